Background: an optimization exercise with open tools, aiming at small area. Do not read the settings as production practice. RTL that was checked went through simulation tests only; none was proved equivalent to the original. The runs stand in the order in which they began. Some may have run side by side, so a run need not build on the results above it, and the first need not be the original design. Some runs may be left out. An edit can pass the tests and still lose a function that they never use. The RTL of run 3 was laid out without a check of its function. No activity file was given, so power comes from the tool's default toggle rates.

$ cat config.mk
export PLATFORM = sky130hd
export DESIGN_NAME = AudDSP
export DESIGN_NICKNAME = AudDSP
export VERILOG_FILES = /design/flow/design.v
export SDC_FILE = /design/flow/constraint.sdc
export NUM_CORES = 4
export LEC_CHECK = 0
export CAP_MARGIN = 20
export CORE_MARGIN = 2
export CORE_UTILIZATION = 40
export SLEW_MARGIN = 20
$ cat constraint.sdc
create_clock -name core_clock -period 100.0 [get_ports {i_clk}]
set_input_delay 20.0000 -clock core_clock [delete_from_list [all_inputs] [get_ports {i_clk}]]
set_output_delay 20.0000 -clock core_clock [all_outputs]
set_load 0.01 [all_outputs]
$ cat run.sh
#!/bin/bash
# synth_recipe.tcl (not shown) runs the flow's synth.tcl, then flattens the netlist and writes it again
# the make line also repeats each setting of config.mk as NAME=value (left out here)
make -C /OpenROAD-flow-scripts/flow DESIGN_CONFIG=/design/flow/config.mk WORK_HOME=/design/flow/orfs CLKGATE_MAP_FILE= SYNTH_SCRIPT=/design/flow/synth_recipe.tcl finish
$ cat design.v
module AudDSP (
    input i_rst_n,
    input i_clk,
    input i_start,  
    input i_pause,  
    input [2:0] i_speed,
    input i_is_slow,
    input i_slow_mode,
    input i_daclrck,                
    input signed [15:0] i_sram_data,
    input [19:0] i_sram_stop_addr,  
    output signed [15:0] o_dac_data,
    output o_en,                    
    output o_is_pause,
    output [19:0] o_sram_addr
);
    localparam S_IDLE = 0;
    localparam S_PAUSE = 1;
    localparam S_PLAY = 2;
    localparam S_EMPTY = 3;
    reg [2:0] state_r, state_w;
    reg is_pause_r, is_pause_w;
    reg is_slow_r, is_slow_w;
    reg slow_mode_r, slow_mode_w;
    reg [2:0] speed_r, speed_w;
    reg [3:0] slow_counter_r, slow_counter_w;
    reg [1:0] get_data_counter_r, get_data_counter_w;
    reg [19:0] addr_r, addr_w;
    reg signed [15:0] sram_data_r, sram_data_w, sram_data_next_r, sram_data_next_w;
    reg [15:0] o_data_r, o_data_w;
    assign o_en = !i_daclrck;
    assign o_dac_data = o_data_r;
    assign o_sram_addr = addr_r;
    assign o_is_pause = is_pause_r;
    always @(*) begin
        state_w = state_r;
        case(state_r)
            S_IDLE: begin
                if(i_start)         state_w = S_PAUSE;
                else                state_w = S_IDLE;
            end
            S_PAUSE: begin
                if(!is_pause_r)     state_w = S_PLAY;
                else                state_w = S_PAUSE;
            end
            S_PLAY: begin
                if(is_pause_r)      state_w = S_PAUSE;
                else begin
                    if(!i_daclrck)  state_w = S_EMPTY;
                    else            state_w = S_PLAY;
                end
            end
            S_EMPTY: begin
                if(is_pause_r)      state_w = S_PAUSE;
                else begin
                    if(!i_daclrck)  state_w = S_EMPTY;
                    else            state_w = S_PLAY;
                end
            end
        endcase
    end
    always @(*) begin
        slow_counter_w = slow_counter_r;
        case(state_r)
            S_IDLE:     slow_counter_w = 0;
            S_PAUSE:    slow_counter_w = 0;
            S_PLAY: begin
                if(is_slow_r && !is_pause_r && i_daclrck) begin
                    if(slow_counter_r == speed_r)   slow_counter_w = 0;
                    else                            slow_counter_w = slow_counter_r + 1;
                end
            end
        endcase
    end
    always @(*) begin
        get_data_counter_w = get_data_counter_r;
        case(state_r)
            S_IDLE:     get_data_counter_w = 0;
            S_PAUSE:    get_data_counter_w = 0;
            S_PLAY: begin
                if(get_data_counter_r < 3)  get_data_counter_w = get_data_counter_r + 1;
            end
            S_EMPTY:    get_data_counter_w = 0;
        endcase
    end
    always @(*) begin
        is_pause_w = is_pause_r;
        case(state_r)
            S_IDLE:                 is_pause_w = 1;
            S_PAUSE: if(i_pause)    is_pause_w = 0;
            S_PLAY:  if(i_pause)    is_pause_w = 1;
            S_EMPTY: if(i_pause)    is_pause_w = 1;
        endcase
    end
    always @(*) begin
        is_slow_w = is_slow_r;
        slow_mode_w = slow_mode_r;
        speed_w = speed_r;
        case(state_r)
            S_IDLE: begin
                is_slow_w = 0;
                slow_mode_w = 0;
                speed_w = 0;
            end
            S_PAUSE: begin
                is_slow_w = i_is_slow;
                slow_mode_w = i_slow_mode;
                speed_w = i_speed;
            end
            S_PLAY: begin
                is_slow_w = is_slow_r;
                slow_mode_w = slow_mode_r;
                speed_w = speed_r;
            end
            S_EMPTY: begin
                is_slow_w = i_is_slow;
                slow_mode_w = i_slow_mode;
                speed_w = i_speed;
            end
        endcase
    end
    reg [20:0] temp_addr;      
    always @(*) begin
        addr_w = addr_r;
        temp_addr = addr_r;
        case(state_r)
            S_IDLE:     temp_addr = 0;
            S_PLAY: begin
                if(get_data_counter_r == 0) begin
                    if(is_slow_r) begin
                        if(slow_counter_r == 0)     temp_addr = addr_r + 1;
                    end
                    else                            temp_addr = addr_r + speed_r + 1;
                end
            end
        endcase
        if(temp_addr > i_sram_stop_addr)    addr_w = 0;
        else                                addr_w = temp_addr;
    end
    always @(*) begin
        sram_data_w = sram_data_r;
        sram_data_next_w = sram_data_next_r;
        case(state_r)
            S_IDLE: begin
                sram_data_w = 0;
                sram_data_next_w = 0;
            end
            S_PAUSE: begin
                sram_data_next_w = i_sram_data;
            end
            S_PLAY: begin
                if(get_data_counter_r == 2) begin
                    if(is_slow_r)begin           
                        if(slow_counter_r == 0) begin
                            sram_data_w = sram_data_next_r;
                            sram_data_next_w = i_sram_data;
                        end
                    end
                    else begin                   
                        sram_data_w = sram_data_next_r;
                        sram_data_next_w = i_sram_data;
                    end
                end
            end
        endcase
    end
    reg signed [16:0] diff;
    reg signed [20:0] diff_counter_prod;
    reg signed [20:0] diff_counter_prod_div_speed;
    always @(*) begin
        o_data_w = o_data_r;
        diff = 0;
        diff_counter_prod = 0;
        diff_counter_prod_div_speed = 0;
        case(state_r)
            S_IDLE: o_data_w = 0;
            S_PLAY: begin
                if(get_data_counter_r == 3) begin
                    if(is_slow_r) begin
                        if(slow_mode_r) begin
                            diff = $signed(sram_data_next_r) - $signed(sram_data_r);
                            diff_counter_prod = $signed(diff) * $signed({1'b0, slow_counter_r});
                            diff_counter_prod_div_speed = $signed($signed(diff_counter_prod) / $signed({1'b0, speed_r + 1}));
                            o_data_w = $signed($signed(sram_data_r) + $signed(diff_counter_prod_div_speed));
                        end
                        else o_data_w = sram_data_r;
                    end
                    else o_data_w = sram_data_r;
                end
            end
        endcase
    end
    always_ff @(posedge i_clk or negedge i_rst_n) begin
        if(!i_rst_n) begin
            state_r <= S_IDLE;
            is_pause_r <= 1;
            addr_r <= 0;
            speed_r <= 0;
            o_data_r <= 0;
            is_slow_r <= 0;
            slow_mode_r <= 0;
            sram_data_r <= 0;
            slow_counter_r <= 0;
            sram_data_next_r <= 0;
            get_data_counter_r <= 0;
        end
        else begin
            state_r <= state_w;
            is_pause_r <= is_pause_w;
            addr_r <= addr_w;
            speed_r <= i_speed;
            o_data_r <= o_data_w;
            is_slow_r <= i_is_slow;
            slow_mode_r <= i_slow_mode;
            sram_data_r <= sram_data_w;
            slow_counter_r <= slow_counter_w;
            sram_data_next_r <= sram_data_next_w;
            get_data_counter_r <= get_data_counter_w;
        end
    end
endmodule
==> results of run 1 <==
## state kept, by name (all words and copies together) (netlist names), 2 cells and up
name,flops
addr_r,20
o_data_r,16
sram_data_next_r,16
sram_data_r,16
slow_counter_r,4
speed_r,3
get_data_counter_r,2
state_r,2
## through the flow
| step | instance area, sq um | setup WS [ns] | utilization, % | hold WS (ns) |
|---|---|---|---|---|
| CTS | 30200 | 20.80 | 43.2 | 0.483 |
| global route | 30200 | 12.30 | 43.2 | 0.498 |
| detailed placement | 30000 | 20.99 | 42.8 | 0.473 |
| finish | 30200 | 20.01 | 43.2 | 0.481 |
| floorplan | 28400 | 31.56 | - | 0.450 |
| global placement | 30000 | 23.34 | 42.8 | 0.462 |
## layout by cell type, fill, tap and decap left out, types with 29 or more instances in the layout
cell type / Yosys / final
dfrtp_1: 81 / 80
nand3_1: 116 / 115
nor2_1: 346 / 346
clkdlybuf4s50_1: 0 / 82
and3_1: 66 / 66
fa_1: 37 / 37
o21ai_0: 198 / 198
nor4_1: 31 / 31
xnor2_1: 175 / 173
a21oi_1: 253 / 253
o21a_1: 88 / 88
o211ai_1: 42 / 42
and2_1: 125 / 125
ha_1: 235 / 235
o21ai_1: 29 / 29
or2_2: 42 / 42
o31ai_1: 49 / 49
nand2_1: 383 / 383
a31oi_1: 59 / 59
a211oi_1: 50 / 50
nor3_1: 135 / 134
xor2_1: 92 / 91
nor2b_1: 31 / 31
a21o_1: 96 / 96
or3_1: 60 / 60
nand2b_1: 51 / 51
mux2i_1: 51 / 51
nand4_1: 67 / 67
inv_1: 188 / 188
## logic make-up (layout without fill, tap and decap cells)
logic type	Yosys count	in the layout	synth area share, %
buffers and inverters	303	310	4.75
adders and majority gates	273	273	13.0
muxes	80	80	3.03
other	1	12	0.0132
xor gates and xnor gates	277	277	8.83
AOI/OAI and AO/OA	1224	1224	30.9
and+or+nand+nor	1681	1681	32.2
DFF	82	82	7.25
## tightest hold or removal path, cell delays in order (launching register included)
cell and delay, ns:
dfrtp_1 0.34, nand2_1 0.04, o21ai_0 0.06
## worst max path at each step
stage / start / endpoint / slack (ns)
after detailed placement: speed_r[0] / o_data_r[15] / 20.99
after CTS: speed_r[0] / o_data_r[15] / 20.80
after floorplan: speed_r[0] / o_data_r[15] / 31.56
final: speed_r[0] / o_data_r[15] / 20.01
after global placement: speed_r[0] / o_data_r[15] / 23.34
after global routing: speed_r[0] / o_data_r[15] / 12.30
## layer usage
metal	global-route usage (%)	part of all wire [%]	wire length [um]
met5	0	0	0
met4	3.85	1.4	1220
met3	1.59	4.1	3520
met2	37.7	45	38800
met1	32.2	49	42300
## synthesized netlist by cell type (25+ instances only)
library cell	n
clkbuf_1	46
inv_1	188
a21oi_1	253
o211ai_1	42
xor2_1	92
and2_1	125
or3_1	60
nor4_1	31
o31ai_1	49
nand2b_1	51
buf_2	29
and3_1	66
a211oi_1	50
a31oi_1	59
nand2_1	383
nor2b_1	31
or2_2	42
o21a_1	88
mux2i_1	51
nor3_1	135
xnor2_1	175
and4_1	25
fa_1	37
o21ai_0	198
nor2_1	346
o21ai_1	29
buf_4	25
ha_1	235
dfrtp_1	81
nand4_1	67
a21o_1	96
nand3_1	116
## area by class of cell
cell class	instances	area share, %
flip-flops and latches	82	6.80
repair buffers	107	3.34
multi-input cells	3547	82.8
well taps	940	3.89
inverters	188	2.34
clock buffers	12	0.816
clock inverters	3	0.0580
==> impl_metrics.csv, run 1 <==
group,metric,value,unit
routing,drc,0,
setup_path,crit_buf_inv,7,
setup_path,critPathMaxFanout,37,
cts,clk_path_buf_depth,2,
setup_path,worstSetupPathType,"flip-flop to flip-flop",
cts,clk_pin_slew,0.06,ns
place,post-place-cells,4864,
hold_path,hp-class,"flip-flop to flip-flop",
setup_path,crit_arrival,80.19,ns
cts,cts_root_buf,"clkbuf_16",
finish,final_cells,4879,
floorplanning,die_w,270,um
setup_path,crit_required,100.20,ns
logic_synthesis,synthFlopType,"dfrtp_1",
finish,regArea,2050,sq um
finish,fillers,7349,
hold_path,hold_path_depth,2,
timing,rsz0062_at_grt,"false",
floorplanning,std_cell_rows,97,
timing,finalSetupViolations,0,
setup_path,end_kind,"flip-flop",
cts,postCtsSetupRepairBufs,0,
place,post-dp-hpwl,70500,um
cts,holdBufCountCts,0,
cts,cts_buffers,9,
logic_synthesis,syn-cell-area,28300,sq um
setup_path,cp-start-kind,"flip-flop",
setup_path,r2r-end,"o_data_r[15]",
routing,avgRoutedWirePerCell,17.6,um
outcome,outcome,"timing/DRC/antenna clean",
cts,cts_resized,0,
routing,vias,29400,
logic_synthesis,postSynthCellCount,3921,
setup_path,cp_slowest_cell,"nor4_2",
floorplanning,top_level_ports,84,
logic_synthesis,synth.distinct_cells,161,
timing,fin_setup_tns,0,ns
finish,drive_gt1_share,7.01,%
floorplanning,die_area,73000,sq um
timing,slew_headroom,28.5,%
logic_synthesis,synth_area_leaders,"ha_1, dfrtp_1, xnor2_1",
setup_path,cp_common_cell,"ha_1",
global_route,overflow,0,
routing,drt_iter0_markers,1963,
global_route,antenna_found_initial,0,
timing,fin_skew,0.00875,ns
setup_path,crit_family,"simple AND/OR/NAND/NOR gates",
floorplanning,start_util,40.4,%
timing,worst_slew_pin_slew,1.06,ns
finish,final_nets,4253,
logic_synthesis,avgSynthCellArea,7.22,sq um
logic_synthesis,ys_ff_latch,82,
timing,fmax,12.5,MHz
hold_path,worstHoldStart,"o_data_r[14]",
setup_path,r2r_cells,316,
timing,finalMaxSlewViolations,0,
cts,clock_latency,0.33,ns
timing,finalCritPeriodShare,80.0,%
routing,routed_wl,85900,um
logic_synthesis,synth-edff-count,0,
global_route,grt_max_degree,69,
logic_synthesis,yosysSeqAreaShare,7.25,%
cts,cts.sinks,82,
routing,viasPerCell,6.03,
floorplanning,coreArea,70000,sq um
setup_path,slowest_delay,0.81,ns
routing,drt_first_pass_iters,8,
cts,htreeDepth,3,
setup_path,reg2reg_from,"speed_r[0]",
timing,fin_crit,79.99,ns
logic_synthesis,synth_top_area_cell,"ha_1",
place,place.gp.congestion,0.973,
setup_path,cp.depth,316,
logic_synthesis,ys_warn_count,1,
job,cap_violations,0,
global_route,grt_pass1_vias,27400,
global_route,track_usage,22.6,%
floorplanning,die_h,270,um
finish,n_antenna_cell,0,
logic_synthesis,synth_top_area_share,10.4,%
logic_synthesis,async_reset_ff_share,100,%
timing,hold_viol,0,
global_route,grt_pass1_wl,142000,um
finish,multi_input_area,25000,sq um
finish,syn2layout_area_growth,6.68,%
hold_path,whs_endpoint,"o_data_r[14]",
routing,ant_nets,0,
cts,cts_tree,"yes",
place,io_buffers,83,
setup_path,timing.reg2reg.setup_slack,20.01,ns
Power of run 1 is left out: the tool's default activity adds up to more than one toggle a clock period on the data nets, which glitch-free logic cannot reach.
==> run 2, diff against run 1 <==
==> design.v (replaced) <==
module AudDSP (
    input i_rst_n,
    input i_clk,
    input i_start,
    input i_pause,
    input [2:0] i_speed,
    input i_is_slow,
    input i_slow_mode,
    input i_daclrck,
    input signed [15:0] i_sram_data,
    input [19:0] i_sram_stop_addr,
    output signed [15:0] o_dac_data,
    output o_en,
    output o_is_pause,
    output [19:0] o_sram_addr
);
    localparam S_IDLE  = 2'd0;
    localparam S_PAUSE = 2'd1;
    localparam S_PLAY  = 2'd2;
    localparam S_EMPTY = 2'd3;
    reg [1:0]  state_r;
    reg        is_pause_r;
    reg [19:0] addr_r;
    reg [15:0] o_data_r;
    reg [15:0] sram_data_r;
    reg [2:0]  speed_r;
    reg        is_slow_r;
    reg        slow_mode_r;
    reg [3:0]  slow_counter_r;
    reg [1:0]  get_data_counter_r;
    reg [15:0] sram_data_next_r;
    assign o_en = !i_daclrck;
    assign o_dac_data = o_data_r;
    assign o_sram_addr = addr_r;
    assign o_is_pause = is_pause_r;
    wire idle  = state_r == S_IDLE;
    wire pause = state_r == S_PAUSE;
    wire play  = state_r == S_PLAY;
    wire empty = state_r == S_EMPTY;
    wire play0 = play && get_data_counter_r == 2'd0;
    wire play2 = play && get_data_counter_r == 2'd2;
    wire play3 = play && get_data_counter_r == 2'd3;
    wire sc_zero = slow_counter_r == 4'd0;
    wire fetch   = !is_slow_r || sc_zero;
    reg [1:0] state_w;
    always @(*) begin
        case (state_r)
            S_IDLE:  state_w = i_start ? S_PAUSE : S_IDLE;
            S_PAUSE: state_w = is_pause_r ? S_PAUSE : S_PLAY;
            default: state_w = is_pause_r ? S_PAUSE : (i_daclrck ? S_PLAY : S_EMPTY);
        endcase
    end
    wire [3:0]  addr_inc = !play0 ? 4'd0 : (is_slow_r ? {3'd0, sc_zero} : {1'b0, speed_r} + 4'd1);
    wire [20:0] temp_addr = {1'b0, addr_r} + {17'd0, addr_inc};
    wire [19:0] addr_w = (temp_addr > {1'b0, i_sram_stop_addr}) ? 20'd0 : temp_addr[19:0];
    wire [15:0] interp;
    AudDSP_interp u_interp (
        .cur(sram_data_r), .nxt(sram_data_next_r),
        .k((is_slow_r && slow_mode_r) ? slow_counter_r : 4'd0),
        .sp(speed_r), .out(interp)
    );
    always @(posedge i_clk or negedge i_rst_n) begin
        if (!i_rst_n) begin
            state_r     <= S_IDLE;
            is_pause_r  <= 1'b1;
            addr_r      <= 20'd0;
            o_data_r    <= 16'd0;
            sram_data_r <= 16'd0;
        end else begin
            state_r <= state_w;
            if (pause)                      is_pause_r <= is_pause_r && !i_pause;
            else if (play || empty)         is_pause_r <= is_pause_r || i_pause;
            addr_r <= addr_w;
            if (play3)                      o_data_r <= interp;
            if (play2 && fetch)             sram_data_r <= sram_data_next_r;
        end
    end
    always @(posedge i_clk) begin
        speed_r     <= i_speed;
        is_slow_r   <= i_is_slow;
        slow_mode_r <= i_slow_mode;
        if (pause || (play2 && fetch)) sram_data_next_r <= i_sram_data;
        if (!play) get_data_counter_r <= 2'd0;
        else if (get_data_counter_r != 2'd3) get_data_counter_r <= get_data_counter_r + 2'd1;
        if (pause || idle) slow_counter_r <= 4'd0;
        else if (play && is_slow_r && i_daclrck)
            slow_counter_r <= (slow_counter_r == {1'b0, speed_r}) ? 4'd0 : slow_counter_r + 4'd1;
    end
endmodule
module AudDSP_interp (
    input  [15:0] cur,
    input  [15:0] nxt,
    input  [3:0]  k,
    input  [2:0]  sp,
    output [15:0] out
);
    wire signed [16:0] diff = $signed({nxt[15], nxt}) - $signed({cur[15], cur});
    wire neg = diff[16];
    wire signed [20:0] prod = diff * $signed({1'b0, k}) + $signed({18'd0, neg ? sp : 3'd0});
    wire [3:0] dv = {1'b0, sp} + 4'd1;
    reg [2:0] rem [0:20];
    reg [15:0] quo;
    integer i;
    reg [4:0] t;
    reg [4:0] sub;
    always @(*) begin
        rem[20] = prod[20] ? sp : 3'd0;
        quo = 16'd0;
        for (i = 19; i >= 0; i = i - 1) begin
            t = {1'b0, rem[i+1], prod[i]};
            sub = t - {1'b0, dv};
            if (!sub[4]) rem[i] = sub[2:0];
            else         rem[i] = t[2:0];
            if (i < 16) quo[i] = !sub[4];
        end
    end
    assign out = cur + quo;
endmodule
==> run 2 against run 1 <==
Net effect: clock-buffer cell count down 2; synthesized cell count is 68% lower; sequential share of layout area increased by 10 points; cell area is 60% lower; still clean on timing, DRC and antenna; global-route usage shrank 5.1 points; critical path depth shrank 313; cell count fell by 66%; via count fell by 71%; critical endpoint is now o_en; first-iteration DRC count down 85%; register-to-register slack gained 46 ns.
==> impl_metrics.csv, run 2 <==
group,metric,value,unit
logic_synthesis,netlist_top_cells_count,"inv_1, ha_1, nor2_1",
finish,layout_common_cells,"inv_1, ha_1, nor2_1",
timing,hold_viol,0,
global_route,met3_usage,2.52,%
logic_synthesis,avgSynthCellArea,8.56,sq um
routing,drt_iter0_markers,293,
global_route,met1_usage,23.4,%
logic_synthesis,synth.distinct_cells,68,
setup_path,cp_slowest_cell,"clkdlybuf4s50_1",
timing,fmax,24.4,MHz
hold_path,hp-class,"flip-flop to flip-flop",
cts,htreeDepth,3,
routing,ant_nets,0,
logic_synthesis,ys_warn_count,3,
finish,largest_reg_flops,20,
cts,cts_buffers,9,
global_route,grt_busiest_layer,"met2",
setup_path,worstSetupPathType,"input port to primary output",
logic_synthesis,syn-cell-area,10600,sq um
global_route,grt_pass1_wl,40300,um
setup_path,crit_chain,"clkdlybuf4s50_1 > inv_1 > clkdlybuf4s50_1",
floorplanning,coreArea,26100,sq um
finish,syn2layout_area_growth,14.8,%
floorplanning,start_util,40.8,%
floorplanning,top_level_ports,84,
cts,cts.sinks,82,
routing,drt_first_pass_iters,6,
timing,finalSetupViolations,0,
routing,viasPerCell,5.08,
routing,drc,0,
outcome,outcome,"timing/DRC/antenna clean",
timing,finalCritPeriodShare,41.1,%
logic_synthesis,async_reset_ff_share,67.1,%
finish,final_core_util,46.8,%
timing,finalMaxSlewViolations,0,
finish,final_common_cell,"inv_1",
timing,fin_setup_tns,0,ns
finish,top_register,"addr_r",
global_route,track_usage,17.5,%
global_route,grt_max_degree,56,
cts,clk_path_buf_depth,2,
floorplanning,die_h,167,um
cts,cts_tree,"yes",
timing,fin_skew,0.0119,ns
timing,rsz0062_at_grt,"false",
cts,holdBufCountCts,0,
logic_synthesis,synth_area_leaders,"ha_1, dfrtp_1, fa_1",
place,io_buffers,83,
logic_synthesis,postSynthCellCount,1241,
timing,worst_slew_pin_slew,0.856,ns
timing,slew_headroom,42.9,%
setup_path,crit_arrival,21.06,ns
setup_path,critPathMaxFanout,3,
floorplanning,std_cell_rows,59,
logic_synthesis,synth-edff-count,16,
timing,fin_crit,41.06,ns
setup_path,cp_common_cell,"clkdlybuf4s50_1",
cts,cts_root_buf,"clkbuf_16",
finish,final_cells,1665,
finish,drive_gt1_share,4.89,%
job,cap_violations,0,
cts,cts_resized,0,
place,place_ws,58.95,ns
setup_path,cp-start-kind,"input port",
setup_path,slowest_delay,0.53,ns
cts,clock_latency,0.35,ns
place,post-dp-hpwl,20100,um
routing,avgRoutedWirePerCell,14.7,um
logic_synthesis,yosysMostFrequentCell,"inv_1",
place,place.gp.congestion,0.847,
setup_path,timing.reg2reg.setup_slack,66.35,ns
place,post-place-cells,1649,
cts,postCtsSetupRepairBufs,0,
floorplanning,die_area,27900,sq um
global_route,overflow,0,
global_route,antenna_found_initial,0,
logic_synthesis,synth_top_area_share,20.7,%
setup_path,crit_required,80.00,ns
logic_synthesis,ys_ff_latch,82,
routing,routed_wl,24400,um
global_route,grt_pass1_vias,8364,
logic_synthesis,synth_top_area_cell,"ha_1",
routing,vias,8452,
finish,n_antenna_cell,0,
cts,clk_pin_slew,0.07,ns
finish,final_nets,1605,
floorplanning,die_w,167,um
logic_synthesis,synthFlopType,"dfrtp_1",
logic_synthesis,yosysSeqAreaShare,19.6,%
global_route,met2_usage,30.0,%
timing,fin_ws,58.94,ns
setup_path,end_kind,"primary output",
## run 2: metrics by stage
step	instance area, sq um	hold slack, ns
floorplan	10600	0.456
finish	12200	0.486
CTS	12200	0.485
global route	12200	0.517
detailed placement	11900	0.471
global placement	11900	0.466
## run 2: cell families (layout without fill, tap and decap cells)
| family | Yosys count | count (layout) | synth area share (%) |
|---|---|---|---|
| mux | 35 | 35 | 3.60 |
| flops | 82 | 82 | 19.6 |
| fa+ha+maj | 234 | 234 | 31.7 |
| xor+xnor | 82 | 82 | 6.83 |
| compound gates | 265 | 265 | 16.0 |
| simple gates | 341 | 341 | 15.2 |
| buf+inv | 202 | 291 | 7.15 |
## run 2: layout make-up
class / instances / area (sq um)
Clock buffer: 10 / 250
Clock inverter: 6 / 70.1
Fill cell: 2546 / 13900
Inverter: 183 / 687
Multi-Input combinational cell: 957 / 7790
Sequential cell: 82 / 2080
Tap cell: 335 / 419
Timing Repair Buffer: 92 / 893
## run 2: final timing paths
| path | startpoint | end | cells after the start |
|---|---|---|---|
| worst max-delay path | i_daclrck | o_en | 3 |
| worst max register to register | sram_data_next_r[0] | o_data_r[14] | 122 |
| worst min-delay path | o_data_r[6] | o_data_r[6] | 2 |
| max in group asynchronous | i_rst_n | state_r[0] | 2 |
| worst min register to register | o_data_r[6] | o_data_r[6] | 2 |
| min in group asynchronous | i_rst_n | sram_data_r[13] | 2 |
## run 2: worst max-delay path: cells and delay by family
kind | cells | cell delay, ns
buf+inv | 3 | 1.07
## run 2: routing by layer
layer	vias up	wire (um)	part of all wire (%)
met5	-	0	0
li1	4380	-	-
met4	0	339	1.4
met3	22	964	4.0
met2	129	11400	47
met1	3921	11700	48
Power of run 2 is left out for the same reason.
==> run 3, diff against run 2 <==
--- a/design.v
+++ b/design.v
@@ -21,3 +21,3 @@
     reg [1:0]  state_r;
-    reg        is_pause_r;
+    reg        is_play_r;      
     reg [19:0] addr_r;
@@ -34,3 +34,4 @@
     assign o_sram_addr = addr_r;
-    assign o_is_pause = is_pause_r;
+    assign o_is_pause = !is_play_r;
+    wire is_pause_r = !is_play_r;
     wire idle  = state_r == S_IDLE;
@@ -52,5 +53,16 @@
     end
-    wire [3:0]  addr_inc = !play0 ? 4'd0 : (is_slow_r ? {3'd0, sc_zero} : {1'b0, speed_r} + 4'd1);
-    wire [20:0] temp_addr = {1'b0, addr_r} + {17'd0, addr_inc};
-    wire [19:0] addr_w = (temp_addr > {1'b0, i_sram_stop_addr}) ? 20'd0 : temp_addr[19:0];
+    wire [3:0] addr_inc = !play0 ? 4'd0 : (is_slow_r ? {3'd0, sc_zero} : {1'b0, speed_r} + 4'd1);
+    reg [19:0] temp_addr;
+    reg        temp_c, gt_c;
+    always @(*) begin
+        temp_c = 1'b0;
+        for (int j = 0; j < 20; j = j + 1) begin
+            temp_addr[j] = addr_r[j] ^ (j < 4 ? addr_inc[j] : 1'b0) ^ temp_c;
+            temp_c = (addr_r[j] & (j < 4 ? addr_inc[j] : 1'b0)) | (temp_c & (addr_r[j] ^ (j < 4 ? addr_inc[j] : 1'b0)));
+        end
+        gt_c = 1'b0;
+        for (int j = 0; j < 20; j = j + 1)
+            gt_c = (temp_addr[j] & !i_sram_stop_addr[j]) | (gt_c & !(i_sram_stop_addr[j] & !temp_addr[j]));
+    end
+    wire [19:0] addr_w = (temp_c || gt_c) ? 20'd0 : temp_addr;
     wire [15:0] interp;
@@ -64,3 +76,3 @@
             state_r     <= S_IDLE;
-            is_pause_r  <= 1'b1;
+            is_play_r   <= 1'b0;
             addr_r      <= 20'd0;
@@ -70,4 +82,4 @@
             state_r <= state_w;
-            if (pause)                      is_pause_r <= is_pause_r && !i_pause;
-            else if (play || empty)         is_pause_r <= is_pause_r || i_pause;
+            if (pause)                      is_play_r <= is_play_r || i_pause;
+            else if (play || empty)         is_play_r <= is_play_r && !i_pause;
             addr_r <= addr_w;
@@ -96,23 +108,75 @@
 );
-    wire signed [16:0] diff = $signed({nxt[15], nxt}) - $signed({cur[15], cur});
+    function automatic [1:0] fa(input a, input b, input c);
+        fa = {(a & b) | (c & (a ^ b)), a ^ b ^ c};
+    endfunction
+    reg [16:0] diff;
+    always @(*) begin
+        reg c;
+        reg [1:0] r;
+        c = 1'b1;
+        for (int i = 0; i < 16; i = i + 1) begin
+            r = fa(nxt[i], !cur[i], c);
+            diff[i] = r[0];
+            c = r[1];
+        end
+        diff[16] = nxt[15] ^ !cur[15] ^ c;
+    end
     wire neg = diff[16];
-    wire signed [20:0] prod = diff * $signed({1'b0, k}) + $signed({18'd0, neg ? sp : 3'd0});
-    wire [3:0] dv = {1'b0, sp} + 4'd1;
-    reg [2:0] rem [0:20];
+    reg [20:0] prod;
+    always @(*) begin
+        reg [20:0] acc;
+        reg [20:0] row;
+        reg c;
+        reg [1:0] r;
+        acc = 21'd0;
+        acc[15:0] = diff[15:0] & {16{k[0]}};
+        acc[16] = diff[16] & k[0];
+        acc[17] = !(diff[16] & k[0]);
+        for (int j = 1; j < 4; j = j + 1) begin
+            row = 21'd0;
+            for (int i = 0; i < 16; i = i + 1) row[i + j] = diff[i] & k[j];
+            row[16 + j] = !(diff[16] & k[j]);
+            c = 1'b0;
+            for (int i = j; i < 17 + j; i = i + 1) begin
+                r = fa(acc[i], row[i], c);
+                acc[i] = r[0];
+                c = r[1];
+            end
+            acc[17 + j] = c;
+        end
+        acc[20] = !acc[20];
+        prod = acc;
+    end
     reg [15:0] quo;
-    integer i;
-    reg [4:0] t;
-    reg [4:0] sub;
+    reg [2:0] rem;
     always @(*) begin
-        rem[20] = prod[20] ? sp : 3'd0;
+        reg [3:0] t;
+        reg [2:0] s;
+        reg [1:0] r0, r1, r2;
+        reg q;
+        rem = prod[20] ? sp : 3'd0;
         quo = 16'd0;
-        for (i = 19; i >= 0; i = i - 1) begin
-            t = {1'b0, rem[i+1], prod[i]};
-            sub = t - {1'b0, dv};
-            if (!sub[4]) rem[i] = sub[2:0];
-            else         rem[i] = t[2:0];
-            if (i < 16) quo[i] = !sub[4];
+        for (int i = 19; i >= 0; i = i - 1) begin
+            t = {rem, prod[i]};
+            r0 = fa(t[0], !sp[0], 1'b0);
+            r1 = fa(t[1], !sp[1], r0[1]);
+            r2 = fa(t[2], !sp[2], r1[1]);
+            s = {r2[0], r1[0], r0[0]};
+            q = t[3] | r2[1];
+            rem = q ? s : t[2:0];
+            if (i < 16) quo[i] = q;
         end
     end
-    assign out = cur + quo;
+    reg [15:0] o;
+    always @(*) begin
+        reg c;
+        reg [1:0] r;
+        c = neg & (rem != 3'd0);
+        for (int i = 0; i < 16; i = i + 1) begin
+            r = fa(cur[i], quo[i], c);
+            o[i] = r[0];
+            c = r[1];
+        end
+    end
+    assign out = o;
 endmodule
==> flow/run.sh (new file) <==
#!/bin/bash
# Layout flow: the standard layout, on a netlist whose combinational logic
# is mapped by ABC for area. The flip-flops are those of the standard
# synthesis, with the same names and cell types; when a re-mapped netlist does
# not keep them, the standard synthesis netlist is used.
set -uo pipefail
W=$(pwd)
F=$W/flow
R=orfs/results/$FLOW_PLATFORM/AudDSP/base

# 1. the standard synthesis (reference for the flip-flops)
bash standard.sh synth > $W/log_synth_standard.txt 2>&1 || exit 1
cp $R/1_2_yosys.v $W/netlist_standard.v
cp orfs/reports/$FLOW_PLATFORM/AudDSP/base/synth_stat.txt $W/stat_standard.txt
best=$W/netlist_standard.v
best_area=$(sed -n 's/.*Chip area for module.*: *//p' $W/stat_standard.txt | head -1)
echo "standard: $best_area" > $W/log_choice.txt

# 2. the same synthesis script with an area-oriented ABC script in place of
#    the final ABC call; variant "noabc" also skips the quick ABC pass of
#    synth's fine step
sed 's|log_cmd abc {\*}\$abc_args|log_cmd abc -script $::env(MY_ABC_SCRIPT) {*}[lrange $abc_args 2 end]|' \
  $FLOW_HOME/scripts/synth.tcl > $W/synth_area.tcl
sed "s|source \$::env(SCRIPTS_DIR)/synth.tcl|source $W/synth_area.tcl|" $W/synth_recipe.tcl > $W/synth_recipe_area.tcl
for v in fast noabc; do
  extra=()
  [[ $v == noabc ]] && extra=(SYNTH_ARGS=-noabc)
  MY_ABC_SCRIPT=$F/area.script make -C $FLOW_HOME DESIGN_CONFIG=$W/config.mk WORK_HOME=$W/synth_$v \
    CLKGATE_MAP_FILE= SYNTH_SCRIPT=$W/synth_recipe_area.tcl "${extra[@]}" synth > $W/log_synth_$v.txt 2>&1 || continue
  cr=$W/synth_$v/results/$FLOW_PLATFORM/AudDSP/base
  area=$(sed -n 's/.*Chip area for module.*: *//p' $W/synth_$v/reports/$FLOW_PLATFORM/AudDSP/base/synth_stat.txt | head -1)
  if python3 $F/match.py $W/netlist_standard.v $cr/1_2_yosys.v $W/netlist_$v.v > $W/log_match_$v.txt 2>&1; then
    echo "$v: $area" >> $W/log_choice.txt
    if python3 -c "import sys; sys.exit(0 if float('$area') < float('$best_area') else 1)"; then
      best=$W/netlist_$v.v; best_area=$area
    fi
  else
    echo "$v: $area (flip-flops differ, not used)" >> $W/log_choice.txt
  fi
done
echo "chosen: $best ($best_area)" >> $W/log_choice.txt

# 3. the standard layout of the chosen netlist; ports buffered with buf_1
rm -rf orfs
bash standard.sh SYNTH_NETLIST_FILES=$best "BUFFER_PORTS_ARGS=-buffer_cell sky130_fd_sc_hd__buf_1" finish \
  > $W/log_layout.txt 2>&1
==> flow/area.script (new file) <==
strash
dc2
dc2
dch -f
amap
topo
dnsize
==> flow/match.py (new file) <==
"""Give each flip-flop of a re-optimised netlist the instance name that the
standard synthesis gave the flip-flop driving the same Q net, and check that
both netlists hold the same flip-flops (same Q nets, same cell types).
usage: match.py STANDARD.v CUSTOM.v OUT.v ; exit status 1 when they differ."""
import re
import sys

FF = re.compile(r'^(\s*)(sky130_fd_sc_hd__(?:df|edf|sdf|dl)\w*)\s+(\\\S+\s|\S+)\s*\((.*?)\);', re.S | re.M)
QPIN = re.compile(r'\.Q\(\s*(\\\S+\s|[^\s()]+)\s*\)')


def ffs(text):
    out = {}
    for m in FF.finditer(text):
        cell, name, body = m.group(2), m.group(3).strip(), m.group(4)
        q = QPIN.search(body)
        if not q:
            sys.exit(f"no Q pin on {name}")
        net = q.group(1).strip()
        if net in out:
            sys.exit(f"two flip-flops drive {net}")
        out[net] = (name, cell, m)
    return out


std = open(sys.argv[1]).read()
cus = open(sys.argv[2]).read()
a, b = ffs(std), ffs(cus)
if set(a) != set(b):
    sys.exit(f"flip-flop Q nets differ: {sorted(set(a) ^ set(b))[:10]}")
for net in a:
    if a[net][1] != b[net][1]:
        sys.exit(f"cell type differs for {net}: {a[net][1]} vs {b[net][1]}")
names_std = {v[0] for v in a.values()}
if len(names_std) != len(a):
    sys.exit("duplicate flip-flop names in the standard netlist")
# every instance name in the custom netlist other than its flip-flops
others = set(re.findall(r'^\s*sky130_fd_sc_hd__\w+\s+(\\\S+\s|\S+)\s*\(', cus, re.M))
others = {o.strip() for o in others} - {v[0] for v in b.values()}
clash = names_std & others
for net in b:
    new, old = a[net][0], b[net][0]
    if new != old and not new.startswith('\\'):
        if re.search(r'(?<![\w$\\])' + re.escape(new) + r'(?![\w$])', cus):
            clash.add(new)
if clash:
    sys.exit(f"standard flip-flop names clash with other cells: {sorted(clash)[:5]}")
# rename, from the end so match offsets stay valid
edits = [(b[net][2], a[net][0]) for net in b]
edits.sort(key=lambda e: e[0].start(3), reverse=True)
out = cus
for m, new in edits:
    out = out[:m.start(3)] + new + ' ' + out[m.end(3):]
open(sys.argv[3], 'w').write(out)
renamed = sum(1 for net in b if b[net][0] != a[net][0])
print(f"{len(a)} flip-flops match; {renamed} renamed")
==> standard.sh (new file) <==
#!/bin/bash
# synth_recipe.tcl (not shown) runs the flow's synth.tcl, then flattens the netlist and writes it again
# the make line also repeats each setting of config.mk as NAME=value (left out here)
make -C /OpenROAD-flow-scripts/flow DESIGN_CONFIG=/design/flow/config.mk WORK_HOME=/design/flow/orfs CLKGATE_MAP_FILE= SYNTH_SCRIPT=/design/flow/synth_recipe.tcl "${@:-finish}"
removed: run.sh
==> run 3 against run 2 <==
Net effect: sequential cell count did not move; cell area shrank 34%; critical endpoint is now o_data_r[15]; cell count fell by 41%; non-clock buffer count unchanged; global-route usage is 0.47 points higher; register-to-register slack got worse by 8.7 ns; sequential share of layout area grew 8.8 points; hold slack better by 0.021 ns; still clean; die area shrank 33%; core utilization is 0.35 points lower; clock skew up 0.0014 ns; area after synthesis shrank 33%.
==> impl_metrics.csv, run 3 <==
group,metric,value,unit
cts,clock_latency,0.35,ns
timing,fin_skew,0.0133,ns
routing,vias,5074,
setup_path,end_kind,"flip-flop",
floorplanning,start_util,40.9,%
cts,clk_path_buf_depth,2,
finish,n_antenna_cell,0,
timing,finalCritPeriodShare,42.3,%
timing,finalSetupViolations,0,
routing,drc,0,
cts,cts.sinks,82,
setup_path,crit_arrival,42.53,ns
logic_synthesis,syn-cell-area,7080,sq um
finish,layout_common_cells,"nor2_1, fa_1, clkinv_1",
place,io_buffers,83,
floorplanning,die_w,137,um
routing,routed_wl,15200,um
floorplanning,die_h,137,um
routing,ant_nets,0,
finish,drive_gt1_share,3.97,%
place,post-dp-hpwl,12100,um
routing,drt_iter0_markers,222,
logic_synthesis,postSynthCellCount,648,
finish,syn2layout_area_growth,13.4,%
timing,worst_slew_pin_slew,0.782,ns
setup_path,cp_common_cell,"fa_1",
cts,cts_buffers,9,
global_route,grt_pass1_vias,5620,
setup_path,slowest_delay,0.63,ns
routing,viasPerCell,5.17,
routing,avgRoutedWirePerCell,15.5,um
timing,rsz0062_at_grt,"false",
cts,htreeDepth,3,
timing,hold_viol,0,
place,place.gp.congestion,0.809,
finish,largest_reg_flops,20,
global_route,overflow,0,
global_route,grt_max_degree,56,
setup_path,crit_required,100.23,ns
setup_path,crit_family,"adder cells",
cts,cts_resized,0,
setup_path,critPathMaxFanout,6,
floorplanning,std_cell_rows,48,
finish,top_register,"addr_r",
timing,fmax,23.6,MHz
cts,holdBufCountCts,0,
cts,cts_root_buf,"clkbuf_16",
cts,cts_tree,"yes",
floorplanning,die_area,18800,sq um
global_route,antenna_found_initial,0,
global_route,track_usage,18.0,%
logic_synthesis,ys_warn_count,0,
cts,postCtsSetupRepairBufs,0,
outcome,outcome,"timing/DRC/antenna clean",
floorplanning,top_level_ports,84,
finish,final_nets,966,
timing,fin_setup_tns,0,ns
setup_path,cp_slowest_cell,"fa_1",
finish,final_common_cell,"nor2_1",
timing,fin_crit,42.30,ns
global_route,grt_pass1_wl,26400,um
setup_path,cp-start-kind,"flip-flop",
routing,drt_first_pass_iters,5,
job,cap_violations,0,
hold_path,hp-class,"flip-flop to flip-flop",
cts,clk_pin_slew,0.07,ns
setup_path,worstSetupPathType,"flip-flop to flip-flop",
timing,slew_headroom,47.9,%
floorplanning,coreArea,17300,sq um
setup_path,crit_buf_inv,18,
timing,finalMaxSlewViolations,0,
logic_synthesis,avgSynthCellArea,10.9,sq um
## run 3: changes by cell type in the layout (fill, tap and decap cells not counted), sizes merged, moves of 63 or more
cell           before  now
fa                 58  121
buf                10   91
inv               186    5
ha                176   48
o21ai              76    6
clkdlybuf4s50      82    0
clkinv              1  105
## run 3: worst register-to-register path, delay by kind of cell, from the launching register on
kind                       cells  cell delay [ns]
adders and majority gates     79            30.18
AOI/OAI and AO/OA             42             8.26
buffers and inverters         18             2.92
and+or+nand+nor                5             0.44
DFF                            1             0.36
## run 3: per-layer routing
metal	share of wire [%]	wire, um	GRT usage (%)
met1	43	6450	22.6
met2	51	7790	31.5
met3	4.3	657	3.59
met4	1.8	276	5.15
met5	0	0	0
## run 3: metrics by stage
| step | hold slack [ns] | utilization [%] | instances | area (sq um) | setup slack [ns] |
|---|---|---|---|---|---|
| 2_1_floorplan | 0.459 | - | 648 | 7080 | 59.91 |
| 3_3_place_gp | 0.471 | 44.8 | 965 | 7750 | 58.90 |
| 3_5_place_dp | 0.498 | 44.8 | 965 | 7750 | 57.90 |
| 4_1_cts | 0.515 | 46.4 | 981 | 8030 | 57.68 |
| 5_1_grt | 0.529 | 46.4 | 981 | 8030 | 55.09 |
| 6_report | 0.508 | 46.4 | 981 | 8030 | 57.70 |
## run 3: cell type report
type	count	area, sq um
flip-flops and latches	82	2080
well taps	225	282
fillers	1626	9270
clock inverters	7	56.3
repair buffers	92	380
multi-input cells	462	4620
inverters	104	390
clock buffers	9	225
## run 3: final timing paths
check                                     from            to  slack, ns  cells past startpoint
setup / recovery           sram_data_next_r[0]  o_data_r[15]      57.70                    144
hold / removal                     o_data_r[7]   o_data_r[7]       0.51                      1
setup reg to reg           sram_data_next_r[0]  o_data_r[15]      57.70                    144
hold reg to reg                    o_data_r[7]   o_data_r[7]       0.51                      1
max in group asynchronous              i_rst_n     addr_r[6]      79.71                      2
min in group asynchronous              i_rst_n   o_data_r[3]      19.79                      2
Power of run 3 is left out for the same reason.
==> run 4, diff against run 3 <==
--- a/design.v
+++ b/design.v
@@ -54,15 +54,19 @@
     wire [3:0] addr_inc = !play0 ? 4'd0 : (is_slow_r ? {3'd0, sc_zero} : {1'b0, speed_r} + 4'd1);
-    reg [19:0] temp_addr;
-    reg        temp_c, gt_c;
-    always @(*) begin
-        temp_c = 1'b0;
-        for (int j = 0; j < 20; j = j + 1) begin
-            temp_addr[j] = addr_r[j] ^ (j < 4 ? addr_inc[j] : 1'b0) ^ temp_c;
-            temp_c = (addr_r[j] & (j < 4 ? addr_inc[j] : 1'b0)) | (temp_c & (addr_r[j] ^ (j < 4 ? addr_inc[j] : 1'b0)));
+    wire [19:0] temp_addr;
+    wire [20:0] temp_c;      
+    wire [20:0] gt_c;        
+    assign temp_c[0] = 1'b0;
+    assign gt_c[0] = 1'b0;
+    genvar j;
+    generate
+        for (j = 0; j < 20; j = j + 1) begin : g_addr
+            wire inc_j = (j < 4) ? addr_inc[j < 4 ? j : 0] : 1'b0;
+            assign temp_addr[j] = addr_r[j] ^ inc_j ^ temp_c[j];
+            assign temp_c[j+1] = (addr_r[j] & inc_j) | (temp_c[j] & (addr_r[j] ^ inc_j));
+            assign gt_c[j+1] = (temp_addr[j] & !i_sram_stop_addr[j]) | (gt_c[j] & !(i_sram_stop_addr[j] & !temp_addr[j]));
         end
-        gt_c = 1'b0;
-        for (int j = 0; j < 20; j = j + 1)
-            gt_c = (temp_addr[j] & !i_sram_stop_addr[j]) | (gt_c & !(i_sram_stop_addr[j] & !temp_addr[j]));
-    end
-    wire [19:0] addr_w = (temp_c || gt_c) ? 20'd0 : temp_addr;
+    endgenerate
+    wire temp_cout = temp_c[20];
+    wire temp_gt = gt_c[20];
+    wire [19:0] addr_w = (temp_cout || temp_gt) ? 20'd0 : temp_addr;
     wire [15:0] interp;
@@ -108,75 +112,29 @@
 );
-    function automatic [1:0] fa(input a, input b, input c);
-        fa = {(a & b) | (c & (a ^ b)), a ^ b ^ c};
-    endfunction
-    reg [16:0] diff;
-    always @(*) begin
-        reg c;
-        reg [1:0] r;
-        c = 1'b1;
-        for (int i = 0; i < 16; i = i + 1) begin
-            r = fa(nxt[i], !cur[i], c);
-            diff[i] = r[0];
-            c = r[1];
+    wire [16:0] diff = {nxt[15], nxt} - {cur[15], cur};
+    wire neg = diff[16];
+    wire [3:0] sk = {4{diff[16]}} & k;
+    wire [20:0] row0 = {3'd0, !sk[0], sk[0], diff[15:0] & {16{k[0]}}};
+    wire [20:0] row1 = {3'd0, !sk[1], diff[15:0] & {16{k[1]}}, 1'd0};
+    wire [20:0] row2 = {2'd0, !sk[2], diff[15:0] & {16{k[2]}}, 2'd0};
+    wire [20:0] row3 = {1'd0, !sk[3], diff[15:0] & {16{k[3]}}, 3'd0};
+    wire [20:0] sum1 = row0 + row1;
+    wire [20:0] sum2 = sum1 + row2;
+    wire [20:0] sum3 = sum2 + row3;
+    wire [20:0] prod = {!sum3[20], sum3[19:0]};
+    wire [2:0] rem [0:20];
+    wire [15:0] quo;
+    assign rem[20] = prod[20] ? sp : 3'd0;
+    genvar i;
+    generate
+        for (i = 19; i >= 0; i = i - 1) begin : g_div
+            wire [3:0] t = {rem[i+1], prod[i]};
+            wire [4:0] s = {1'b0, t} + {2'b01, ~sp};
+            assign rem[i] = s[4] ? s[2:0] : t[2:0];
+            if (i < 16) begin : g_q
+                assign quo[i] = s[4];
+            end
         end
-        diff[16] = nxt[15] ^ !cur[15] ^ c;
-    end
-    wire neg = diff[16];
-    reg [20:0] prod;
-    always @(*) begin
-        reg [20:0] acc;
-        reg [20:0] row;
-        reg c;
-        reg [1:0] r;
-        acc = 21'd0;
-        acc[15:0] = diff[15:0] & {16{k[0]}};
-        acc[16] = diff[16] & k[0];
-        acc[17] = !(diff[16] & k[0]);
-        for (int j = 1; j < 4; j = j + 1) begin
-            row = 21'd0;
-            for (int i = 0; i < 16; i = i + 1) row[i + j] = diff[i] & k[j];
-            row[16 + j] = !(diff[16] & k[j]);
-            c = 1'b0;
-            for (int i = j; i < 17 + j; i = i + 1) begin
-                r = fa(acc[i], row[i], c);
-                acc[i] = r[0];
-                c = r[1];
-            end
-            acc[17 + j] = c;
-        end
-        acc[20] = !acc[20];
-        prod = acc;
-    end
-    reg [15:0] quo;
-    reg [2:0] rem;
-    always @(*) begin
-        reg [3:0] t;
-        reg [2:0] s;
-        reg [1:0] r0, r1, r2;
-        reg q;
-        rem = prod[20] ? sp : 3'd0;
-        quo = 16'd0;
-        for (int i = 19; i >= 0; i = i - 1) begin
-            t = {rem, prod[i]};
-            r0 = fa(t[0], !sp[0], 1'b0);
-            r1 = fa(t[1], !sp[1], r0[1]);
-            r2 = fa(t[2], !sp[2], r1[1]);
-            s = {r2[0], r1[0], r0[0]};
-            q = t[3] | r2[1];
-            rem = q ? s : t[2:0];
-            if (i < 16) quo[i] = q;
-        end
-    end
-    reg [15:0] o;
-    always @(*) begin
-        reg c;
-        reg [1:0] r;
-        c = neg & (rem != 3'd0);
-        for (int i = 0; i < 16; i = i + 1) begin
-            r = fa(cur[i], quo[i], c);
-            o[i] = r[0];
-            c = r[1];
-        end
-    end
-    assign out = o;
+    endgenerate
+    wire round = neg & (rem[0] != 3'd0);
+    assign out = cur + quo + {15'd0, round};
 endmodule
--- a/flow/run.sh
+++ b/flow/run.sh
@@ -19,4 +19,4 @@
 # 2. the same synthesis script with an area-oriented ABC script in place of
-#    the final ABC call; variant "noabc" also skips the quick ABC pass of
-#    synth's fine step
+#    the final ABC call and ripple-carry adders in place of Kogge-Stone ones;
+#    variants "noabc*" also skip the quick ABC pass of synth's fine step
 sed 's|log_cmd abc {\*}\$abc_args|log_cmd abc -script $::env(MY_ABC_SCRIPT) {*}[lrange $abc_args 2 end]|' \
@@ -24,6 +24,8 @@
 sed "s|source \$::env(SCRIPTS_DIR)/synth.tcl|source $W/synth_area.tcl|" $W/synth_recipe.tcl > $W/synth_recipe_area.tcl
-for v in fast noabc; do
-  extra=()
-  [[ $v == noabc ]] && extra=(SYNTH_ARGS=-noabc)
-  MY_ABC_SCRIPT=$F/area.script make -C $FLOW_HOME DESIGN_CONFIG=$W/config.mk WORK_HOME=$W/synth_$v \
+for v in fast noabc noabc2; do
+  extra=("SYNTH_OPERATIONS_ARGS=-extra-map $F/ripple_lcu.v")
+  [[ $v == noabc* ]] && extra+=(SYNTH_ARGS=-noabc)
+  script=$F/area.script
+  [[ $v == noabc2 ]] && script=$F/area2.script
+  MY_ABC_SCRIPT=$script make -C $FLOW_HOME DESIGN_CONFIG=$W/config.mk WORK_HOME=$W/synth_$v \
     CLKGATE_MAP_FILE= SYNTH_SCRIPT=$W/synth_recipe_area.tcl "${extra[@]}" synth > $W/log_synth_$v.txt 2>&1 || continue
==> flow/area2.script (new file) <==
strash
dch
amap
topo
dnsize
==> flow/ripple_lcu.v (new file) <==
(* techmap_celltype = "$lcu" *)
module _80_lcu_ripple (P, G, CI, CO);
	parameter WIDTH = 2;

	(* force_downto *)
	input [WIDTH-1:0] P, G;
	input CI;

	(* force_downto *)
	output [WIDTH-1:0] CO;

	genvar i;
	generate
		for (i = 0; i < WIDTH; i = i + 1) begin : g
			if (i == 0) begin : g0
				assign CO[0] = G[0] | (P[0] & CI);
			end else begin : gi
				assign CO[i] = G[i] | (P[i] & CO[i-1]);
			end
		end
	endgenerate
endmodule
==> run 4 against run 3 <==
Net effect: sequential cell count did not move; global-route usage rose by 0.31 points; via count fell by 0.79%; clock-buffer cell count did not move; critical path type unchanged; cell area fell by 0.14%; first-iteration DRC count fell by 18%; area after synthesis barely moved; die area barely moved; register-to-register slack improved by 0.18 ns; cell count fell by 0.82%; clock skew rose by 0.0011 ns.
==> impl_metrics.csv, run 4 <==
group,metric,value,unit
cts,cts_resized,0,
global_route,track_usage,18.3,%
cts,htreeDepth,3,
finish,n_antenna_cell,0,
finish,top_register,"addr_r",
timing,fin_skew,0.0145,ns
cts,clk_pin_slew,0.08,ns
routing,drt_first_pass_iters,4,
timing,worst_slew_pin_slew,0.978,ns
floorplanning,die_h,137,um
setup_path,crit_required,100.23,ns
global_route,grt_pass1_vias,5596,
finish,drive_gt1_share,3.61,%
timing,slew_headroom,34.8,%
cts,cts_root_buf,"clkbuf_16",
timing,fin_ws,57.88,ns
floorplanning,die_w,137,um
timing,fmax,23.7,MHz
setup_path,cp-start-kind,"flip-flop",
setup_path,cp_common_cell,"fa_1",
timing,finalCritPeriodShare,42.1,%
logic_synthesis,avgSynthCellArea,11.0,sq um
routing,routed_wl,15400,um
routing,drt_iter0_markers,183,
cts,cts_buffers,9,
cts,clk_path_buf_depth,2,
finish,fillers,1645,
routing,vias,5034,
finish,layout_common_cells,"nor2_1, fa_1, clkinv_1",
place,place_ws,58.02,ns
place,post-dp-hpwl,12000,um
setup_path,cp_slowest_cell,"fa_1",
timing,finalMaxSlewViolations,0,
logic_synthesis,syn-cell-area,7080,sq um
finish,final_common_cell,"nor2_1",
place,place.gp.congestion,0.848,
hold_path,hp-class,"flip-flop to flip-flop",
timing,fin_setup_tns,0,ns
routing,avgRoutedWirePerCell,15.8,um
logic_synthesis,postSynthCellCount,642,
floorplanning,top_level_ports,84,
floorplanning,coreArea,17300,sq um
setup_path,crit_arrival,42.35,ns
cts,postCtsSetupRepairBufs,0,
finish,largest_reg_flops,20,
floorplanning,die_area,18800,sq um
global_route,antenna_found_initial,0,
cts,clock_latency,0.36,ns
routing,drc,0,
cts,cts_tree,"yes",
floorplanning,std_cell_rows,48,
setup_path,slowest_delay,0.60,ns
timing,fin_crit,42.12,ns
setup_path,end_kind,"flip-flop",
job,cap_violations,0,
global_route,overflow,0,
logic_synthesis,ys_warn_count,0,
routing,viasPerCell,5.17,
finish,syn2layout_area_growth,13.3,%
finish,final_nets,960,
place,io_buffers,83,
global_route,grt_max_degree,56,
global_route,grt_pass1_wl,26800,um
cts,holdBufCountCts,0,
timing,hold_viol,0,
routing,ant_nets,0,
setup_path,worstSetupPathType,"flip-flop to flip-flop",
cts,cts.sinks,82,
timing,finalSetupViolations,0,
outcome,outcome,"timing/DRC/antenna clean",
setup_path,critPathMaxFanout,6,
floorplanning,start_util,40.9,%
timing,rsz0062_at_grt,"false",
-- run 4: critical path, delay by kind of cell, from the launching register on --
family	cells	cell delay [ns]
adders and majority gates	79	29.32
AOI/OAI and AO/OA	42	8.20
buffers and inverters	20	3.34
and+or+nand+nor	5	0.67
DFF	1	0.43
-- run 4: cell type report --
| cell class | count | area, sq um | area share [%] |
|---|---|---|---|
| repair buffers | 90 | 365 | 4.56 |
| well taps | 225 | 282 | 3.51 |
| multi-input cells | 456 | 4620 | 57.6 |
| flip-flops and latches | 82 | 2080 | 25.9 |
| clock inverters | 7 | 61.3 | 0.765 |
| inverters | 104 | 390 | 4.87 |
| clock buffers | 9 | 225 | 2.81 |
-- run 4: metrics by stage --
stage / cells / utilization [%] / hold WS, ns / area (sq um)
2_1_floorplan: 642 / - / 0.459 / 7080
3_3_place_gp: 957 / 44.7 / 0.469 / 7730
3_5_place_dp: 957 / 44.7 / 0.496 / 7730
4_1_cts: 973 / 46.4 / 0.508 / 8020
5_1_grt: 973 / 46.4 / 0.532 / 8020
6_report: 973 / 46.4 / 0.507 / 8020
-- run 4: path summary, 6_finish.rpt --
kind | startpoint | endpoint | slack (ns) | cells past startpoint
max in group asynchronous | i_rst_n | addr_r[3] | 79.71 | 2
min reg2reg | o_data_r[2] | o_data_r[2] | 0.51 | 1
max | sram_data_r[0] | o_data_r[15] | 57.88 | 146
min | o_data_r[2] | o_data_r[2] | 0.51 | 1
max reg2reg | sram_data_r[0] | o_data_r[15] | 57.88 | 146
min in group asynchronous | i_rst_n | o_data_r[4] | 19.79 | 2
-- run 4: metal layers --
layer	share of wire [%]	wire, um	up-vias	global-route usage [%]
li1	-	-	2385	-
met1	44	6800	2533	23.4
met2	50	7620	100	31.1
met3	4.4	675	16	4.41
met4	1.7	265	0	4.81
met5	0	0	-	0
Power of run 4 is left out for the same reason.
==> run 5, diff against run 4 <==
--- a/config.mk
+++ b/config.mk
@@ -7,5 +7,6 @@
 export LEC_CHECK = 0
-export CAP_MARGIN = 20
+export CAP_MARGIN = 10
 export CORE_MARGIN = 2
 export CORE_UTILIZATION = 40
-export SLEW_MARGIN = 20
+export CTS_BUF_LIST = sky130_fd_sc_hd__clkbuf_8
+export SLEW_MARGIN = 10
==> run 5 against run 4 <==
Net effect: cell count unchanged; sequential cell count unchanged; cell area decreased by 1.3%; critical endpoint unchanged; routed wire length decreased by 0.16%; clock skew increased by 0.0056 ns; area after synthesis unchanged; still clean on timing, DRC and antenna; sequential share of layout area increased by 0.33 points; register-to-register slack about the same; core utilization decreased by 0.59 points; clock-buffer cell count unchanged.
==> impl_metrics.csv, run 5 <==
group,metric,value,unit
routing,drt_iter0_markers,183,
timing,rsz0062_at_grt,"false",
routing,drc,0,
finish,multi_input_area,4620,sq um
timing,hold_viol,0,
timing,finalMaxSlewViolations,0,
timing,fmax,23.7,MHz
routing,vias,5028,
finish,syn2layout_area_growth,11.8,%
floorplanning,start_util,40.9,%
global_route,grt_max_degree,56,
setup_path,critPathMaxFanout,6,
floorplanning,die_w,137,um
place,place_area,7730,sq um
global_route,antenna_found_initial,0,
routing,avgRoutedWirePerCell,15.8,um
place,place.gp.congestion,0.848,
timing,worst_slew_pin_slew,0.974,ns
setup_path,cp_slowest_cell,"fa_1",
cts,cts_tree,"yes",
timing,fin_crit,42.12,ns
outcome,outcome,"timing/DRC/antenna clean",
global_route,grt_pass1_vias,5599,
cts,holdBufCountCts,0,
cts,cts_resized,0,
finish,regArea,2080,sq um
place,io_buffers,83,
finish,final_common_cell,"nor2_1",
timing,finalCritPeriodShare,42.1,%
cts,cts_buffers,9,
finish,largest_reg_flops,20,
finish,top_register,"addr_r",
timing,fin_setup_tns,0,ns
routing,ant_nets,0,
finish,layout_common_cells,"nor2_1, fa_1, clkinv_1",
cts,clk_pin_slew,0.11,ns
cts,clock_latency,0.39,ns
timing,finalSetupViolations,0,
routing,routed_wl,15300,um
floorplanning,die_area,18800,sq um
floorplanning,top_level_ports,84,
global_route,overflow,0,
floorplanning,std_cell_rows,48,
job,cap_violations,0,
cts,cts_root_buf,"clkbuf_8",
floorplanning,coreArea,17300,sq um
cts,htreeDepth,3,
setup_path,r2r_cells,146,
setup_path,slowest_delay,0.60,ns
finish,drive_gt1_share,3.61,%
routing,viasPerCell,5.17,
cts,cts.sinks,82,
finish,n_antenna_cell,0,
routing,drt_first_pass_iters,4,
global_route,track_usage,18.3,%
timing,fin_skew,0.0201,ns
hold_path,hold_path_depth,1,
logic_synthesis,postSynthCellCount,642,
setup_path,cp-start-kind,"flip-flop",
hold_path,hp-class,"flip-flop to flip-flop",
place,post-dp-hpwl,12000,um
setup_path,crit_required,100.26,ns
floorplanning,die_h,137,um
finish,finalInstanceArea,7920,sq um
setup_path,cp_common_cell,"fa_1",
logic_synthesis,syn-cell-area,7080,sq um
setup_path,crit_arrival,42.39,ns
global_route,grt_pass1_wl,26900,um
finish,fillers,1655,
cts,clk_path_buf_depth,2,
timing,slew_headroom,35.1,%
setup_path,end_kind,"flip-flop",
finish,final_nets,960,
setup_path,worstSetupPathType,"flip-flop to flip-flop",
cts,postCtsSetupRepairBufs,0,
logic_synthesis,ys_warn_count,0,
logic_synthesis,avgSynthCellArea,11.0,sq um
[run 5: cell types whose count changed in the layout (fill, tap and decap cells not counted)]
cell / previous run / this run
clkbuf_16: 9 / 0
clkbuf_8: 0 / 9
[run 5: path summary, 6_finish.rpt]
| path | start | to | slack, ns |
|---|---|---|---|
| max in group asynchronous | i_rst_n | addr_r[3] | 79.74 |
| min in group asynchronous | i_rst_n | o_data_r[4] | 19.75 |
| worst max register to register | sram_data_r[0] | o_data_r[15] | 57.88 |
| worst min register to register | get_data_counter_r[0] | get_data_counter_r[0] | 0.51 |
| worst min-delay path | get_data_counter_r[0] | get_data_counter_r[0] | 0.51 |
| worst max-delay path | sram_data_r[0] | o_data_r[15] | 57.88 |
[run 5: final cells by class]
type	count	share of cell area [%]
repair buffers	90	4.61
clock inverters	7	0.774
well taps	225	3.56
flip-flops and latches	82	26.3
clock buffers	9	1.56
inverters	104	4.93
multi-input cells	456	58.3
[run 5: critical path, delay by kind of cell (launching register included)]
kind	cells	cell delay [ns]
adder cells (fa/ha/maj)	79	29.35
AO/OA/AOI/OAI	42	8.16
buffers and inverters	20	3.32
AND/OR/NAND/NOR	5	0.67
flip-flops	1	0.44
[run 5: metrics by stage]
stage	hold slack [ns]	utilization, %	instances	worst slack [ns]
after detailed placement	0.496	44.7	957	58.02
after global placement	0.469	44.7	957	59.22
final	0.507	45.8	973	57.88
after CTS	0.513	45.8	973	57.75
after global routing	0.542	45.8	973	55.07
after floorplan	0.459	-	642	59.91
[run 5: metal layers]
| layer | up-vias | share of wire [%] | wire length (um) | GRT usage, % |
|---|---|---|---|---|
| met4 | 0 | 1.5 | 228 | 4.41 |
| met3 | 14 | 4.5 | 683 | 4.26 |
| met1 | 2532 | 44 | 6780 | 23.5 |
| li1 | 2383 | - | - | - |
| met2 | 99 | 50 | 7650 | 31.3 |
| met5 | - | 0 | 0 | 0 |
Power of run 5 is left out for the same reason.
==> run 6, diff against run 5 <==
--- a/design.v
+++ b/design.v
@@ -87,3 +87,3 @@
             if (pause)                      is_play_r <= is_play_r || i_pause;
-            else if (play || empty)         is_play_r <= is_play_r && !i_pause;
+            else                            is_play_r <= is_play_r && !i_pause;
             addr_r <= addr_w;
@@ -100,3 +100,3 @@
         else if (get_data_counter_r != 2'd3) get_data_counter_r <= get_data_counter_r + 2'd1;
-        if (pause || idle) slow_counter_r <= 4'd0;
+        if (pause) slow_counter_r <= 4'd0;
         else if (play && is_slow_r && i_daclrck)
==> run 6 against run 5 <==
Net effect: clock-buffer cell count unchanged; synthesized cell count increased by 0.47%; global-route usage about the same; register-to-register slack got worse by 0.59 ns; sequential cell count unchanged.
==> impl_metrics.csv, run 6 <==
group,metric,value,unit
timing,fin_setup_tns,0,ns
floorplanning,die_h,137,um
job,cap_violations,0,
setup_path,critPathMaxFanout,6,
floorplanning,start_util,40.9,%
timing,worst_slew_pin_slew,0.955,ns
setup_path,cp_slowest_cell,"fa_1",
floorplanning,std_cell_rows,48,
outcome,outcome,"timing/DRC/antenna clean",
setup_path,slowest_delay,0.60,ns
floorplanning,top_level_ports,84,
cts,clock_latency,0.38,ns
timing,fin_ws,57.29,ns
finish,final_common_cell,"nor2_1",
global_route,overflow,0,
timing,fmax,23.4,MHz
cts,cts_tree,"yes",
global_route,grt_pass1_wl,26800,um
routing,avgRoutedWirePerCell,15.5,um
timing,fin_skew,0.0140,ns
timing,hold_viol,0,
cts,holdBufCountCts,0,
setup_path,critPathLaunch,"sram_data_r[0]",
timing,rsz0062_at_grt,"false",
routing,drt_iter0_markers,220,
place,io_buffers,83,
setup_path,crit_required,100.27,ns
finish,drive_gt1_share,3.33,%
finish,top_register,"addr_r",
cts,cts_buffers,9,
finish,n_antenna_cell,0,
place,place_ws,57.44,ns
routing,routed_wl,15200,um
cts,clk_path_buf_depth,2,
global_route,grt_max_degree,56,
timing,finalCritPeriodShare,42.7,%
cts,postCtsSetupRepairBufs,0,
logic_synthesis,avgSynthCellArea,11.0,sq um
timing,fin_crit,42.71,ns
setup_path,timing.reg2reg.setup_slack,57.29,ns
routing,ant_nets,0,
floorplanning,coreArea,17300,sq um
timing,finalSetupViolations,0,
logic_synthesis,ys_warn_count,0,
cts,htreeDepth,3,
place,place.gp.congestion,0.863,
global_route,grt_pass1_vias,5626,
setup_path,end_kind,"flip-flop",
finish,final_nets,962,
routing,drc,0,
cts,cts.sinks,82,
setup_path,cp-start-kind,"flip-flop",
setup_path,crit_arrival,42.98,ns
routing,viasPerCell,5.28,
timing,slew_headroom,36.4,%
routing,vias,5144,
floorplanning,die_w,137,um
timing,hold_ws,0.492,ns
logic_synthesis,syn-cell-area,7080,sq um
setup_path,worstSetupPathType,"flip-flop to flip-flop",
cts,cts_resized,0,
hold_path,hp-class,"flip-flop to flip-flop",
finish,syn2layout_area_growth,12.2,%
setup_path,r2r_cells,147,
setup_path,critical_path.endpoint,"o_data_r[15]",
setup_path,r2r-end,"o_data_r[15]",
routing,drt_first_pass_iters,4,
place,post-dp-hpwl,12100,um
setup_path,reg2reg_from,"sram_data_r[0]",
global_route,track_usage,18.3,%
finish,largest_reg_flops,20,
cts,clk_pin_slew,0.09,ns
global_route,antenna_found_initial,0,
logic_synthesis,postSynthCellCount,645,
cts,cts_root_buf,"clkbuf_8",
timing,finalMaxSlewViolations,0,
finish,layout_common_cells,"nor2_1, fa_1, clkinv_1",
setup_path,cp_common_cell,"fa_1",
floorplanning,die_area,18800,sq um
-- run 6: cell count changes in the layout (fill, tap and decap cells not counted), sizes merged, moves of 2 or more --
cell    previous run  this run
a211oi             5         3
a21oi             22        24
a221oi             5         3
a22o              19        17
bufinv             0         2
clkinv           106       109
inv                4         0
nand2             12        15
o21ai              8         6
o22ai             25        28
-- run 6: critical path, delay by kind of cell, from the launching register on --
kind,cells,cell delay [ns]
compound gates,43,8.53
fa+ha+maj,79,29.45
buf+inv,21,3.62
flops,1,0.44
simple gates,4,0.54
-- run 6: stage by stage --
stage               utilization, %  cell area [sq um]  std cells
global placement              44.6               7720        959
detailed placement            44.6               7720        959
CTS                           45.9               7940        975
finish                        45.9               7940        975
global route                  45.9               7940        975
floorplan                        -               7080        645
-- run 6: worst min-delay path by stage --
stage               cells after the start             startpoint  slack (ns)               endpoint
floorplan                               1  get_data_counter_r[0]        0.46  get_data_counter_r[0]
global placement                        1  get_data_counter_r[0]        0.47  get_data_counter_r[0]
detailed placement                      1  get_data_counter_r[0]        0.49  get_data_counter_r[0]
CTS                                     1  get_data_counter_r[0]        0.50  get_data_counter_r[0]
global route                            1  get_data_counter_r[0]        0.53  get_data_counter_r[0]
finish                                  1  get_data_counter_r[0]        0.49  get_data_counter_r[0]
-- run 6: routing by layer --
layer | vias up | routed length (um) | part of all wire [%] | GRT usage [%]
met5 | - | 0 | 0 | 0
met4 | 0 | 463 | 3.1 | 7.56
met3 | 34 | 792 | 5.2 | 3.89
met2 | 124 | 7380 | 49 | 30.7
met1 | 2611 | 6520 | 43 | 23.0
li1 | 2375 | - | - | -
-- run 6: area by class of cell --
class                           instances  area (sq um)
Multi-Input combinational cell        458          4610
Clock inverter                          7          93.8
Inverter                              105           394
Fill cell                            1659          9360
Sequential cell                        82          2080
Timing Repair Buffer                   89           358
Clock buffer                            9           124
Tap cell                              225           282
Power of run 6 is left out for the same reason.
==> run 7, diff against run 6 <==
--- a/design.v
+++ b/design.v
@@ -125,2 +125,3 @@
     wire [15:0] quo;
+    wire [2:0] nsp = ~sp;
     assign rem[20] = prod[20] ? sp : 3'd0;
@@ -130,6 +131,9 @@
             wire [3:0] t = {rem[i+1], prod[i]};
-            wire [4:0] s = {1'b0, t} + {2'b01, ~sp};
-            assign rem[i] = s[4] ? s[2:0] : t[2:0];
+            wire c0 = t[0] & nsp[0];
+            wire c1 = (t[1] & nsp[1]) | (c0 & (t[1] | nsp[1]));
+            wire c2 = (t[2] & nsp[2]) | (c1 & (t[2] | nsp[2]));
+            wire q = t[3] | c2;
+            assign rem[i] = {t[2] ^ (q & (nsp[2] ^ c1)), t[1] ^ (q & (nsp[1] ^ c0)), t[0] ^ (q & nsp[0])};
             if (i < 16) begin : g_q
-                assign quo[i] = s[4];
+                assign quo[i] = q;
             end
--- a/flow/run.sh
+++ b/flow/run.sh
@@ -44,5 +44,7 @@
 
-# 3. the standard layout of the chosen netlist; ports buffered with buf_1
+# 3. the standard layout of the chosen netlist; ports buffered with buf_1,
+#    and no dummy loads on the clock tree
 rm -rf orfs
-bash standard.sh SYNTH_NETLIST_FILES=$best "BUFFER_PORTS_ARGS=-buffer_cell sky130_fd_sc_hd__buf_1" finish \
+bash standard.sh SYNTH_NETLIST_FILES=$best "BUFFER_PORTS_ARGS=-buffer_cell sky130_fd_sc_hd__buf_1" \
+  "CTS_ARGS=-sink_clustering_enable -repair_clock_nets -buf_list sky130_fd_sc_hd__clkbuf_8 -dont_use_dummy_load" finish \
   > $W/log_layout.txt 2>&1
==> run 7 against run 6 <==
Net effect: cell count rose by 19%; critical endpoint unchanged; maximum frequency up 5.0%; die area decreased by 0.14%; first-iteration DRC count grew 5.9%; clock skew rose by 0.029 ns; still clean on timing, DRC and antenna; highest routed layer is now met5; global-route usage down 0.61 points; non-clock buffer count increased by 4; via count rose by 11%; core utilization down 0.42 points; area after synthesis fell by 0.14%.
==> impl_metrics.csv, run 7 <==
group,metric,value,unit
place,io_buffers,83,
finish,final_common_cell,"nor2_1",
cts,cts.sinks,82,
routing,routed_wl,15400,um
routing,drc,0,
cts,holdBufCountCts,0,
routing,drt_first_pass_iters,5,
floorplanning,die_area,18700,sq um
timing,worst_slew_pin_slew,0.907,ns
outcome,outcome,"timing/DRC/antenna clean",
setup_path,critPathMaxFanout,4,
global_route,grt_pass1_wl,26000,um
hold_path,worstHoldStart,"slow_counter_r[3]",
logic_synthesis,ys_warn_count,0,
logic_synthesis,syn-cell-area,7070,sq um
finish,layout_common_cells,"nor2_1, clkinv_1, buf_1",
global_route,grt_max_degree,59,
place,post-dp-hpwl,11800,um
floorplanning,start_util,40.9,%
power_and_ir_drop,p_per_area,21.0,nW/um^2
timing,fin_crit,40.68,ns
routing,avgRoutedWirePerCell,13.3,um
routing,vias,5725,
timing,fin_skew,0.0434,ns
setup_path,reg2reg_from,"sram_data_next_r[0]",
routing,viasPerCell,4.95,
hold_path,hp-class,"flip-flop to flip-flop",
timing,fin_setup_tns,0,ns
cts,cts_tree,"yes",
cts,clock_latency,0.39,ns
cts,htreeDepth,3,
timing,fmax,24.6,MHz
cts,cts_root_buf,"clkbuf_8",
setup_path,cp-start-kind,"flip-flop",
finish,final_cells,1156,
power_and_ir_drop,p_leak,3.44,nW
finish,largest_reg_flops,20,
timing,slew_headroom,39.2,%
finish,finalInstanceArea,7870,sq um
timing,finalMaxSlewViolations,0,
global_route,overflow,0,
setup_path,cp_common_cell,"nor2_1",
setup_path,end_kind,"flip-flop",
floorplanning,coreArea,17300,sq um
finish,fillers,1754,
routing,ant_nets,0,
cts,clk_path_buf_depth,2,
global_route,grt_pass1_vias,5335,
timing,rsz0062_at_grt,"false",
power_and_ir_drop,power.ir.vdd_worst,0.00888,mV
routing,drt_iter0_markers,233,
timing,hold_ws,0.501,ns
setup_path,crit_required,100.25,ns
place,place_area,7740,sq um
logic_synthesis,avgSynthCellArea,8.52,sq um
setup_path,slowest_delay,0.61,ns
job,cap_violations,0,
floorplanning,die_w,137,um
cts,cts_resized,0,
place,place_ws,59.43,ns
timing,hold_viol,0,
setup_path,worstSetupPathType,"flip-flop to flip-flop",
finish,top_register,"addr_r",
finish,n_antenna_cell,0,
timing,finalCritPeriodShare,40.7,%
cts,clk_pin_slew,0.11,ns
finish,syn2layout_area_growth,11.3,%
floorplanning,top_level_ports,84,
setup_path,cp_slowest_cell,"fa_1",
logic_synthesis,postSynthCellCount,829,
finish,drive_gt1_share,2.36,%
global_route,antenna_found_initial,1,
place,post-place-cells,1147,
setup_path,crit_arrival,40.94,ns
cts,postCtsSetupRepairBufs,0,
floorplanning,die_h,137,um
cts,cts_buffers,9,
setup_path,critPathLaunch,"sram_data_next_r[0]",
timing,fin_ws,59.32,ns
timing,finalSetupViolations,0,
global_route,track_usage,17.7,%
floorplanning,std_cell_rows,48,
place,place.gp.congestion,0.789,
finish,final_nets,1090,
==> run 7: layout make-up <==
class                   instances  area (sq um)  area share [%]
inverters                      94           353            4.49
multi-input cells             653          4640            59.0
flip-flops and latches         82          2080            26.4
clock buffers                   9           124            1.57
well taps                     225           282            3.58
repair buffers                 93           388            4.93
==> run 7: per-layer routing <==
metal	part of all wire (%)	GRT usage (%)
met1	50	25.3
met2	44	27.2
met3	5.0	4.93
met4	1.1	3.21
met5	0.085	0
==> run 7: final timing paths <==
path / end / slack (ns) / cells past startpoint
min in group asynchronous: addr_r[12] / 19.74 / 2
max: o_data_r[15] / 59.32 / 176
max reg2reg: o_data_r[15] / 59.32 / 176
max in group asynchronous: o_data_r[11] / 79.70 / 2
min reg2reg: slow_counter_r[3] / 0.50 / 2
min: slow_counter_r[3] / 0.50 / 2
==> run 7: power by group <==
part           internal (W)  switching [W]   total, W
logic             0.0000357      0.0000623  0.0000979
clock network    0.00000807      0.0000118  0.0000199
registers         0.0000418     0.00000587  0.0000477
==> run 7: stage by stage <==
step                util, %  total power, W
floorplan                 -        0.000121
global placement       44.8        0.000146
detailed placement     44.8        0.000147
CTS                    45.5        0.000167
finish                 45.5        0.000165
global route           45.5        0.000182
==> run 7: critical path: cells and delay by family (launching register included) <==
kind	cells	cell delay, ns
compound gates	62	14.94
simple gates	51	5.10
flops	1	0.37
fa+ha+maj	38	16.96
buf+inv	25	3.10
==> run 8, diff against run 7 <==
--- a/flow/run.sh
+++ b/flow/run.sh
@@ -48,3 +48,3 @@
 bash standard.sh SYNTH_NETLIST_FILES=$best "BUFFER_PORTS_ARGS=-buffer_cell sky130_fd_sc_hd__buf_1" \
-  "CTS_ARGS=-sink_clustering_enable -repair_clock_nets -buf_list sky130_fd_sc_hd__clkbuf_8 -dont_use_dummy_load" finish \
+  "CTS_ARGS=-sink_clustering_enable -repair_clock_nets -buf_list sky130_fd_sc_hd__clkbuf_8 -dont_use_dummy_load -sink_clustering_size 30 -sink_clustering_max_diameter 150" finish \
   > $W/log_layout.txt 2>&1
==> run 8 against run 7 <==
Net effect: clock power hardly changed; setup slack unchanged; sequential power hardly changed; highest routed layer unchanged; largest power group unchanged; synthesized cell count is the same; sequential share of layout area is the same; cell area did not move.
==> impl_metrics.csv, run 8 <==
group,metric,value,unit
job,cap_violations,0,
setup_path,crit_required,100.25,ns
finish,final_common_cell,"nor2_1",
timing,hold_viol,0,
finish,n_antenna_cell,0,
finish,final_nets,1090,
place,io_buffers,83,
timing,worst_slew_pin_slew,0.907,ns
routing,drt_iter0_markers,233,
cts,cts_buffers,9,
finish,drive_gt1_share,2.36,%
cts,clk_pin_slew,0.11,ns
finish,multi_input_area,4640,sq um
setup_path,critPathMaxFanout,4,
setup_path,worstSetupPathType,"flip-flop to flip-flop",
setup_path,end_kind,"flip-flop",
cts,cts_root_buf,"clkbuf_8",
power_and_ir_drop,p_leak,3.44,nW
setup_path,cp-start-kind,"flip-flop",
floorplanning,top_level_ports,84,
floorplanning,die_area,18700,sq um
cts,postCtsSetupRepairBufs,0,
timing,fin_skew,0.0434,ns
timing,fin_setup_tns,0,ns
cts,holdBufCountCts,0,
setup_path,cp_slowest_cell,"fa_1",
finish,regArea,2080,sq um
logic_synthesis,syn-cell-area,7070,sq um
global_route,grt_busiest_layer,"met2",
timing,finalCritPeriodShare,40.7,%
setup_path,cp_common_cell,"nor2_1",
setup_path,crit_family,"adder cells",
global_route,track_usage,17.7,%
cts,clock_latency,0.39,ns
cts,cts_tree,"yes",
floorplanning,die_w,137,um
global_route,antenna_found_initial,1,
floorplanning,coreArea,17300,sq um
global_route,grt_pass1_vias,5335,
floorplanning,std_cell_rows,48,
cts,cts_resized,0,
routing,viasPerCell,4.95,
setup_path,crit_buf_inv,25,
cts,clk_path_buf_depth,2,
logic_synthesis,ys_warn_count,0,
timing,finalSetupViolations,0,
global_route,overflow,0,
global_route,grt_pass1_wl,26000,um
timing,hold_ws,0.501,ns
timing,slew_headroom,39.2,%
outcome,outcome,"timing/DRC/antenna clean",
routing,ant_nets,0,
timing,rsz0062_at_grt,"false",
place,post-dp-hpwl,11800,um
cts,htreeDepth,3,
floorplanning,die_h,137,um
logic_synthesis,postSynthCellCount,829,
global_route,met1_usage,25.3,%
timing,fin_crit,40.68,ns
setup_path,slowest_delay,0.61,ns
global_route,met3_usage,4.93,%
routing,routed_wl,15400,um
routing,avgRoutedWirePerCell,13.3,um
finish,syn2layout_area_growth,11.3,%
finish,finalInstanceArea,7870,sq um
finish,layout_common_cells,"nor2_1, clkinv_1, buf_1",
timing,fmax,24.6,MHz
logic_synthesis,avgSynthCellArea,8.52,sq um
setup_path,crit_arrival,40.94,ns
finish,fillers,1754,
hold_path,hp-class,"flip-flop to flip-flop",
routing,drc,0,
place,place.gp.congestion,0.789,
timing,finalMaxSlewViolations,0,
cts,cts.sinks,82,
routing,drt_first_pass_iters,5,
power_and_ir_drop,p_per_area,21.0,nW/um^2
global_route,met2_usage,27.2,%
routing,vias,5725,
finish,largest_reg_flops,20,
floorplanning,start_util,40.9,%
finish,top_register,"addr_r",
global_route,grt_max_degree,59,
power_and_ir_drop,power.ir.vdd_worst,0.00888,mV
place,place_area,7740,sq um
-- run 8: cell counts in the layout (fill, tap and decap cells not counted) --
Identical to the previous run, type by type.
-- run 8: layout make-up --
type,count,area share [%]
multi-input combinational,653,59.0
timing repair buffer,93,4.93
tap,225,3.58
sequential,82,26.4
clock buffer,9,1.57
inverter,94,4.49
-- run 8: worst paths after layout --
check                      slack [ns]  cells past startpoint           startpoint                end
setup reg to reg                59.32                    176  sram_data_next_r[0]       o_data_r[15]
min in group asynchronous       19.74                      2              i_rst_n         addr_r[12]
max in group asynchronous       79.70                      2              i_rst_n       o_data_r[11]
hold / removal                   0.50                      2    slow_counter_r[3]  slow_counter_r[3]
hold reg to reg                  0.50                      2    slow_counter_r[3]  slow_counter_r[3]
setup / recovery                59.32                    176  sram_data_next_r[0]       o_data_r[15]
-- run 8: through the flow --
stage          utilization, %  total power, W  setup WS, ns  std cells
6_report                 45.5        0.000165         59.32       1156
5_1_grt                  45.5        0.000182         54.99       1156
4_1_cts                  45.5        0.000167         59.17       1156
3_5_place_dp             44.8        0.000147         59.43       1147
3_3_place_gp             44.8        0.000146         59.65       1147
2_1_floorplan               -        0.000121         59.91        829
-- run 8: layer usage --
metal / share of wire, % / vias to the layer above
li1: - / 3002
met1: 50 / 2610
met2: 44 / 98
met3: 5.0 / 13
met4: 1.1 / 2
met5: 0.085 / -
-- run 8: power by group --
group	switching, W	internal, W	leakage, nW
clock network	0.0000118	0.00000807	0.0647
registers	0.00000587	0.0000418	0.999
logic	0.0000623	0.0000357	2.37
-- run 8: worst reg2reg max path: cells and delay by family, from the launching register on --
kind | cells | cell delay (ns)
simple gates | 51 | 5.11
buf+inv | 25 | 3.10
fa+ha+maj | 38 | 16.96
compound gates | 62 | 14.94
flops | 1 | 0.37
==> run 9, diff against run 8 <==
--- a/flow/run.sh
+++ b/flow/run.sh
@@ -48,3 +48,3 @@
 bash standard.sh SYNTH_NETLIST_FILES=$best "BUFFER_PORTS_ARGS=-buffer_cell sky130_fd_sc_hd__buf_1" \
-  "CTS_ARGS=-sink_clustering_enable -repair_clock_nets -buf_list sky130_fd_sc_hd__clkbuf_8 -dont_use_dummy_load -sink_clustering_size 30 -sink_clustering_max_diameter 150" finish \
+  "CTS_ARGS=-sink_clustering_enable -repair_clock_nets -buf_list sky130_fd_sc_hd__clkbuf_8 -dont_use_dummy_load" finish \
   > $W/log_layout.txt 2>&1
--- a/config.mk
+++ b/config.mk
@@ -9,3 +9,3 @@
 export CORE_MARGIN = 2
-export CORE_UTILIZATION = 40
+export CORE_UTILIZATION = 70
 export CTS_BUF_LIST = sky130_fd_sc_hd__clkbuf_8
==> run 9 against run 8 <==
Net effect: setup slack got worse by 0.68 ns; clock skew fell by 0.020 ns; first-iteration DRC count rose by 88%; critical path depth rose by 3; routed wire length rose by 4.4%.
==> impl_metrics.csv, run 9 <==
group,metric,value,unit
setup_path,cp_slowest_cell,"fa_1",
power_and_ir_drop,p_leak,3.44,nW
cts,holdBufCountCts,0,
setup_path,critPathLaunch,"sram_data_next_r[0]",
timing,finalSetupViolations,0,
global_route,antenna_found_initial,0,
setup_path,end_kind,"flip-flop",
floorplanning,die_w,104,um
timing,fin_skew,0.0232,ns
setup_path,cp_common_cell,"nor2_1",
cts,htreeDepth,3,
timing,rsz0062_at_grt,"false",
cts,clock_latency,0.36,ns
timing,finalCritPeriodShare,41.4,%
finish,fillers,689,
cts,cts.sinks,82,
place,post-dp-hpwl,12100,um
setup_path,worstSetupPathType,"flip-flop to flip-flop",
power_and_ir_drop,power.ir.vdd_worst,0.0139,mV
cts,cts_buffers,9,
setup_path,crit_required,100.24,ns
timing,fin_setup_tns,0,ns
finish,largest_reg_flops,20,
cts,cts_resized,0,
logic_synthesis,syn-cell-area,7070,sq um
place,io_buffers,83,
setup_path,cp.depth,179,
setup_path,crit_arrival,41.60,ns
logic_synthesis,avgSynthCellArea,8.52,sq um
global_route,track_usage,31.3,%
routing,drc,0,
setup_path,reg2reg_from,"sram_data_next_r[0]",
logic_synthesis,ys_warn_count,0,
job,cap_violations,0,
routing,drt_first_pass_iters,5,
timing,hold_viol,0,
finish,final_nets,1090,
logic_synthesis,postSynthCellCount,829,
finish,drive_gt1_share,2.26,%
power_and_ir_drop,p_per_area,21.6,nW/um^2
timing,fmax,24.2,MHz
setup_path,critical_path.endpoint,"o_data_r[15]",
setup_path,r2r-end,"o_data_r[15]",
floorplanning,die_area,10900,sq um
timing,worst_slew_pin_slew,0.764,ns
finish,regArea,2080,sq um
global_route,grt_max_degree,59,
floorplanning,die_h,104,um
outcome,outcome,"timing/DRC/antenna clean",
hold_path,hp-class,"flip-flop to flip-flop",
timing,finalMaxSlewViolations,0,
cts,clk_pin_slew,0.08,ns
timing,fin_crit,41.37,ns
global_route,grt_pass1_wl,27500,um
finish,top_register,"addr_r",
finish,syn2layout_area_growth,9.63,%
timing,slew_headroom,48.9,%
finish,final_core_util,79.3,%
cts,cts_tree,"yes",
place,place.gp.congestion,0.846,
setup_path,crit_family,"adder cells",
routing,vias,6305,
cts,cts_root_buf,"clkbuf_8",
finish,multi_input_area,4640,sq um
global_route,overflow,0,
finish,layout_common_cells,"nor2_1, clkinv_1, buf_1",
cts,clk_path_buf_depth,2,
setup_path,r2r_cells,179,
cts,postCtsSetupRepairBufs,0,
floorplanning,top_level_ports,84,
floorplanning,std_cell_rows,36,
routing,drt_iter0_markers,437,
finish,n_antenna_cell,0,
routing,routed_wl,16000,um
routing,avgRoutedWirePerCell,15.1,um
setup_path,timing.reg2reg.setup_slack,58.63,ns
setup_path,cp-start-kind,"flip-flop",
setup_path,slowest_delay,0.59,ns
setup_path,critPathMaxFanout,4,
setup_path,crit_buf_inv,25,
global_route,grt_pass1_vias,6318,
floorplanning,coreArea,9770,sq um
routing,ant_nets,0,
floorplanning,start_util,72.3,%
finish,final_common_cell,"nor2_1",
routing,viasPerCell,5.93,
[run 9: routing by layer]
metal	wire length [um]	global-route usage (%)	share of wire (%)
met1	6520	39.3	41
met4	444	13.0	2.8
met5	0	0	0
met3	1190	5.83	7.4
met2	7880	53.5	49
[run 9: worst min-delay path by stage]
stage | slack, ns | from | endpoint | cells after the start
after floorplan | 0.46 | get_data_counter_r[0] | get_data_counter_r[0] | 1
after global placement | 0.47 | get_data_counter_r[0] | get_data_counter_r[0] | 1
after detailed placement | 0.50 | o_data_r[12] | o_data_r[12] | 1
after CTS | 0.51 | o_data_r[11] | o_data_r[11] | 1
after global routing | 0.52 | o_data_r[12] | o_data_r[12] | 1
final | 0.50 | o_data_r[12] | o_data_r[12] | 1
[run 9: through the flow]
stage	instances	power, W	instance area (sq um)	setup slack, ns	hold slack [ns]
CTS	1064	0.000166	7750	59.12	0.511
global placement	1055	0.000140	7620	59.68	0.472
detailed placement	1055	0.000147	7620	59.38	0.495
global route	1064	0.000183	7750	54.64	0.517
floorplan	829	0.000121	7070	59.91	0.459
finish	1064	0.000167	7750	58.63	0.504
[run 9: layout make-up]
| class | count | share of cell area [%] |
|---|---|---|
| Inverter | 94 | 4.55 |
| Timing Repair Buffer | 93 | 5.01 |
| Clock buffer | 9 | 1.60 |
| Sequential cell | 82 | 26.8 |
| Multi-Input combinational cell | 653 | 59.9 |
| Tap cell | 133 | 2.15 |
[run 9: where the power goes]
part	total [W]	switching [W]	internal, W
clock	0.0000192	0.0000112	0.00000807
combinational	0.000100	0.0000645	0.0000356
sequential	0.0000478	0.00000598	0.0000418
total	0.000167	0.0000816	0.0000854
==> run 10, diff against run 9 <==
--- a/flow/run.sh
+++ b/flow/run.sh
@@ -20,3 +20,4 @@
 #    the final ABC call and ripple-carry adders in place of Kogge-Stone ones;
-#    variants "noabc*" also skip the quick ABC pass of synth's fine step
+#    "noabc" variants also skip the quick ABC pass of synth's fine step.
+#    The variants run two at a time.
 sed 's|log_cmd abc {\*}\$abc_args|log_cmd abc -script $::env(MY_ABC_SCRIPT) {*}[lrange $abc_args 2 end]|' \
@@ -24,11 +25,22 @@
 sed "s|source \$::env(SCRIPTS_DIR)/synth.tcl|source $W/synth_area.tcl|" $W/synth_recipe.tcl > $W/synth_recipe_area.tcl
-for v in fast noabc noabc2; do
-  extra=("SYNTH_OPERATIONS_ARGS=-extra-map $F/ripple_lcu.v")
-  [[ $v == noabc* ]] && extra+=(SYNTH_ARGS=-noabc)
-  script=$F/area.script
-  [[ $v == noabc2 ]] && script=$F/area2.script
-  MY_ABC_SCRIPT=$script make -C $FLOW_HOME DESIGN_CONFIG=$W/config.mk WORK_HOME=$W/synth_$v \
-    CLKGATE_MAP_FILE= SYNTH_SCRIPT=$W/synth_recipe_area.tcl "${extra[@]}" synth > $W/log_synth_$v.txt 2>&1 || continue
+variants="fast_b8 noabc_b8 noabc_a5 noabc_d2 noabc_c3"
+run_variant() {
+  local v=$1
+  local extra=("SYNTH_OPERATIONS_ARGS=-extra-map $F/ripple_lcu.v")
+  [[ $v == noabc_* ]] && extra+=(SYNTH_ARGS=-noabc)
+  MY_ABC_SCRIPT=$F/area_${v#*_}.script make -C $FLOW_HOME DESIGN_CONFIG=$W/config.mk WORK_HOME=$W/synth_$v \
+    CLKGATE_MAP_FILE= SYNTH_SCRIPT=$W/synth_recipe_area.tcl "${extra[@]}" synth > $W/log_synth_$v.txt 2>&1
+}
+n=0
+for v in $variants; do
+  run_variant $v &
+  n=$((n + 1))
+  if (( n % 2 == 0 )); then wait; fi
+done
+wait
+for v in $variants; do
   cr=$W/synth_$v/results/$FLOW_PLATFORM/AudDSP/base
-  area=$(sed -n 's/.*Chip area for module.*: *//p' $W/synth_$v/reports/$FLOW_PLATFORM/AudDSP/base/synth_stat.txt | head -1)
+  st=$W/synth_$v/reports/$FLOW_PLATFORM/AudDSP/base/synth_stat.txt
+  [[ -f $cr/1_2_yosys.v && -f $st ]] || { echo "$v: failed" >> $W/log_choice.txt; continue; }
+  area=$(sed -n 's/.*Chip area for module.*: *//p' $st | head -1)
   if python3 $F/match.py $W/netlist_standard.v $cr/1_2_yosys.v $W/netlist_$v.v > $W/log_match_$v.txt 2>&1; then
@@ -49,2 +61,7 @@
   "CTS_ARGS=-sink_clustering_enable -repair_clock_nets -buf_list sky130_fd_sc_hd__clkbuf_8 -dont_use_dummy_load" finish \
-  > $W/log_layout.txt 2>&1
+  > $W/log_layout.txt 2>&1 && [[ -s out/final.def ]] && exit 0
+
+# 4. if that layout failed, the standard layout as it is
+echo "layout of the chosen netlist failed; standard layout" >> $W/log_choice.txt
+rm -rf orfs out/final.def
+bash standard.sh finish > $W/log_layout_standard.txt 2>&1
==> flow/area_a5.script (new file) <==
strash
dch
amap
topo
dnsize
==> flow/area_b8.script (new file) <==
strash
dc2
dc2
dch -f
amap
topo
dnsize
==> flow/area_c3.script (new file) <==
strash
dc2
dch -f
amap
strash
dc2
dch -f
amap
topo
dnsize
==> flow/area_d2.script (new file) <==
strash
dc2
dc2
dc2
dch -f
amap
topo
dnsize
--- a/config.mk
+++ b/config.mk
@@ -9,4 +9,5 @@
 export CORE_MARGIN = 2
-export CORE_UTILIZATION = 70
+export CORE_UTILIZATION = 40
 export CTS_BUF_LIST = sky130_fd_sc_hd__clkbuf_8
+export GPL_TIMING_DRIVEN = 0
 export SLEW_MARGIN = 10
removed: flow/area.script
removed: flow/area2.script
==> run 10 against run 9 <==
Net effect: cell count is 7.0% higher; total power is 11% lower; area after synthesis is 0.74% lower; sequential share of layout area is 0.15 points lower; cell area is 0.63% higher; core utilization is 34 points lower; critical path type unchanged; largest power group unchanged; sequential power is 4.2% lower; via count is 8.9% lower; critical path depth is 7 lower.
==> impl_metrics.csv, run 10 <==
group,metric,value,unit
outcome,outcome,"timing/DRC/antenna clean",
setup_path,r2r_cells,172,
routing,drc,0,
setup_path,r2r-end,"o_data_r[15]",
power_and_ir_drop,p_int,0.0000784,W
finish,n_antenna_cell,0,
timing,fin_crit,40.65,ns
floorplanning,top_level_ports,84,
hold_path,worstHoldStart,"get_data_counter_r[0]",
setup_path,worstSetupPathType,"flip-flop to flip-flop",
finish,final_common_cell,"nor2_1",
floorplanning,coreArea,17200,sq um
finish,top_register,"addr_r",
routing,avgRoutedWirePerCell,13.4,um
setup_path,crit_required,100.27,ns
global_route,track_usage,17.7,%
power_and_ir_drop,p_per_area,19.1,nW/um^2
hold_path,hold_path_depth,1,
setup_path,end_kind,"flip-flop",
setup_path,cp-start-kind,"flip-flop",
setup_path,cp_slowest_cell,"fa_1",
cts,htreeDepth,3,
routing,ant_nets,0,
power_and_ir_drop,p_switching,0.0000706,W
timing,finalCritPeriodShare,40.6,%
global_route,antenna_found_initial,0,
cts,cts_root_buf,"clkbuf_8",
logic_synthesis,avgSynthCellArea,8.57,sq um
cts,cts.sinks,82,
place,place_area,7670,sq um
cts,cts_tree,"yes",
logic_synthesis,postSynthCellCount,818,
job,cap_violations,0,
finish,finalInstanceArea,7800,sq um
power_and_ir_drop,p_leak,3.37,nW
timing,fin_skew,0.0379,ns
finish,syn2layout_area_growth,11.1,%
timing,fin_setup_tns,0,ns
global_route,grt_pass1_wl,25900,um
routing,vias,5743,
timing,fmax,24.6,MHz
setup_path,timing.reg2reg.setup_slack,59.35,ns
timing,hold_viol,0,
finish,drive_gt1_share,2.08,%
power_and_ir_drop,clkPwrFrac,13.2,%
global_route,grt_pass1_vias,5477,
global_route,overflow,0,
power_and_ir_drop,power.ir.vdd_worst,0.0107,mV
place,place.gp.congestion,0.790,
routing,viasPerCell,5.05,
floorplanning,die_h,136,um
cts,holdBufCountCts,0,
power_and_ir_drop,p_comb_share,56.0,%
power_and_ir_drop,switching_share,47.4,%
cts,clk_pin_slew,0.11,ns
cts,clk_path_buf_depth,2,
timing,worst_slew_pin_slew,0.878,ns
cts,clock_latency,0.39,ns
global_route,grt_max_degree,58,
hold_path,hp-class,"flip-flop to flip-flop",
floorplanning,std_cell_rows,48,
hold_path,whs_endpoint,"get_data_counter_r[0]",
timing,finalSetupViolations,0,
setup_path,critPathMaxFanout,4,
floorplanning,start_util,40.7,%
finish,layout_common_cells,"nor2_1, o21ai_0, clkinv_1",
finish,largest_reg_flops,20,
floorplanning,die_w,136,um
cts,cts_buffers,9,
routing,drt_iter0_markers,261,
timing,slew_headroom,41.1,%
cts,postCtsSetupRepairBufs,0,
floorplanning,die_area,18600,sq um
routing,routed_wl,15200,um
cts,cts_resized,0,
power_and_ir_drop,seq_power_share,30.7,%
setup_path,slowest_delay,0.59,ns
timing,rsz0062_at_grt,"false",
finish,final_nets,1072,
finish,fillers,1697,
setup_path,cp_common_cell,"o21ai_0",
routing,drt_first_pass_iters,4,
timing,finalMaxSlewViolations,0,
place,post-dp-hpwl,12000,um
setup_path,crit_arrival,40.91,ns
setup_path,reg2reg_from,"sram_data_next_r[0]",
logic_synthesis,syn-cell-area,7010,sq um
place,io_buffers,83,
logic_synthesis,ys_warn_count,0,
==> run 10: changes by cell type in the layout (fill, tap and decap cells not counted), sizes merged, moves of 3 or more <==
cell,previous run,this run
a22o,0,15
a31oi,6,1
buf,92,86
clkinv,94,88
nand2,56,69
nand3,9,19
nor2,222,187
nor2b,22,18
o21ai,75,98
o221ai,6,3
o22a,17,2
o22ai,5,9
==> run 10: layer usage <==
| layer | vias up | GRT usage, % | routed length (um) |
|---|---|---|---|
| met3 | 9 | 3.99 | 627 |
| met1 | 2670 | 24.9 | 7610 |
| li1 | 2974 | - | - |
| met2 | 90 | 28.1 | 6860 |
| met4 | 0 | 3.65 | 106 |
| met5 | - | 0 | 0 |
==> run 10: power by group through the flow <==
stage | logic [W] | clock network [W] | registers [W]
floorplan | 0.0000622 | 0 | 0.0000459
global placement | 0.0000817 | 0 | 0.0000466
detailed placement | 0.0000838 | 0 | 0.0000464
CTS | 0.0000839 | 0.0000205 | 0.0000459
global route | 0.0000962 | 0.0000215 | 0.0000468
finish | 0.0000835 | 0.0000197 | 0.0000458
==> run 10: worst max path at each step <==
stage | from | endpoint | slack (ns) | depth (start not counted)
6_report | sram_data_next_r[0] | o_data_r[15] | 59.35 | 172
5_1_grt | sram_data_next_r[0] | o_data_r[15] | 54.81 | 172
4_1_cts | sram_data_next_r[0] | o_data_r[15] | 59.27 | 172
3_5_place_dp | sram_data_next_r[0] | o_data_r[15] | 59.42 | 172
3_3_place_gp | sram_data_next_r[0] | o_data_r[15] | 59.06 | 171
2_1_floorplan | i_daclrck | o_en | 59.91 | 1
==> run 10: layout make-up <==
cell class                      instances  area, sq um  share of cell area [%]
Clock buffer                            9          124                    1.59
Inverter                               88          333                    4.27
Multi-Input combinational cell        648         4620                    59.2
Sequential cell                        82         2080                    26.7
Tap cell                              225          282                    3.61
Timing Repair Buffer                   86          363                    4.65
==> run 10: stage by stage <==
step	setup WS [ns]	hold slack (ns)	utilization, %	cells	power (W)
finish	59.35	0.489	45.2	1138	0.000149
global placement	59.06	0.479	44.1	1126	0.000128
floorplan	59.91	0.459	-	818	0.000108
CTS	59.27	0.497	45.2	1138	0.000150
detailed placement	59.42	0.483	44.5	1129	0.000130
global route	54.81	0.507	45.2	1138	0.000164
==> run 10: worst max-delay path: cells and delay by family, from the launching register on <==
family          cells  cell delay (ns)
buf+inv            21             2.74
flops               1             0.36
compound gates     64            15.21
fa+ha+maj          38            16.92
simple gates       49             5.25
==> run 11, diff against run 10 <==
--- a/design.v
+++ b/design.v
@@ -16,7 +16,7 @@
 );
-    localparam S_IDLE  = 2'd0;
-    localparam S_PAUSE = 2'd1;
-    localparam S_PLAY  = 2'd2;
-    localparam S_EMPTY = 2'd3;
-    reg [1:0]  state_r;
+    localparam S_IDLE  = 3'b000;
+    localparam S_PAUSE = 3'b001;
+    localparam S_EMPTY = 3'b010;
+    localparam S_PLAY0 = 3'b100;
+    reg [2:0]  state_r;
     reg        is_play_r;      
@@ -29,3 +29,2 @@
     reg [3:0]  slow_counter_r;
-    reg [1:0]  get_data_counter_r;
     reg [15:0] sram_data_next_r;
@@ -38,16 +37,16 @@
     wire pause = state_r == S_PAUSE;
-    wire play  = state_r == S_PLAY;
-    wire empty = state_r == S_EMPTY;
-    wire play0 = play && get_data_counter_r == 2'd0;
-    wire play2 = play && get_data_counter_r == 2'd2;
-    wire play3 = play && get_data_counter_r == 2'd3;
+    wire play  = state_r[2];
+    wire play0 = state_r == 3'b100;
+    wire play2 = state_r == 3'b110;
+    wire play3 = state_r == 3'b111;
     wire sc_zero = slow_counter_r == 4'd0;
     wire fetch   = !is_slow_r || sc_zero;
-    reg [1:0] state_w;
+    reg [2:0] state_w;
     always @(*) begin
-        case (state_r)
-            S_IDLE:  state_w = i_start ? S_PAUSE : S_IDLE;
-            S_PAUSE: state_w = is_pause_r ? S_PAUSE : S_PLAY;
-            default: state_w = is_pause_r ? S_PAUSE : (i_daclrck ? S_PLAY : S_EMPTY);
-        endcase
+        if (idle)             state_w = i_start ? S_PAUSE : S_IDLE;
+        else if (is_pause_r)  state_w = S_PAUSE;
+        else if (pause)       state_w = S_PLAY0;
+        else if (!i_daclrck)  state_w = S_EMPTY;
+        else if (!play)       state_w = S_PLAY0;
+        else                  state_w = {1'b1, state_r[1:0] == 2'd3 ? 2'd3 : state_r[1:0] + 2'd1};
     end
@@ -98,4 +97,2 @@
         if (pause || (play2 && fetch)) sram_data_next_r <= i_sram_data;
-        if (!play) get_data_counter_r <= 2'd0;
-        else if (get_data_counter_r != 2'd3) get_data_counter_r <= get_data_counter_r + 2'd1;
         if (pause) slow_counter_r <= 4'd0;
--- a/flow/run.sh
+++ b/flow/run.sh
@@ -25,8 +25,17 @@
 sed "s|source \$::env(SCRIPTS_DIR)/synth.tcl|source $W/synth_area.tcl|" $W/synth_recipe.tcl > $W/synth_recipe_area.tcl
-variants="fast_b8 noabc_b8 noabc_a5 noabc_d2 noabc_c3"
+# Variant names: <mode>_<script>[_noha]; mode fast or noabc, script
+# flow/area_<script>.script, _noha keeps extract_fa from making half adders
+# (their cells are left out of this synthesis only).
+variants="noabc_b8_noha noabc_c3_noha noabc_d2_noha fast_b8_noha noabc_b8 noabc_d2"
+dont_use_noha="$(make -s -C $FLOW_HOME DESIGN_CONFIG=$W/config.mk WORK_HOME=$W/synth_probe print-DONT_USE_CELLS 2>/dev/null | sed -n 's/^DONT_USE_CELLS *[:=] *//p') sky130_fd_sc_hd__ha_1 sky130_fd_sc_hd__ha_2 sky130_fd_sc_hd__ha_4"
+echo "dont_use for _noha: $dont_use_noha" > $W/log_dont_use.txt
 run_variant() {
   local v=$1
+  local mode=${v%%_*}
+  local rest=${v#*_}
+  local script=${rest%%_*}
   local extra=("SYNTH_OPERATIONS_ARGS=-extra-map $F/ripple_lcu.v")
-  [[ $v == noabc_* ]] && extra+=(SYNTH_ARGS=-noabc)
-  MY_ABC_SCRIPT=$F/area_${v#*_}.script make -C $FLOW_HOME DESIGN_CONFIG=$W/config.mk WORK_HOME=$W/synth_$v \
+  [[ $mode == noabc ]] && extra+=(SYNTH_ARGS=-noabc)
+  [[ $v == *_noha ]] && extra+=("DONT_USE_CELLS=$dont_use_noha")
+  MY_ABC_SCRIPT=$F/area_$script.script make -C $FLOW_HOME DESIGN_CONFIG=$W/config.mk WORK_HOME=$W/synth_$v \
     CLKGATE_MAP_FILE= SYNTH_SCRIPT=$W/synth_recipe_area.tcl "${extra[@]}" synth > $W/log_synth_$v.txt 2>&1
==> run 11 against run 10 <==
Net effect: clock skew decreased by 0.0099 ns; sequential power is 26% higher; combinational power grew 95%; total power is 61% higher; setup slack better by 0.20 ns; critical path type is now input port to primary output.
==> impl_metrics.csv, run 11 <==
group,metric,value,unit
outcome,outcome,"timing/DRC/antenna clean",
floorplanning,die_area,18000,sq um
global_route,met3_usage,3.21,%
setup_path,crit_arrival,20.44,ns
setup_path,cp-start-kind,"input port",
finish,top_register,"addr_r",
routing,drt_iter0_markers,316,
setup_path,critPathMaxFanout,4,
timing,fin_ws,59.56,ns
timing,fmax,24.7,MHz
cts,cts_tree,"yes",
timing,worst_slew_pin_slew,1.17,ns
global_route,met1_usage,28.2,%
setup_path,cp_slowest_cell,"buf_1",
timing,finalMaxSlewViolations,0,
floorplanning,start_util,40.9,%
place,post-dp-hpwl,12600,um
timing,hold_viol,0,
setup_path,slowest_delay,0.18,ns
routing,avgRoutedWirePerCell,14.6,um
setup_path,r2r-end,"o_data_r[15]",
logic_synthesis,avgSynthCellArea,8.27,sq um
global_route,grt_max_degree,44,
timing,finalSetupViolations,0,
setup_path,r2r_cells,175,
cts,clock_latency,0.37,ns
setup_path,worstSetupPathType,"input port to primary output",
finish,layout_common_cells,"nor2_1, clkinv_1, a21oi_1",
finish,drive_gt1_share,2.07,%
logic_synthesis,syn-cell-area,6790,sq um
cts,clk_pin_slew,0.07,ns
cts,cts_root_buf,"clkbuf_8",
global_route,met2_usage,30.9,%
floorplanning,coreArea,16600,sq um
place,io_buffers,83,
place,place.gp.congestion,0.837,
setup_path,crit_required,80.00,ns
setup_path,crit_family,"buffers and inverters",
global_route,grt_pass1_vias,5657,
setup_path,end_kind,"primary output",
global_route,track_usage,19.6,%
setup_path,timing.reg2reg.setup_slack,60.18,ns
floorplanning,die_w,134,um
global_route,antenna_found_initial,1,
cts,htreeDepth,3,
routing,viasPerCell,5.20,
global_route,grt_pass1_wl,28000,um
cts,postCtsSetupRepairBufs,0,
cts,cts.sinks,81,
setup_path,crit_buf_inv,3,
global_route,grt_busiest_layer,"met2",
hold_path,hp-class,"flip-flop to flip-flop",
finish,final_common_cell,"nor2_1",
place,post-place-cells,1129,
setup_path,critPathLaunch,"i_daclrck",
cts,holdBufCountCts,0,
power_and_ir_drop,p_leak,3.01,nW
timing,slew_headroom,22.0,%
place,place_ws,59.57,ns
floorplanning,die_h,134,um
routing,drt_first_pass_iters,5,
power_and_ir_drop,power.ir.vdd_worst,0.0166,mV
floorplanning,std_cell_rows,47,
job,cap_violations,0,
setup_path,cp.depth,3,
timing,finalCritPeriodShare,40.4,%
timing,fin_setup_tns,0,ns
setup_path,crit_chain,"buf_1 > clkinv_1 > buf_1",
setup_path,cp_common_cell,"buf_1",
power_and_ir_drop,p_per_area,31.7,nW/um^2
logic_synthesis,ys_warn_count,0,
cts,cts_resized,0,
cts,cts_buffers,9,
routing,vias,5921,
global_route,overflow,0,
setup_path,critical_path.endpoint,"o_en",
timing,rsz0062_at_grt,"false",
finish,syn2layout_area_growth,11.6,%
finish,largest_reg_flops,20,
routing,routed_wl,16600,um
finish,final_nets,1047,
routing,ant_nets,0,
setup_path,reg2reg_from,"sram_data_r[0]",
cts,clk_path_buf_depth,2,
finish,final_cells,1139,
routing,drc,0,
timing,fin_skew,0.0280,ns
logic_synthesis,postSynthCellCount,821,
timing,fin_crit,40.44,ns
floorplanning,top_level_ports,84,
-- run 11: cell count changes in the layout (fill, tap and decap cells not counted), sizes merged, moves of 16 or more --
| cell | previous run | this run |
|---|---|---|
| o21ai | 98 | 65 |
| nor2 | 187 | 215 |
| nand2 | 69 | 41 |
| clkinv | 88 | 109 |
| ha | 30 | 0 |
| o22a | 2 | 18 |
| a21oi | 65 | 100 |
-- run 11: per-layer routing --
metal | wire (um) | share of wire [%]
met5 | 0 | 0
met4 | 283 | 1.7
met3 | 707 | 4.3
met2 | 7540 | 45
met1 | 8050 | 49
-- run 11: layout make-up --
class                      count  area (sq um)
clock buffer                   9           124
fill                        1722          9000
multi-input combinational    630          4330
inverter                     110           413
antenna                        1          2.50
tap                          220           275
timing repair buffer          88           374
sequential                    81          2060
-- run 11: worst register-to-register path: cells and delay by family (launching register included) --
| family | cells | cell delay, ns |
|---|---|---|
| adders and majority gates | 37 | 16.59 |
| AOI/OAI and AO/OA | 71 | 14.96 |
| and+or+nand+nor | 45 | 4.77 |
| buffers and inverters | 22 | 3.01 |
| DFF | 1 | 0.40 |
-- run 11: how the worst min path moves through the flow --
stage	start	to	slack, ns	cells after the start
floorplan	flip-flop	flip-flop	0.50	2
global placement	o_data_r[6]	o_data_r[6]	0.49	1
detailed placement	o_data_r[4]	o_data_r[4]	0.50	1
CTS	o_data_r[4]	o_data_r[4]	0.51	1
global route	o_data_r[6]	o_data_r[6]	0.53	1
finish	o_data_r[6]	o_data_r[6]	0.51	1
-- run 11: power breakdown --
group	leakage (nW)	switching [W]	internal [W]
registers	0.923	0.0000108	0.0000467
clock network	0.0647	0.0000114	0.00000807
logic	2.02	0.0000995	0.0000634
total	3.01	0.000122	0.000118
-- run 11: through the flow --
stage	instance area [sq um]	hold slack (ns)	power [W]	util, %
after floorplan	6790	0.500	0.000180	-
after global placement	7380	0.492	0.000222	44.5
after detailed placement	7450	0.496	0.000223	44.9
after CTS	7580	0.514	0.000243	45.7
after global routing	7580	0.535	0.000270	45.7
final	7580	0.507	0.000240	45.7
==> run 12, diff against run 11 <==
--- a/design.v
+++ b/design.v
@@ -109,13 +109,36 @@
 );
-    wire [16:0] diff = {nxt[15], nxt} - {cur[15], cur};
+    genvar i, j;
+    wire [16:0] diff;
+    wire [16:0] dc;
+    assign dc[0] = 1'b1;
+    generate
+        for (i = 0; i < 16; i = i + 1) begin : g_sub
+            wire a = nxt[i];
+            wire b = !cur[i];
+            assign diff[i] = a ^ b ^ dc[i];
+            assign dc[i+1] = (a & b) | (dc[i] & (a ^ b));
+        end
+    endgenerate
+    assign diff[16] = nxt[15] ^ !cur[15] ^ dc[16];
     wire neg = diff[16];
-    wire [3:0] sk = {4{diff[16]}} & k;
-    wire [20:0] row0 = {3'd0, !sk[0], sk[0], diff[15:0] & {16{k[0]}}};
-    wire [20:0] row1 = {3'd0, !sk[1], diff[15:0] & {16{k[1]}}, 1'd0};
-    wire [20:0] row2 = {2'd0, !sk[2], diff[15:0] & {16{k[2]}}, 2'd0};
-    wire [20:0] row3 = {1'd0, !sk[3], diff[15:0] & {16{k[3]}}, 3'd0};
-    wire [20:0] sum1 = row0 + row1;
-    wire [20:0] sum2 = sum1 + row2;
-    wire [20:0] sum3 = sum2 + row3;
-    wire [20:0] prod = {!sum3[20], sum3[19:0]};
+    wire [20:0] acc [0:3];
+    assign acc[0] = {3'd0, !(diff[16] & k[0]), diff[16] & k[0], diff[15:0] & {16{k[0]}}};
+    generate
+        for (j = 1; j < 4; j = j + 1) begin : g_row
+            wire [20:0] row = {{(4 - j){1'b0}}, !(diff[16] & k[j]), diff[15:0] & {16{k[j]}}, {j{1'b0}}};
+            wire [21:0] c;
+            wire [20:0] s;
+            assign c[j] = 1'b0;
+            for (i = j; i < 17 + j; i = i + 1) begin : g_bit
+                assign s[i] = acc[j-1][i] ^ row[i] ^ c[i];
+                assign c[i+1] = (acc[j-1][i] & row[i]) | (c[i] & (acc[j-1][i] ^ row[i]));
+            end
+            if (j < 3) begin : g_mid
+                assign acc[j] = {{(3 - j){1'b0}}, c[17 + j], s[16 + j:j], acc[j-1][j-1:0]};
+            end else begin : g_last
+                assign acc[j] = {!c[20], s[19:3], acc[2][2:0]};
+            end
+        end
+    endgenerate
+    wire [20:0] prod = acc[3];
     wire [2:0] rem [0:20];
@@ -124,3 +147,2 @@
     assign rem[20] = prod[20] ? sp : 3'd0;
-    genvar i;
     generate
@@ -138,4 +160,10 @@
     endgenerate
-    wire round = neg & (rem[0] != 3'd0);
-    assign out = cur + quo + {15'd0, round};
+    wire [16:0] oc;
+    assign oc[0] = neg & (rem[0] != 3'd0);
+    generate
+        for (i = 0; i < 16; i = i + 1) begin : g_add
+            assign out[i] = cur[i] ^ quo[i] ^ oc[i];
+            assign oc[i+1] = (cur[i] & quo[i]) | (oc[i] & (cur[i] ^ quo[i]));
+        end
+    endgenerate
 endmodule
--- a/flow/run.sh
+++ b/flow/run.sh
@@ -28,3 +28,3 @@
 # (their cells are left out of this synthesis only).
-variants="noabc_b8_noha noabc_c3_noha noabc_d2_noha fast_b8_noha noabc_b8 noabc_d2"
+variants="noabc_b8_noha noabc_e1_noha noabc_e2_noha noabc_c3_noha noabc_d2_noha noabc_b8"
 dont_use_noha="$(make -s -C $FLOW_HOME DESIGN_CONFIG=$W/config.mk WORK_HOME=$W/synth_probe print-DONT_USE_CELLS 2>/dev/null | sed -n 's/^DONT_USE_CELLS *[:=] *//p') sky130_fd_sc_hd__ha_1 sky130_fd_sc_hd__ha_2 sky130_fd_sc_hd__ha_4"
==> flow/area_e1.script (new file) <==
strash
&get -n
&deepsyn -T 60
&put
dc2
dch -f
amap
topo
dnsize
==> flow/area_e2.script (new file) <==
strash
&get -n
&dc2
&dc2
&dch -f
&put
amap
topo
dnsize
--- a/flow/match.py
+++ b/flow/match.py
@@ -7,3 +7,3 @@
 
-FF = re.compile(r'^(\s*)(sky130_fd_sc_hd__(?:df|edf|sdf|dl)\w*)\s+(\\\S+\s|\S+)\s*\((.*?)\);', re.S | re.M)
+FF = re.compile(r'^(\s*)(sky130_fd_sc_hd__(?:df|edf|sdf|sedf|dl(?!y))\w*)\s+(\\\S+\s|\S+)\s*\((.*?)\);', re.S | re.M)
 QPIN = re.compile(r'\.Q\(\s*(\\\S+\s|[^\s()]+)\s*\)')
==> run 12 against run 11 <==
Net effect: still clean on timing, DRC and antenna; sequential share of layout area up 0.39 points; die area fell by 0.77%; routed wire length shrank 8.7%; clock-buffer cell count is the same.
==> impl_metrics.csv, run 12 <==
group,metric,value,unit
cts,cts_buffers,9,
routing,vias,5663,
finish,top_register,"addr_r",
floorplanning,coreArea,16500,sq um
timing,fmax,24.4,MHz
setup_path,critPathMaxFanout,5,
cts,cts_resized,0,
cts,postCtsSetupRepairBufs,0,
finish,fillers,1638,
global_route,track_usage,18.2,%
power_and_ir_drop,p_leak,3.20,nW
logic_synthesis,ys_warn_count,0,
timing,finalCritPeriodShare,41.0,%
cts,cts.sinks,81,
global_route,grt_pass1_vias,5229,
logic_synthesis,avgSynthCellArea,8.36,sq um
finish,syn2layout_area_growth,11.1,%
timing,worst_slew_pin_slew,0.834,ns
setup_path,slowest_delay,0.59,ns
hold_path,hp-class,"flip-flop to flip-flop",
setup_path,critPathLaunch,"sram_data_r[0]",
routing,ant_nets,0,
power_and_ir_drop,switching_share,50.0,%
cts,clk_pin_slew,0.06,ns
power_and_ir_drop,p_per_area,29.2,nW/um^2
routing,drt_iter0_markers,288,
timing,fin_skew,0.0208,ns
setup_path,reg2reg_from,"sram_data_r[0]",
floorplanning,top_level_ports,84,
cts,htreeDepth,3,
job,cap_violations,0,
power_and_ir_drop,seq_power_share,24.4,%
global_route,antenna_found_initial,0,
power_and_ir_drop,power.ir.vdd_worst,0.0129,mV
timing,fin_setup_tns,0,ns
cts,cts_tree,"yes",
finish,final_core_util,45.3,%
finish,final_cells,1119,
power_and_ir_drop,clkPwrFrac,8.5,%
finish,final_nets,1028,
finish,n_antenna_cell,0,
floorplanning,start_util,40.8,%
timing,slew_headroom,44.4,%
power_and_ir_drop,p_switching,0.000109,W
outcome,outcome,"timing/DRC/antenna clean",
global_route,grt_max_degree,42,
global_route,grt_pass1_wl,25800,um
place,io_buffers,83,
floorplanning,std_cell_rows,47,
routing,avgRoutedWirePerCell,13.5,um
floorplanning,die_w,134,um
power_and_ir_drop,p_int,0.000109,W
setup_path,cp_common_cell,"nor2_1",
global_route,overflow,0,
timing,finalSetupViolations,0,
hold_path,worstHoldStart,"o_data_r[14]",
logic_synthesis,postSynthCellCount,806,
place,post-place-cells,1110,
finish,largest_reg_flops,20,
cts,cts_root_buf,"clkbuf_8",
timing,hold_ws,0.492,ns
routing,viasPerCell,5.06,
finish,drive_gt1_share,1.78,%
floorplanning,die_h,134,um
place,post-dp-hpwl,12300,um
setup_path,cp-start-kind,"flip-flop",
floorplanning,die_area,17900,sq um
power_and_ir_drop,p_comb_share,67.1,%
setup_path,crit_arrival,41.33,ns
cts,clock_latency,0.37,ns
setup_path,worstSetupPathType,"flip-flop to flip-flop",
timing,fin_crit,41.05,ns
timing,hold_viol,0,
place,place.gp.congestion,0.831,
routing,drt_first_pass_iters,5,
finish,layout_common_cells,"nor2_1, clkinv_1, o21ai_0",
cts,holdBufCountCts,0,
setup_path,cp_slowest_cell,"fa_1",
routing,drc,0,
setup_path,crit_required,100.29,ns
logic_synthesis,syn-cell-area,6740,sq um
cts,clk_path_buf_depth,2,
setup_path,end_kind,"flip-flop",
timing,rsz0062_at_grt,"false",
finish,final_common_cell,"nor2_1",
routing,routed_wl,15100,um
timing,finalMaxSlewViolations,0,
## run 12: final cells by class
type,count,area [sq um],area share [%]
Inverter,97,364,4.87
Tap cell,220,275,3.68
Sequential cell,81,2060,27.6
Multi-Input combinational cell,628,4320,57.8
Clock buffer,9,124,1.66
Timing Repair Buffer,84,333,4.45
## run 12: final timing paths
check,endpoint,slack (ns),cells past startpoint
setup / recovery,o_data_r[15],58.95,205
hold / removal,o_data_r[14],0.49,1
setup reg to reg,o_data_r[15],58.95,205
hold reg to reg,o_data_r[14],0.49,1
max in group asynchronous,state_r[1],79.69,2
min in group asynchronous,sram_data_r[3],19.69,1
## run 12: stage by stage
| stage | power, W | worst slack, ns | cell area (sq um) |
|---|---|---|---|
| 6_report | 0.000218 | 58.95 | 7480 |
| 5_1_grt | 0.000244 | 54.51 | 7480 |
| 2_1_floorplan | 0.000160 | 59.88 | 6740 |
| 3_3_place_gp | 0.000200 | 58.69 | 7320 |
| 3_5_place_dp | 0.000201 | 58.67 | 7360 |
| 4_1_cts | 0.000221 | 58.56 | 7480 |
## run 12: power by group through the flow
| stage | Clock, W | Sequential (W) | Combinational, W |
|---|---|---|---|
| finish | 0.0000186 | 0.0000533 | 0.000147 |
| floorplan | 0 | 0.0000541 | 0.000106 |
| global placement | 0 | 0.0000542 | 0.000146 |
| global route | 0.0000209 | 0.0000550 | 0.000168 |
| CTS | 0.0000196 | 0.0000535 | 0.000148 |
| detailed placement | 0 | 0.0000542 | 0.000147 |
## run 12: critical path, delay by kind of cell (launching register included)
family                   cells  cell delay (ns)
AO/OA/AOI/OAI               75            13.64
AND/OR/NAND/NOR             78             9.42
buffers and inverters       15             2.08
adder cells (fa/ha/maj)     37            15.39
flip-flops                   1             0.40
## run 12: layer usage
layer / track usage [%] / share of wire [%] / vias to the layer above
met4: 5.20 / 0.98 / 0
met3: 3.44 / 4.1 / 9
met1: 26.8 / 50 / 2653
met5: 0 / 0 / -
li1: - / - / 2906
met2: 27.4 / 45 / 95
==> run 13, diff against run 12 <==
--- a/design.v
+++ b/design.v
@@ -52,3 +52,4 @@
     end
-    wire [3:0] addr_inc = !play0 ? 4'd0 : (is_slow_r ? {3'd0, sc_zero} : {1'b0, speed_r} + 4'd1);
+    wire [2:0] addr_add = (play0 && !is_slow_r) ? speed_r : 3'd0;
+    wire       addr_cin = play0 && fetch;
     wire [19:0] temp_addr;
@@ -56,3 +57,3 @@
     wire [20:0] gt_c;        
-    assign temp_c[0] = 1'b0;
+    assign temp_c[0] = addr_cin;
     assign gt_c[0] = 1'b0;
@@ -61,3 +62,3 @@
         for (j = 0; j < 20; j = j + 1) begin : g_addr
-            wire inc_j = (j < 4) ? addr_inc[j < 4 ? j : 0] : 1'b0;
+            wire inc_j = (j < 3) ? addr_add[j < 3 ? j : 0] : 1'b0;
             assign temp_addr[j] = addr_r[j] ^ inc_j ^ temp_c[j];
--- a/flow/run.sh
+++ b/flow/run.sh
@@ -21,3 +21,4 @@
 #    "noabc" variants also skip the quick ABC pass of synth's fine step.
-#    The variants run two at a time.
+#    The variants run three at a time. area_s<N> scripts run ABC's deepsyn
+#    with random seed N before mapping.
 sed 's|log_cmd abc {\*}\$abc_args|log_cmd abc -script $::env(MY_ABC_SCRIPT) {*}[lrange $abc_args 2 end]|' \
@@ -28,5 +29,7 @@
 # (their cells are left out of this synthesis only).
-variants="noabc_b8_noha noabc_e1_noha noabc_e2_noha noabc_c3_noha noabc_d2_noha noabc_b8"
+variants="noabc_s51_noha noabc_e4_noha noabc_s3_noha noabc_s7_noha noabc_s11_noha noabc_s23_noha noabc_s37_noha noabc_s77_noha noabc_s91_noha noabc_b8_noha noabc_b8"
 dont_use_noha="$(make -s -C $FLOW_HOME DESIGN_CONFIG=$W/config.mk WORK_HOME=$W/synth_probe print-DONT_USE_CELLS 2>/dev/null | sed -n 's/^DONT_USE_CELLS *[:=] *//p') sky130_fd_sc_hd__ha_1 sky130_fd_sc_hd__ha_2 sky130_fd_sc_hd__ha_4"
 echo "dont_use for _noha: $dont_use_noha" > $W/log_dont_use.txt
+# without the platform's own list, leave the _noha variants out
+if (( $(echo $dont_use_noha | wc -w) < 10 )); then variants="noabc_b8"; fi
 run_variant() {
@@ -46,3 +49,3 @@
   n=$((n + 1))
-  if (( n % 2 == 0 )); then wait; fi
+  if (( n % 3 == 0 )); then wait; fi
 done
==> flow/area_e4.script (new file) <==
strash
&get -n
&deepsyn -T 60
&put
&get -n
&deepsyn -T 60
&put
dch -f
amap
topo
dnsize
==> flow/area_s11.script (new file) <==
strash
&get -n
&deepsyn -S 11 -T 60
&put
dc2
dch -f
amap
topo
dnsize
==> flow/area_s23.script (new file) <==
strash
&get -n
&deepsyn -S 23 -T 60
&put
dc2
dch -f
amap
topo
dnsize
==> flow/area_s3.script (new file) <==
strash
&get -n
&deepsyn -S 3 -T 60
&put
dc2
dch -f
amap
topo
dnsize
==> flow/area_s37.script (new file) <==
strash
&get -n
&deepsyn -S 37 -T 60
&put
dc2
dch -f
amap
topo
dnsize
==> flow/area_s51.script (new file) <==
strash
&get -n
&deepsyn -S 51 -T 60
&put
dc2
dch -f
amap
topo
dnsize
==> flow/area_s7.script (new file) <==
strash
&get -n
&deepsyn -S 7 -T 60
&put
dc2
dch -f
amap
topo
dnsize
==> flow/area_s77.script (new file) <==
strash
&get -n
&deepsyn -S 77 -T 60
&put
dc2
dch -f
amap
topo
dnsize
==> flow/area_s91.script (new file) <==
strash
&get -n
&deepsyn -S 91 -T 60
&put
dc2
dch -f
amap
topo
dnsize
removed: flow/area_a5.script
removed: flow/area_c3.script
removed: flow/area_d2.script
removed: flow/area_e1.script
removed: flow/area_e2.script
==> run 13 against run 12 <==
Net effect: clock skew grew 0.0089 ns; sequential cell count is the same; cell count shrank 4.0%; routed wire length shrank 2.8%; die area shrank 2.4%; non-clock buffer count is the same; first-iteration DRC count grew 2.8%; clock-buffer cell count is the same; still clean.
==> impl_metrics.csv, run 13 <==
group,metric,value,unit
cts,htreeDepth,3,
setup_path,critPathLaunch,"i_daclrck",
routing,viasPerCell,5.06,
hold_path,whs_endpoint,"o_data_r[13]",
place,io_buffers,83,
global_route,grt_max_degree,32,
cts,clk_pin_slew,0.06,ns
logic_synthesis,ys_warn_count,0,
cts,cts_resized,0,
routing,drt_iter0_markers,296,
finish,fillers,1592,
finish,syn2layout_area_growth,11.1,%
setup_path,cp-start-kind,"input port",
power_and_ir_drop,p_per_area,28.3,nW/um^2
timing,fin_crit,40.34,ns
setup_path,worstSetupPathType,"input port to primary output",
logic_synthesis,postSynthCellCount,765,
global_route,grt_pass1_vias,5041,
timing,fmax,24.8,MHz
timing,hold_viol,0,
hold_path,hp-class,"flip-flop to flip-flop",
routing,routed_wl,14700,um
timing,hold_ws,0.502,ns
routing,drt_first_pass_iters,4,
floorplanning,die_area,17500,sq um
timing,fin_setup_tns,0,ns
routing,ant_nets,0,
timing,rsz0062_at_grt,"false",
routing,avgRoutedWirePerCell,13.7,um
routing,drc,0,
setup_path,crit_required,80.00,ns
setup_path,reg2reg_from,"sram_data_r[0]",
setup_path,r2r_cells,162,
hold_path,worstHoldStart,"o_data_r[13]",
cts,clock_latency,0.37,ns
cts,holdBufCountCts,0,
finish,layout_common_cells,"nor2_1, clkinv_1, buf_1",
global_route,antenna_found_initial,0,
logic_synthesis,syn-cell-area,6570,sq um
job,cap_violations,0,
global_route,overflow,0,
cts,postCtsSetupRepairBufs,0,
floorplanning,std_cell_rows,46,
cts,cts_buffers,9,
floorplanning,top_level_ports,84,
finish,drive_gt1_share,1.40,%
finish,largest_reg_flops,20,
floorplanning,coreArea,15900,sq um
cts,cts.sinks,81,
hold_path,hold_path_depth,1,
logic_synthesis,avgSynthCellArea,8.59,sq um
timing,finalMaxSlewViolations,0,
finish,final_common_cell,"nor2_1",
place,place.gp.congestion,0.816,
outcome,outcome,"timing/DRC/antenna clean",
timing,slew_headroom,24.0,%
finish,final_nets,987,
timing,fin_skew,0.0296,ns
cts,clk_path_buf_depth,2,
finish,n_antenna_cell,0,
setup_path,critPathMaxFanout,3,
finish,top_register,"addr_r",
setup_path,end_kind,"primary output",
global_route,grt_pass1_wl,24800,um
timing,worst_slew_pin_slew,1.14,ns
cts,cts_root_buf,"clkbuf_8",
setup_path,timing.reg2reg.setup_slack,61.12,ns
place,post-place-cells,1065,
floorplanning,die_h,132,um
timing,finalCritPeriodShare,40.3,%
floorplanning,die_w,132,um
cts,cts_tree,"yes",
routing,vias,5434,
power_and_ir_drop,power.ir.vdd_worst,0.0128,mV
setup_path,r2r-end,"o_data_r[15]",
timing,finalSetupViolations,0,
finish,final_cells,1074,
global_route,track_usage,17.5,%
place,post-dp-hpwl,12000,um
floorplanning,start_util,41.2,%
setup_path,crit_arrival,20.34,ns
power_and_ir_drop,p_leak,3.01,nW
## run 13: cell types whose count changed in the layout (fill, tap and decap cells not counted), moves of 5 or more
cell / delta
a211oi_1: +5
a21o_1: -14
clkinv_1: +6
nand2_1: +5
nor2_1: -43
o21ai_0: -19
o221ai_1: +8
o22ai_1: +18
o31a_1: -12
xor2_1: -5
## run 13: area by class of cell
| cell class | instances | area, sq um | share of cell area (%) |
|---|---|---|---|
| Timing Repair Buffer | 84 | 333 | 4.56 |
| Tap cell | 216 | 270 | 3.70 |
| Multi-Input combinational cell | 581 | 4120 | 56.5 |
| Clock buffer | 9 | 124 | 1.70 |
| Sequential cell | 81 | 2060 | 28.2 |
| Inverter | 103 | 387 | 5.30 |
## run 13: worst max path at each step
| stage | slack (ns) | endpoint | depth (start not counted) |
|---|---|---|---|
| final | 59.66 | o_en | 3 |
| after global routing | 57.55 | o_data_r[15] | 160 |
| after CTS | 59.66 | o_en | 3 |
| after detailed placement | 59.66 | o_en | 3 |
| after global placement | 59.66 | o_en | 3 |
| after floorplan | 59.92 | o_en | 1 |
## run 13: through the flow
stage	utilization [%]	setup slack (ns)	area, sq um	power [W]
after global routing	45.8	57.55	7300	0.000228
final	45.8	59.66	7300	0.000206
after global placement	44.9	59.66	7150	0.000188
after floorplan	-	59.92	6570	0.000150
after CTS	45.8	59.66	7300	0.000209
after detailed placement	45.0	59.66	7180	0.000190
## run 13: routing by layer
| metal | up-vias | global-route usage (%) | share of wire, % |
|---|---|---|---|
| li1 | 2798 | - | - |
| met1 | 2519 | 25.6 | 50 |
| met2 | 99 | 26.3 | 44 |
| met3 | 18 | 3.27 | 3.8 |
| met4 | 0 | 5.86 | 1.7 |
| met5 | - | 0 | 0 |
## run 13: critical path, stage by stage
cell      delay (ns)
buf_1           0.14
clkinv_1        0.08
buf_1           0.13
## run 13: power breakdown
group | leakage (nW) | switching [W] | internal [W] | total (W)
Clock | 0.0647 | 0.0000104 | 0.00000804 | 0.0000184
Sequential | 0.953 | 0.00000899 | 0.0000453 | 0.0000543
Combinational | 2.00 | 0.0000825 | 0.0000512 | 0.000134
Total | 3.01 | 0.000102 | 0.000104 | 0.000206
==> run 14, diff against run 13 <==
--- a/flow/run.sh
+++ b/flow/run.sh
@@ -21,3 +21,3 @@
 #    "noabc" variants also skip the quick ABC pass of synth's fine step.
-#    The variants run three at a time. area_s<N> scripts run ABC's deepsyn
+#    The variants run four at a time. area_s<N> scripts run ABC's deepsyn
 #    with random seed N before mapping.
@@ -29,3 +29,3 @@
 # (their cells are left out of this synthesis only).
-variants="noabc_s51_noha noabc_e4_noha noabc_s3_noha noabc_s7_noha noabc_s11_noha noabc_s23_noha noabc_s37_noha noabc_s77_noha noabc_s91_noha noabc_b8_noha noabc_b8"
+variants="noabc_s51_noha noabc_e4_noha noabc_s37_noha noabc_s3_noha noabc_s1_noha noabc_s2_noha noabc_s4_noha noabc_s5_noha noabc_s6_noha noabc_s8_noha noabc_s9_noha noabc_s10_noha noabc_s12_noha noabc_s13_noha noabc_s14_noha noabc_s15_noha noabc_s16_noha noabc_s17_noha noabc_s18_noha noabc_s19_noha noabc_s20_noha noabc_b8_noha noabc_b8"
 dont_use_noha="$(make -s -C $FLOW_HOME DESIGN_CONFIG=$W/config.mk WORK_HOME=$W/synth_probe print-DONT_USE_CELLS 2>/dev/null | sed -n 's/^DONT_USE_CELLS *[:=] *//p') sky130_fd_sc_hd__ha_1 sky130_fd_sc_hd__ha_2 sky130_fd_sc_hd__ha_4"
@@ -49,3 +49,3 @@
   n=$((n + 1))
-  if (( n % 3 == 0 )); then wait; fi
+  if (( n % 4 == 0 )); then wait; fi
 done
==> flow/area_s1.script (new file) <==
strash
&get -n
&deepsyn -S 1 -T 60
&put
dc2
dch -f
amap
topo
dnsize
==> flow/area_s10.script (new file) <==
strash
&get -n
&deepsyn -S 10 -T 60
&put
dc2
dch -f
amap
topo
dnsize
==> flow/area_s12.script (new file) <==
strash
&get -n
&deepsyn -S 12 -T 60
&put
dc2
dch -f
amap
topo
dnsize
==> flow/area_s13.script (new file) <==
strash
&get -n
&deepsyn -S 13 -T 60
&put
dc2
dch -f
amap
topo
dnsize
==> flow/area_s14.script (new file) <==
strash
&get -n
&deepsyn -S 14 -T 60
&put
dc2
dch -f
amap
topo
dnsize
==> flow/area_s15.script (new file) <==
strash
&get -n
&deepsyn -S 15 -T 60
&put
dc2
dch -f
amap
topo
dnsize
==> flow/area_s16.script (new file) <==
strash
&get -n
&deepsyn -S 16 -T 60
&put
dc2
dch -f
amap
topo
dnsize
==> flow/area_s17.script (new file) <==
strash
&get -n
&deepsyn -S 17 -T 60
&put
dc2
dch -f
amap
topo
dnsize
==> flow/area_s18.script (new file) <==
strash
&get -n
&deepsyn -S 18 -T 60
&put
dc2
dch -f
amap
topo
dnsize
==> flow/area_s19.script (new file) <==
strash
&get -n
&deepsyn -S 19 -T 60
&put
dc2
dch -f
amap
topo
dnsize
==> flow/area_s2.script (new file) <==
strash
&get -n
&deepsyn -S 2 -T 60
&put
dc2
dch -f
amap
topo
dnsize
==> flow/area_s20.script (new file) <==
strash
&get -n
&deepsyn -S 20 -T 60
&put
dc2
dch -f
amap
topo
dnsize
==> flow/area_s4.script (new file) <==
strash
&get -n
&deepsyn -S 4 -T 60
&put
dc2
dch -f
amap
topo
dnsize
==> flow/area_s5.script (new file) <==
strash
&get -n
&deepsyn -S 5 -T 60
&put
dc2
dch -f
amap
topo
dnsize
==> flow/area_s6.script (new file) <==
strash
&get -n
&deepsyn -S 6 -T 60
&put
dc2
dch -f
amap
topo
dnsize
==> flow/area_s8.script (new file) <==
strash
&get -n
&deepsyn -S 8 -T 60
&put
dc2
dch -f
amap
topo
dnsize
==> flow/area_s9.script (new file) <==
strash
&get -n
&deepsyn -S 9 -T 60
&put
dc2
dch -f
amap
topo
dnsize
removed: flow/area_s11.script
removed: flow/area_s23.script
removed: flow/area_s7.script
removed: flow/area_s77.script
removed: flow/area_s91.script
==> run 14 against run 13 <==
Net effect: cell count fell by 0.47%; global-route usage shrank 0.42 points; area after synthesis down 0.23%; combinational power grew 14%; critical path type unchanged; sequential power rose by 6.6%; sequential cell count did not move; still clean on timing, DRC and antenna.
==> impl_metrics.csv, run 14 <==
group,metric,value,unit
setup_path,crit_required,80.00,ns
timing,finalSetupViolations,0,
place,place_area,7180,sq um
global_route,overflow,0,
hold_path,hold_path_depth,1,
place,place.gp.congestion,0.812,
floorplanning,die_w,132,um
outcome,outcome,"timing/DRC/antenna clean",
finish,final_core_util,45.9,%
floorplanning,start_util,41.1,%
place,io_buffers,83,
timing,fin_crit,40.32,ns
routing,drc,0,
logic_synthesis,ys_warn_count,0,
floorplanning,top_level_ports,84,
finish,layout_common_cells,"nor2_1, clkinv_1, buf_1",
global_route,grt_pass1_vias,5066,
finish,syn2layout_area_growth,11.6,%
power_and_ir_drop,p_per_area,31.4,nW/um^2
cts,clk_path_buf_depth,2,
global_route,grt_max_degree,40,
routing,viasPerCell,4.99,
job,cap_violations,0,
setup_path,crit_chain,"buf_1 > clkinv_1 > buf_1",
floorplanning,die_h,132,um
setup_path,timing.reg2reg.setup_slack,62.91,ns
cts,cts_resized,0,
finish,final_nets,982,
timing,hold_viol,0,
cts,cts_buffers,9,
timing,worst_slew_pin_slew,0.945,ns
cts,cts_tree,"yes",
setup_path,end_kind,"primary output",
setup_path,cp.depth,3,
cts,cts_root_buf,"clkbuf_8",
timing,finalCritPeriodShare,40.3,%
timing,fmax,24.8,MHz
finish,top_register,"addr_r",
cts,holdBufCountCts,0,
timing,fin_skew,0.0243,ns
setup_path,cp-start-kind,"input port",
finish,fillers,1577,
setup_path,crit_family,"buffers and inverters",
setup_path,slowest_delay,0.13,ns
routing,drt_iter0_markers,316,
setup_path,r2r_cells,161,
finish,largest_reg_flops,20,
floorplanning,die_area,17400,sq um
global_route,track_usage,17.1,%
power_and_ir_drop,finalPower,0.000230,W
setup_path,crit_arrival,20.32,ns
hold_path,hp-class,"flip-flop to flip-flop",
place,post-dp-hpwl,11200,um
logic_synthesis,syn-cell-area,6550,sq um
power_and_ir_drop,p_leak,2.91,nW
timing,fin_setup_tns,0,ns
finish,drive_gt1_share,1.99,%
cts,htreeDepth,3,
floorplanning,std_cell_rows,46,
finish,multi_input_area,4140,sq um
timing,slew_headroom,36.9,%
finish,final_common_cell,"nor2_1",
routing,drt_first_pass_iters,5,
floorplanning,coreArea,15900,sq um
routing,ant_nets,0,
routing,routed_wl,13800,um
setup_path,cp_slowest_cell,"buf_1",
timing,fin_ws,59.68,ns
global_route,antenna_found_initial,0,
cts,clock_latency,0.36,ns
timing,finalMaxSlewViolations,0,
timing,rsz0062_at_grt,"false",
routing,avgRoutedWirePerCell,12.9,um
setup_path,cp_common_cell,"buf_1",
finish,regArea,2060,sq um
setup_path,critPathMaxFanout,3,
finish,finalInstanceArea,7310,sq um
cts,postCtsSetupRepairBufs,0,
setup_path,crit_buf_inv,3,
power_and_ir_drop,power.ir.vdd_worst,0.0158,mV
logic_synthesis,avgSynthCellArea,8.65,sq um
global_route,grt_pass1_wl,24300,um
finish,n_antenna_cell,0,
cts,clk_pin_slew,0.06,ns
logic_synthesis,postSynthCellCount,758,
setup_path,worstSetupPathType,"input port to primary output",
routing,vias,5337,
place,place_ws,59.66,ns
cts,cts.sinks,81,
## run 14: area by class of cell
class,instances,area share (%)
Clock buffer,9,1.69
Sequential cell,81,28.2
Tap cell,216,3.70
Timing Repair Buffer,86,4.81
Multi-Input combinational cell,582,56.7
Inverter,95,4.88
## run 14: worst paths after layout
kind	startpoint	end
setup / recovery	i_daclrck	o_en
hold / removal	o_data_r[5]	o_data_r[5]
setup reg to reg	sram_data_r[0]	o_data_r[15]
hold reg to reg	o_data_r[5]	o_data_r[5]
max in group asynchronous	i_rst_n	sram_data_r[5]
min in group asynchronous	i_rst_n	state_r[1]
## run 14: through the flow
stage                     std cells  hold slack, ns
after floorplan                 758           0.468
after global placement         1057           0.491
after detailed placement       1060           0.494
after CTS                      1069           0.509
after global routing           1069           0.529
final                          1069           0.500
## run 14: power by group
group	leakage, nW	internal [W]	switching (W)
registers	0.912	0.0000465	0.0000114
clock network	0.0647	0.00000804	0.0000102
logic	1.93	0.0000636	0.0000898
total	2.91	0.000118	0.000111
## run 14: routing by layer
metal  global-route usage, %  share of wire [%]  up-vias
li1                        -                  -     2777
met1                    25.4                 52     2444
met2                    24.7                 41      106
met3                    5.11                6.3       10
met4                    3.80                1.0        0
met5                       0                  0        -

## static timing again, ports no longer ideal
How much do the figures lean on ideal ports? The routed layouts below were timed once more, with nothing changed but the port constraints.
Step 1 assumes that a clkbuf_16 drives the clock port and a buf_2 every other input.
Step 2 moves the port delays by t, midway between the first and last clock arrival at a register: inputs arrive t later, outputs are due t later. That takes back most of the time a late clock gives input paths.
Three values: no drivers, after step 1, after step 2; two values: the first two.
run	t, ns	setup WS [ns]	worst hold slack (ns)	worst setup path at the end	worst register clock-pin slew, ns
run 1	0.366	20.009 / 20.009 / 20.009	0.481 / 0.481 / 0.481	register to register	0.06 / 0.06
run 2	0.382	58.936 / 58.912 / 58.912	0.486 / 0.486 / 0.486	input to output	0.07 / 0.07
run 3	0.380	57.700 / 57.700 / 57.700	0.508 / 0.508 / 0.508	register to register	0.07 / 0.07
run 4	0.384	57.880 / 57.880 / 57.880	0.507 / 0.507 / 0.507	register to register	0.08 / 0.08
run 5	0.407	57.877 / 57.877 / 57.877	0.507 / 0.507 / 0.507	register to register	0.11 / 0.11
run 6	0.402	57.288 / 57.288 / 57.288	0.492 / 0.492 / 0.492	register to register	0.10 / 0.10
run 7	0.403	59.316 / 59.316 / 59.316	0.501 / 0.501 / 0.501	register to register	0.11 / 0.11
run 8	0.403	59.316 / 59.316 / 59.316	0.501 / 0.501 / 0.501	register to register	0.11 / 0.11
run 9	0.383	58.632 / 58.632 / 58.632	0.504 / 0.504 / 0.504	register to register	0.08 / 0.08
run 10	0.405	59.353 / 59.353 / 59.353	0.489 / 0.489 / 0.489	register to register	0.11 / 0.11
run 11	0.401	59.558 / 59.526 / 59.526	0.507 / 0.507 / 0.507	input to output	0.10 / 0.10
run 12	0.394	58.951 / 58.951 / 58.951	0.492 / 0.492 / 0.492	register to register	0.09 / 0.09
run 13	0.389	59.661 / 59.638 / 59.638	0.502 / 0.502 / 0.502	input to output	0.09 / 0.09
run 14	0.382	59.675 / 59.651 / 59.651	0.500 / 0.500 / 0.500	input to output	0.08 / 0.08
After both steps every run listed still meets setup and hold. The setup slack of run 11, which loses most, moves by -0.032 ns with the drivers and by -0.032 ns with both steps.
